Context: an optimization exercise on an open-source flow, tuned for small area. The choices shown serve that exercise and are no tape-out recipe.
The RTL was checked by simulation tests, not by an equivalence proof against the original design.
The runs stand in the order in which they began. Some may have run side by side, so a run need not build on the results above it, and the first need not be the original design.
Not every run is shown, and edits may drop behaviour that the tests do not exercise.
Power and IR drop assume default switching activity.

**design/flow/config.mk**
```make
export PLATFORM = sky130hd
export DESIGN_NAME = top
export DESIGN_NICKNAME = top
export VERILOG_FILES = /design/flow/design.v
export SDC_FILE = /design/flow/constraint.sdc
export NUM_CORES = 4
export LEC_CHECK = 0
export CAP_MARGIN = 20
export CORE_MARGIN = 2
export CORE_UTILIZATION = 30
export SLEW_MARGIN = 20
export SYNTH_MEMORY_MAX_BITS = 1048576
```
**design/flow/constraint.sdc**
```tcl
create_clock -name core_clock -period 10.0 [get_ports {clk}]
set_input_delay 2.0000 -clock core_clock [delete_from_list [all_inputs] [get_ports {clk}]]
set_output_delay 2.0000 -clock core_clock [all_outputs]
set_load 0.01 [all_outputs]
```
**design/flow/design.v**
```verilog
`timescale 1ns / 1ps
module top(
clk, rst, Xdata, Ydata, btn1, btn2,
vgaRed, vgaGreen, vgaBlue, Hsync, Vsync
    );
input clk;
input rst;
output [2:0] vgaRed;
output [2:0] vgaGreen;
output [2:1] vgaBlue;
output Hsync;
output Vsync;
input [9:0] Xdata;
input [9:0] Ydata;
input btn1;
input btn2;
reg [9:0] h;
reg [9:0] v;
always @(posedge clk)
	if (rst) begin
		h <= 0;
		v <= 0;
	end else if (h == 10'd799) begin
		h <= 0;
		v <= (v == 10'd520) ? 10'd0 : v + 10'd1;
	end else
		h <= h + 10'd1;
assign Hsync = (h >= 10'd96);
assign Vsync = (v >= 10'd2);
reg [1:0] cx;
reg [1:0] cy;
reg pend, axis_y, dec;
wire xl = Xdata < 10'd200;
wire xh = Xdata > 10'd800;
wire yl = Ydata < 10'd200;
wire yh = Ydata > 10'd800;
wire neutral = (Xdata > 10'd200) && (Xdata < 10'd800) && (Ydata > 10'd200) && (Ydata < 10'd800);
always @(posedge clk)
	if (rst) begin
		cx <= 2'd1;
		cy <= 2'd1;
		pend <= 1'b0;
	end else if (!pend) begin
		pend <= xl | xh | yl | yh;
		axis_y <= yl | yh;
		dec <= (yl | yh) ? yh : xh;
	end else if (neutral) begin
		pend <= 1'b0;
		if (!axis_y) begin
			if (!dec && cx != 2'd2) cx <= cx + 2'd1;
			if (dec && cx != 2'd0) cx <= cx - 2'd1;
		end else begin
			if (!dec && cy != 2'd2) cy <= cy + 2'd1;
			if (dec && cy != 2'd0) cy <= cy - 2'd1;
		end
	end
wire [2:0] colh = {cx == 2'd2, cx == 2'd1, cx == 2'd0};
wire [2:0] rowh = {cy == 2'd2, cy == 2'd1, cy == 2'd0};
wire [8:0] cur = {rowh[2] & colh[2], rowh[2] & colh[1], rowh[2] & colh[0],
                  rowh[1] & colh[2], rowh[1] & colh[1], rowh[1] & colh[0],
                  rowh[0] & colh[2], rowh[0] & colh[1], rowh[0] & colh[0]};
reg [8:0] gx;
reg [8:0] go;
reg [7:0] p1wins;
reg [7:0] p2wins;
reg [7:0] ties;
reg mode;
reg turn;
reg [19:0] hold;    
function line3;
	input [8:0] g;
	line3 = (g[0] & g[1] & g[2]) | (g[3] & g[4] & g[5]) | (g[6] & g[7] & g[8]) |
	        (g[0] & g[3] & g[6]) | (g[1] & g[4] & g[7]) | (g[2] & g[5] & g[8]) |
	        (g[0] & g[4] & g[8]) | (g[6] & g[4] & g[2]);
endfunction
wire xwin = line3(gx);
wire owin = line3(go);
wire full = &(gx | go);
wire place = btn1 & ~|((gx | go) & cur);
wire [8:0] keepx = btn2 ? 9'd0 : gx;
wire [8:0] keepo = btn2 ? 9'd0 : go;
always @(posedge clk) begin
	if (rst) begin
		gx <= 0;
		go <= 0;
		p1wins <= 0;
		p2wins <= 0;
		ties <= 0;
		mode <= 1'b0;
		turn <= 1'b0;
	end else if (!mode) begin
		if (place) turn <= ~turn;
		if (xwin | owin | full) begin
			gx <= 0;
			go <= 0;
			mode <= 1'b1;
		end else begin
			gx <= keepx | ((place & ~turn) ? cur : 9'd0);
			go <= keepo | ((place & turn) ? cur : 9'd0);
		end
		if (xwin) p1wins <= p1wins + 8'd1;
		else if (owin) p2wins <= p2wins + 8'd1;
		else if (full) ties <= ties + 8'd1;
	end else begin
		if (btn2 || hold == 20'h7fe00) mode <= 1'b0;
	end
end
always @(posedge clk)
	if (!mode) hold <= 20'd0;
	else hold <= {hold[18:0], ~(hold[19] ^ hold[16])};
wire in_gx = (h >= 10'd344) && (h < 10'd584);
wire in_gy = (v >= 10'd151) && (v < 10'd391);
wire in_grid = in_gx & in_gy;
wire [9:0] hh = h - 10'd344;
wire [9:0] vv = v - 10'd151;
wire [1:0] ccol = (hh < 10'd80) ? 2'd0 : (hh < 10'd160) ? 2'd1 : 2'd2;
wire [1:0] crow = (vv < 10'd80) ? 2'd0 : (vv < 10'd160) ? 2'd1 : 2'd2;
wire [6:0] cu = hh[6:0] - (ccol == 2'd0 ? 7'd0 : ccol == 2'd1 ? 7'd80 : 7'd32);  
wire [6:0] cw = vv[6:0] - (crow == 2'd0 ? 7'd0 : crow == 2'd1 ? 7'd80 : 7'd32);
wire [5:0] a = (cu >= 7'd40) ? cu - 7'd40 : 7'd39 - cu;
wire [5:0] b = (cw >= 7'd40) ? cw - 7'd40 : 7'd39 - cw;
wire gridline = in_grid & ((hh[7:0] >= 8'd78 && hh[7:0] <= 8'd81) || (hh[7:0] >= 8'd158 && hh[7:0] <= 8'd161) ||
                           (vv[7:0] >= 8'd78 && vv[7:0] <= 8'd81) || (vv[7:0] >= 8'd158 && vv[7:0] <= 8'd161));
wire [6:0] apb = a + b;
wire [5:0] amb = (a >= b) ? a - b : b - a;
wire img_x = in_grid & (amb <= 6'd2) & (apb <= 7'd49);
wire img_o = in_grid & (a <= 6'd17) & (b <= 6'd25) & (apb <= 7'd33) & ~((a <= 6'd13) & (b <= 6'd21) & (apb <= 7'd28));
wire img_c = in_grid & ~((a == 6'd33) & (b == 6'd33)) &
	(((b >= 6'd30) & (b <= 6'd33) & (a >= 6'd6) & (a <= 6'd33) & ~(((b == 6'd30) | (b == 6'd33)) & (a == 6'd6))) |
	 ((a >= 6'd30) & (a <= 6'd33) & (b >= 6'd6) & (b <= 6'd33) & ~(((a == 6'd30) | (a == 6'd33)) & (b == 6'd6))));
wire in_sx = (h >= 10'd344) && (h <= 10'd376);
wire in_sy = (v >= 10'd151) && (v <= 10'd167);
reg [32:0] srow;
always @(*)
	case (vv[4:0])
	5'd0: srow = 33'h021ba2617;
	5'd1: srow = 33'h132894915;
	5'd2: srow = 33'h021b88f17;
	5'd3: srow = 33'h122888911;
	5'd4: srow = 33'h072b88971;
	5'd6: srow = 33'h021ba2617;
	5'd7: srow = 33'h152894915;
	5'd8: srow = 33'h041b88f17;
	5'd9: srow = 33'h122888911;
	5'd10: srow = 33'h072b88971;
	5'd12: srow = 33'h067770000;
	5'd13: srow = 33'h111220000;
	5'd14: srow = 33'h027220000;
	5'd15: srow = 33'h141220000;
	5'd16: srow = 33'h037720000;
	default: srow = 33'h0;
	endcase
wire stext = in_sx & in_sy & srow[hh[5:0]];
wire in_dx = (h >= 10'd378) && (h <= 10'd380);
wire [1:0] du = h[1:0] - 2'd2;    
wire d1 = (v >= 10'd151) && (v <= 10'd155);
wire d2 = (v >= 10'd157) && (v <= 10'd161);
wire d3 = (v >= 10'd163) && (v <= 10'd167);
wire [2:0] dw = d1 ? vv[2:0] : d2 ? vv[2:0] - 3'd6 : vv[2:0] - 3'd4;   
wire [7:0] num = d1 ? p1wins : d2 ? p2wins : ties;
wire [3:0] dcls = (num > 8'd9) ? 4'd10 : num[3:0];
reg [14:0] glyph;
always @(*)
	case (dcls)
	4'd0: glyph = 15'h2b6a;
	4'd1: glyph = 15'h749a;
	4'd2: glyph = 15'h752a;
	4'd3: glyph = 15'h38e3;
	4'd4: glyph = 15'h49ed;
	4'd5: glyph = 15'h38cf;
	4'd6: glyph = 15'h2ace;
	4'd7: glyph = 15'h12a7;
	4'd8: glyph = 15'h2aaa;
	4'd9: glyph = 15'h49aa;
	default: glyph = 15'h00aa;
	endcase
wire [3:0] gi = {dw, 1'b0} + dw + du;   
wire sdig = in_dx & (d1 | d2 | d3) & glyph[gi];
wire spic = stext | sdig;
reg gpix;           
reg spix;           
reg hx, ho, hc;     
reg [1:0] hcol, hrow;
reg cw_r, cb_r;     
reg [1:0] p1, p2, p3;
wire [1:0] chc = hcol;
wire [8:0] hsel = {hrow == 2'd2 & chc == 2'd2, hrow == 2'd2 & chc == 2'd1, hrow == 2'd2 & chc == 2'd0,
                   hrow == 2'd1 & chc == 2'd2, hrow == 2'd1 & chc == 2'd1, hrow == 2'd1 & chc == 2'd0,
                   hrow == 2'd0 & chc == 2'd2, hrow == 2'd0 & chc == 2'd1, hrow == 2'd0 & chc == 2'd0};
wire selx = |(gx & hsel);
wire selo = |(go & hsel);
wire selc = |(cur & hsel);
always @(posedge clk) begin
	if (rst) begin
		gpix <= 1'b0;
		spix <= 1'b1;
		hc <= 1'b0;
		cw_r <= 1'b0;
		cb_r <= 1'b0;
		p1 <= 2'b00;
		p2 <= 2'b00;
		p3 <= 2'b00;
	end else begin
		if (!mode) begin
			gpix <= gridline;
			hx <= img_x;
			ho <= img_o;
			hc <= img_c;
			hcol <= ccol;
			hrow <= crow;
		end else
			spix <= spic;
		cw_r <= (selx & hx) | (selo & ho);
		cb_r <= (selx & hx) | (selo & ho) | (selc & hc);
		p1 <= mode ? {spix, spix} : {gpix | cw_r, gpix | cb_r};
		p2 <= p1;
		p3 <= p2;
	end
end
assign vgaRed = {3{p3[1]}};
assign vgaGreen = {3{p3[1]}};
assign vgaBlue = {2{p3[0]}};
endmodule
```
**design/flow/run.sh**
```bash
#!/bin/bash
# synth_recipe.tcl (not shown) runs the flow's synth.tcl, then flattens the netlist and writes it again
# the make line also repeats each setting of config.mk as NAME=value (left out here)
make -C /OpenROAD-flow-scripts/flow DESIGN_CONFIG=/design/flow/config.mk WORK_HOME=/design/flow/orfs CLKGATE_MAP_FILE= SYNTH_SCRIPT=/design/flow/synth_recipe.tcl finish
```
==> results of run 1 <==
[layout make-up]
class,instances,share of cell area
Multi-Input combinational cell,887,0.6190
Clock inverter,7,0.009534
Clock buffer,9,0.02351
Timing Repair Buffer,41,0.04022
Inverter,60,0.02351
Tap cell,384,0.05015
Sequential cell,108,0.2340
[worst reg2reg max path, cell delays in order, from the launching register on]
cell and delay, ps:
dfxtp_1 710, clkinv_1 430, ha_1 490, inv_1 130, o211a_1 240, a211oi_1 220
o21ai_1 140, inv_1 110, ha_1 160, fa_1 470, a21oi_1 190, nor2_1 80
mux2i_2 830, xnor2_1 280, ha_1 440, inv_1 110, nor4_1 620, a221oi_4 170
a222oi_1 430, o311ai_2 130, xnor2_1 160, nor4_2 270
[placed cells by master, fill, tap and decap left out, types with 8 or more instances in the layout]
cell type	netlist	layout
nor2_1	116	115
dfxtp_1	100	100
nand2_1	87	87
a21oi_1	75	75
o21ai_0	75	75
ha_1	56	56
inv_1	55	55
xnor2_1	51	51
nand3_1	38	38
clkdlybuf4s50_1	0	32
nor3_1	30	30
and2_1	28	28
xor2_1	21	21
nor2b_1	18	18
a31oi_1	18	18
nand4_1	15	15
nor4_1	13	13
o22ai_1	13	13
and3_1	12	12
nand2b_1	12	12
mux2i_1	13	12
a211oi_1	10	10
o31ai_1	10	10
a32o_1	10	10
clkbuf_16	0	9
or3_1	8	8
edfxtp_1	8	8
buf_4	11	8
[flip-flops by register name, summed over array words and instances, names as in the netlist, 8 cells and up]
signal,flops
p1wins,8
h,10
gx,9
hold,20
v,10
ties,8
p2wins,8
go,9
[report_power, final]
part	total [mW]	switching (mW)	internal [mW]
Sequential	0.447	0.00638	0.440
Combinational	0.124	0.0734	0.0507
Clock	0.377	0.196	0.182
Total	0.948	0.276	0.673
[worst paths after layout]
check                                        end  slack, ps  depth (start not counted)
worst max-delay path                hx$_DFFE_PP_       3020                         21
worst min-delay path            p2[0]$_SDFF_PP0_        440                          1
worst max register to register      hx$_DFFE_PP_       3020                         21
worst min register to register  p2[0]$_SDFF_PP0_        440                          1
[metrics by stage]
stage | power (mW) | cell area (µm²) | hold WS (ps) | utilization
6_report | 0.9483 | 9580 | 444.7 | 0.3338
5_1_grt | 0.9903 | 9580 | 461.7 | 0.3338
4_1_cts | 0.9598 | 9580 | 448.4 | 0.3338
3_5_place_dp | 0.5794 | 9264 | 431.0 | 0.3228
3_3_place_gp | 0.5795 | 9261 | 420.4 | 0.3227
2_1_floorplan | 0.5429 | 8731 | 412.7 | -
[logic make-up after synthesis]
| logic type | count (synthesis) | share of synthesized area |
|---|---|---|
| compound gates | 311 | 0.2402 |
| xor+xnor | 76 | 0.08169 |
| fa+ha+maj | 62 | 0.09172 |
| buf+inv | 137 | 0.06463 |
| flops | 108 | 0.2568 |
| mux | 19 | 0.02393 |
| simple gates | 419 | 0.2410 |
[metal layers]
layer	wire, µm	global-route usage	vias to the layer above
met1	10850	0.2024	3847
li1	-	-	4040
met2	10620	0.2454	268
met4	368	0.04167	0
met5	0	0	-
met3	1384	0.02872	33
==> impl_metrics.json, run 1 <==
{
  "start_util": 0.3042,
  "timing.final.crit_period_ps": 6975,
  "ioPinCount": 34,
  "timing.final.crit_share": 0.6975,
  "drv.max_cap_violation_count": 0,
  "cp-startpoint": "h[3]$_SDFF_PP0_",
  "grt_pass1_vias": 7563,
  "r2r_start": "h[3]$_SDFF_PP0_",
  "slew_headroom": 0.2747,
  "cts_resized": 0,
  "gp_congestion": 0.8786,
  "ir_drop_uv": 76.98,
  "clk_latency_ps": 360,
  "hold_viol": 0,
  "tightest_slew_ps": 1067,
  "cts_tree": "built",
  "path_max_fanout": 20,
  "min_from": "p1[0]$_SDFF_PP0_",
  "finalWorstSetupSlack_ps": 3025,
  "routedWlPerCell_um": 15.52,
  "cts_setup_buffers": 0,
  "diodes": 0,
  "critical_path_class": "reg2reg",
  "p_leak_nw": 3.408,
  "cts_hold_buf": 0,
  "final.setup.tns_ps": 0,
  "die_h_um": 174.6,
  "synth-warning-count": 1,
  "hold_class": "reg2reg",
  "post-synth-top-area-cell": "dfxtp_1",
  "cp_slowest_cell": "mux2i_2",
  "fmax_ghz": 0.1434,
  "finalSetupViolCount": 0,
  "drv_slew": 0,
  "synth_edf_count": 8,
  "multi_input_area_um2": 5931,
  "io_buffer_count": 33,
  "cp.required_ps": 10190,
  "path_clk_slew_ps": 90,
  "htreeDepth": 3,
  "clk_path_buf_depth": 2,
  "antenna_found_initial": 0,
  "cts_buffers": 9,
  "seq_area_frac_synth": 0.2568,
  "clk_root_buffer_cell": "clkbuf_16",
  "ys_types": 89,
  "post-place-cells": 1480,
  "start_kind": "flip-flop",
  "synthMostInstantiatedCell": "nor2_1",
  "drive_above_1_share": 0.05126,
  "routed_wirelength_um": 23220,
  "skew_ps": 10.30,
  "fp.dieArea_um2": 30480,
  "synth_fp_nets": 1216,
  "syn2layout_area_growth_pct": 9.731,
  "instances_no_fill": 1496,
  "rsz0062_at_grt": "no",
  "vias": 8188,
  "cts.sinks": 108,
  "synth-async-reset-ratio": 0,
  "rows": 62,
  "critical_path_buf_inv_count": 4,
  "drcViolationCount": 0,
  "nets": 1191,
  "drtIter0Drc": 728,
  "die_x_um": 174.6,
  "critPathTopFamily": "adder cells",
  "dp_slack_ps": 3104,
  "post-dp-hpwl_um": 16770,
  "floorplan.core_area_um2": 28700,
  "syn_avg_cell_area_um2": 7.713,
  "synth_top_area_frac": 0.2293,
  "fillers": 3039,
  "ys_seq_elements": 108,
  "grt_pass1_wl_um": 38070,
  "overflow": 0,
  "synth_commonest_cells": "nor2_1 (116), dfxtp_1 (100), nand2_1 (87)",
  "slowest_delay_ps": 830,
  "crit_path_end_kind": "flip-flop",
  "grt_util_all_layers": 0.1502,
  "ant_nets": 0,
  "cp.arrival_ps": 7170,
  "dr.pass1.iters": 6,
  "synthCells": 1132,
  "seq_area_um2": 2242,
  "netlist_area_um2": 8731,
  "cp_cell_sequence": "clkinv_1 -> ha_1 -> inv_1 -> o211a_1 -> a211oi_1 -> o21ai_1 -> inv_1 -> ha_1 -> fa_1 -> a21oi_1 -> nor2_1 -> mux2i_2 -> xnor2_1 -> ha_1 -> inv_1 -> nor4_1 -> a221oi_4 -> a222oi_1 -> o311ai_2 -> xnor2_1 -> nor4_2",
  "outcome": "complete, no violations",
  "synth_top_cells_by_area": "dfxtp_1 (23%), ha_1 (8.0%), xnor2_1 (5.1%)",
  "viasPerCell": 5.473,
  "p_per_area_nw_per_um2": 98.98,
  "grt_max_degree": 53,
  "yosys_most_used_dff": "dfxtp_1"
}
==> run 2: changes to the inputs <==
==> design/flow/design.v (replaced) <==
`timescale 1ns / 1ps
module cell_sprite(hc, hp, vc, vp, gridline, img_x, img_o, img_c);
input [3:0] hc;
input [6:0] hp;
input [2:0] vc;
input [6:0] vp;
output gridline;
output img_x;
output img_o;
output img_c;
wire in_grid = (hc >= 4'd5) & (hc <= 4'd7) & (vc >= 3'd2) & (vc <= 3'd4);
wire [5:0] a = hp[5:0] ^ {6{hp[6]}};
wire [5:0] b = vp[5:0] ^ {6{vp[6]}};
wire glx = (a[5:1] == 5'b10011) & ~(hc == 4'd5 & hp[6]) & ~(hc == 4'd7 & ~hp[6]);
wire gly = (b[5:1] == 5'b10011) & ~(vc == 3'd2 & vp[6]) & ~(vc == 3'd4 & ~vp[6]);
assign gridline = in_grid & (glx | gly);
wire img_x_, img_o_, img_c_;
cell_images images_(.a(a), .b(b), .img_x(img_x_), .img_o(img_o_), .img_c(img_c_));
assign img_x = in_grid & img_x_;
assign img_o = in_grid & img_o_;
assign img_c = in_grid & img_c_;
endmodule
module cell_images(a, b, img_x, img_o, img_c);
input [5:0] a;
input [5:0] b;
output img_x;
output img_o;
output img_c;
wire [6:0] d = {1'b0, a} - {1'b0, b};
assign img_x = ((d <= 7'd2) | (d >= 7'd126)) & (a <= 6'd25) & (b <= 6'd25) & ~(a == 6'd25 & b == 6'd25);
wire [6:0] s = a + b;
assign img_o = (a <= 6'd17) & (b <= 6'd25) & (s <= 7'd33) & ~((a <= 6'd13) & (b <= 6'd21) & (s <= 7'd28));
assign img_c = ~((a == 6'd33) & (b == 6'd33)) &
	(((b >= 6'd30) & (b <= 6'd33) & (a >= 6'd6) & (a <= 6'd33) & ~(((b == 6'd30) | (b == 6'd33)) & (a == 6'd6))) |
	 ((a >= 6'd30) & (a <= 6'd33) & (b >= 6'd6) & (b <= 6'd33) & ~(((a == 6'd30) | (a == 6'd33)) & (b == 6'd6))));
endmodule
`timescale 1ns / 1ps
module score_sprite(hc, hp, vc, vp, p1wins, p2wins, ties, pix);
input [3:0] hc;
input [6:0] hp;
input [2:0] vc;
input [6:0] vp;
input [7:0] p1wins;
input [7:0] p2wins;
input [7:0] ties;
output pix;
reg sv;             
reg [1:0] band;
reg [2:0] r5;       
always @(*) begin
	sv = 1'b1; band = 2'd0; r5 = 3'd0;
	case (vp[4:0])
	5'd24: begin band = 2'd0; r5 = 3'd0; end
	5'd25: begin band = 2'd0; r5 = 3'd1; end
	5'd26: begin band = 2'd0; r5 = 3'd2; end
	5'd27: begin band = 2'd0; r5 = 3'd3; end
	5'd28: begin band = 2'd0; r5 = 3'd4; end
	5'd30: begin band = 2'd1; r5 = 3'd0; end
	5'd31: begin band = 2'd1; r5 = 3'd1; end
	5'd0:  begin band = 2'd1; r5 = 3'd2; end
	5'd1:  begin band = 2'd1; r5 = 3'd3; end
	5'd2:  begin band = 2'd1; r5 = 3'd4; end
	5'd4:  begin band = 2'd2; r5 = 3'd0; end
	5'd5:  begin band = 2'd2; r5 = 3'd1; end
	5'd6:  begin band = 2'd2; r5 = 3'd2; end
	5'd7:  begin band = 2'd2; r5 = 3'd3; end
	5'd8:  begin band = 2'd2; r5 = 3'd4; end
	default: sv = 1'b0;
	endcase
end
wire in_s = sv & (vc == 3'd2) & vp[6] & (vp[5:0] <= 6'd40) & (hc == 4'd5) & hp[6];
reg [63:0] player, one, two, tword;
always @(*) begin
	case (r5)
	3'd0: player = 64'h0001ba2617000000;
	3'd1: player = 64'h0002894915000000;
	3'd2: player = 64'h0001b88f17000000;
	3'd3: player = 64'h0002888911000000;
	default: player = 64'h0002b88971000000;
	endcase
	case (r5)
	3'd0: one = 64'h0020000000000000;
	3'd1: one = 64'h0030000000000000;
	3'd2: one = 64'h0020000000000000;
	3'd3: one = 64'h0020000000000000;
	default: one = 64'h0070000000000000;
	endcase
	case (r5)
	3'd0: two = 64'h0020000000000000;
	3'd1: two = 64'h0050000000000000;
	3'd2: two = 64'h0040000000000000;
	3'd3: two = 64'h0020000000000000;
	default: two = 64'h0070000000000000;
	endcase
	case (r5)
	3'd0: tword = 64'h0067770000000000;
	3'd1: tword = 64'h0011220000000000;
	3'd2: tword = 64'h0027220000000000;
	3'd3: tword = 64'h0041220000000000;
	default: tword = 64'h0037720000000000;
	endcase
end
wire [5:0] col = hp[5:0];
wire colon = (col == 6'd56) & (r5 == 3'd1 | r5 == 3'd3);
wire stext = colon | (band != 2'd2 & player[col]) | (band == 2'd0 & one[col]) |
             (band == 2'd1 & two[col]) | (band == 2'd2 & tword[col]);
wire [7:0] num = (band == 2'd0) ? p1wins : (band == 2'd1) ? p2wins : ties;
wire [3:0] dcls = (num > 8'd9) ? 4'd10 : num[3:0];
reg [19:0] glyph;   
always @(*)
	case (dcls)
	4'd0: glyph = 20'h85558;
	4'd1: glyph = 20'hd88c8;
	4'd2: glyph = 20'hd8158;
	4'd3: glyph = 20'hc1c1c;
	4'd4: glyph = 20'h11d55;
	4'd5: glyph = 20'hc1c4d;
	4'd6: glyph = 20'h85c49;
	4'd7: glyph = 20'h4481d;
	4'd8: glyph = 20'h85858;
	4'd9: glyph = 20'h11958;
	default: glyph = 20'h00858;
	endcase
wire in_dx = (col >= 6'd58) & (col <= 6'd60);
wire sdig = in_dx & glyph[{r5, col[1:0]}];
assign pix = in_s & (stext | sdig);
endmodule
`timescale 1ns / 1ps
module vga_sync(clk, sys_rst, hc, hp, vc, vp, Hsync, Vsync);
input clk;
input sys_rst;
output reg [3:0] hc;       
output reg [6:0] hp;       
output reg [2:0] vc;       
output reg [6:0] vp;       
output Hsync;
output Vsync;
wire hp_end = (hp == 7'd39);
wire line_end = (hc == 4'd10) & (hp == 7'd15);         
wire frame_end = (vc == 3'd6) & (vp == 7'd9);           
always @(posedge clk)
	if (sys_rst) begin
		hc <= 4'd0;
		hp <= 7'd16;           
		vc <= 3'd0;
		vp <= 7'd97;           
	end else begin
		hp <= hp_end ? 7'd88 : hp + 7'd1;    
		if (line_end) hc <= 4'd0;
		else if (hp_end) hc <= hc + 4'd1;
		if (line_end) begin
			if (frame_end) begin
				vc <= 3'd0;
				vp <= 7'd97;
			end else if (vp == 7'd39) begin
				vc <= vc + 3'd1;
				vp <= 7'd88;
			end else
				vp <= vp + 7'd1;
		end
	end
assign Hsync = (hc >= 4'd2) | ((hc == 4'd1) & ~hp[6] & hp[5]);
assign Vsync = (vc != 3'd0) | ~vp[6] | (vp[5:0] >= 6'd35);
endmodule
`timescale 1ns / 1ps
module display(clk, sys_rst, cur, gx, go, mode, p1wins, p2wins, ties,
	vgaRed, vgaGreen, vgaBlue, Hsync, Vsync);
input clk;
input sys_rst;
input [8:0] cur;
input [8:0] gx;
input [8:0] go;
input mode;
input [7:0] p1wins;
input [7:0] p2wins;
input [7:0] ties;
output [2:0] vgaRed;
output [2:0] vgaGreen;
output [1:0] vgaBlue;
output Hsync;
output Vsync;
wire [3:0] hc;
wire [6:0] hp;
wire [2:0] vc;
wire [6:0] vp;
vga_sync vga_(.clk(clk), .sys_rst(sys_rst), .hc(hc), .hp(hp), .vc(vc), .vp(vp), .Hsync(Hsync), .Vsync(Vsync));
wire gridline, img_x, img_o, img_c, spic;
cell_sprite cells_(.hc(hc), .hp(hp), .vc(vc), .vp(vp), .gridline(gridline), .img_x(img_x), .img_o(img_o), .img_c(img_c));
score_sprite score_(.hc(hc), .hp(hp), .vc(vc), .vp(vp), .p1wins(p1wins), .p2wins(p2wins), .ties(ties), .pix(spic));
reg gpix;           
reg spix;           
reg hx, ho;         
reg hc_img;         
reg [1:0] hcol;     
reg [1:0] hrow;
reg cw, cb;         
reg [1:0] p1, p2, p3;
wire [2:0] hcs = {hcol == 2'd3, hcol == 2'd2, hcol == 2'd1};
wire [2:0] hrs = {hrow == 2'd0, hrow == 2'd3, hrow == 2'd2};
wire [8:0] hsel = {hrs[2] & hcs[2], hrs[2] & hcs[1], hrs[2] & hcs[0],
                   hrs[1] & hcs[2], hrs[1] & hcs[1], hrs[1] & hcs[0],
                   hrs[0] & hcs[2], hrs[0] & hcs[1], hrs[0] & hcs[0]};
wire selx = |(gx & hsel);
wire selo = |(go & hsel);
wire selc = |(cur & hsel);
always @(posedge clk) begin
	hx <= img_x;
	ho <= img_o;
	if (sys_rst) begin
		gpix <= 1'b0;
		spix <= 1'b1;
		hc_img <= 1'b0;
		cw <= 1'b0;
		cb <= 1'b0;
		p1 <= 2'b00;
		p2 <= 2'b00;
		p3 <= 2'b00;
	end else begin
		if (!mode) begin
			gpix <= gridline;
			hc_img <= img_c;
			hcol <= hc[1:0];
			hrow <= vc[1:0];
		end else
			spix <= spic;
		cw <= (selx & hx) | (selo & ho);
		cb <= (selx & hx) | (selo & ho) | (selc & hc_img);
		p1 <= mode ? {spix, spix} : {gpix | cw, gpix | cb};
		p2 <= p1;
		p3 <= p2;
	end
end
assign vgaRed = {3{p3[1]}};
assign vgaGreen = {3{p3[1]}};
assign vgaBlue = {2{p3[0]}};
endmodule
`timescale 1ns / 1ps
module cursor_logic(clk, sys_rst, Xdata, Ydata, cur);
input clk;
input sys_rst;
input [9:0] Xdata;
input [9:0] Ydata;
output [8:0] cur;    
reg [1:0] cx;
reg [1:0] cy;
reg pend, axis_y, dec;
wire xl = Xdata < 10'd200;
wire xh = Xdata > 10'd800;
wire yl = Ydata < 10'd200;
wire yh = Ydata > 10'd800;
wire neutral = (Xdata > 10'd200) && (Xdata < 10'd800) && (Ydata > 10'd200) && (Ydata < 10'd800);
always @(posedge clk)
	if (sys_rst) begin
		cx <= 2'd1;
		cy <= 2'd1;
		pend <= 1'b0;
	end else if (!pend) begin
		pend <= xl | xh | yl | yh;
		axis_y <= yl | yh;
		dec <= (yl | yh) ? yh : xh;
	end else if (neutral) begin
		pend <= 1'b0;
		if (!axis_y) begin
			if (!dec && cx != 2'd2) cx <= cx + 2'd1;
			if (dec && cx != 2'd0) cx <= cx - 2'd1;
		end else begin
			if (!dec && cy != 2'd2) cy <= cy + 2'd1;
			if (dec && cy != 2'd0) cy <= cy - 2'd1;
		end
	end
wire [2:0] colh = {cx == 2'd2, cx == 2'd1, cx == 2'd0};
wire [2:0] rowh = {cy == 2'd2, cy == 2'd1, cy == 2'd0};
assign cur = {rowh[2] & colh[2], rowh[2] & colh[1], rowh[2] & colh[0],
              rowh[1] & colh[2], rowh[1] & colh[1], rowh[1] & colh[0],
              rowh[0] & colh[2], rowh[0] & colh[1], rowh[0] & colh[0]};
endmodule
`timescale 1ns / 1ps
module game(clk, sys_rst, cur, set, clr, gx, go, p1wins, p2wins, ties, mode);
input clk;
input sys_rst;
input [8:0] cur;
input set;
input clr;
output reg [8:0] gx;
output reg [8:0] go;
output reg [7:0] p1wins;
output reg [7:0] p2wins;
output reg [7:0] ties;
output reg mode;      
reg turn;
reg [19:0] hold;      
function line3;
	input [8:0] g;
	line3 = (g[0] & g[1] & g[2]) | (g[3] & g[4] & g[5]) | (g[6] & g[7] & g[8]) |
	        (g[0] & g[3] & g[6]) | (g[1] & g[4] & g[7]) | (g[2] & g[5] & g[8]) |
	        (g[0] & g[4] & g[8]) | (g[6] & g[4] & g[2]);
endfunction
wire xwin = line3(gx);
wire owin = line3(go);
wire full = &(gx | go);
wire place = set & ~|((gx | go) & cur);
wire [8:0] keepx = clr ? 9'd0 : gx;
wire [8:0] keepo = clr ? 9'd0 : go;
always @(posedge clk) begin
	if (sys_rst) begin
		gx <= 0;
		go <= 0;
		p1wins <= 0;
		p2wins <= 0;
		ties <= 0;
		mode <= 1'b0;
		turn <= 1'b0;
	end else if (!mode) begin
		if (place) turn <= ~turn;
		if (xwin | owin | full) begin
			gx <= 0;
			go <= 0;
			mode <= 1'b1;
		end else begin
			gx <= keepx | ((place & ~turn) ? cur : 9'd0);
			go <= keepo | ((place & turn) ? cur : 9'd0);
		end
		if (xwin) p1wins <= p1wins + 8'd1;
		else if (owin) p2wins <= p2wins + 8'd1;
		else if (full) ties <= ties + 8'd1;
	end else begin
		if (clr || hold == 20'h7fe00) mode <= 1'b0;
	end
end
always @(posedge clk)
	if (!mode) hold <= 20'd0;
	else hold <= {hold[18:0], ~(hold[19] ^ hold[16])};
endmodule
`timescale 1ns / 1ps
module top(
clk, rst, Xdata, Ydata, btn1, btn2,
vgaRed, vgaGreen, vgaBlue, Hsync, Vsync
    );
input clk;
input rst;
output [2:0] vgaRed;
output [2:0] vgaGreen;
output [2:1] vgaBlue;
output Hsync;
output Vsync;
input [9:0] Xdata;
input [9:0] Ydata;
input btn1;
input btn2;
wire [8:0] cur;
wire [8:0] gx;
wire [8:0] go;
wire [7:0] p1wins;
wire [7:0] p2wins;
wire [7:0] ties;
wire mode;
cursor_logic cursor_(.clk(clk), .sys_rst(rst), .Xdata(Xdata), .Ydata(Ydata), .cur(cur));
game game_(.clk(clk), .sys_rst(rst), .cur(cur), .set(btn1), .clr(btn2), .gx(gx), .go(go),
	.p1wins(p1wins), .p2wins(p2wins), .ties(ties), .mode(mode));
display display_(.clk(clk), .sys_rst(rst), .cur(cur), .gx(gx), .go(go), .mode(mode),
	.p1wins(p1wins), .p2wins(p2wins), .ties(ties),
	.vgaRed(vgaRed), .vgaGreen(vgaGreen), .vgaBlue(vgaBlue), .Hsync(Hsync), .Vsync(Vsync));
endmodule
==> run 2 against run 1 <==
Against the previous run:
- still clean
- combinational power is 37% lower
- clock skew is 2.1 ps lower
- sequential power is 6.9% higher
- wire length is 24% lower
- total power is 27% higher
- setup slack better by 2800 ps
- fmax is 66% higher
- critical path depth is 18 lower
- largest cell class unchanged
- largest power group is now clock
- highest routed layer unchanged
==> impl_metrics.json, run 2 <==
{
  "drive_above_1_share": 0.06954,
  "p_per_area_nw_per_um2": 139.4,
  "synth_commonest_cells": "dfxtp_1 (109), nor2_1 (88), nand2_1 (52)",
  "synth-async-reset-ratio": 0,
  "tightest_slew_ps": 1016,
  "ir_drop_uv": 101.9,
  "post-place-cells": 1198,
  "pwr-share-seq": 0.398,
  "cp.required_ps": 8000,
  "ys_seq_elements": 115,
  "cp.arrival_ps": 2190,
  "critical_path_class": "reg2out",
  "synth_edf_count": 6,
  "yosys_most_used_dff": "dfxtp_1",
  "syn2layout_area_growth_pct": 15.11,
  "final_cell_mix": "dfxtp_1 (109), nor2_1 (88), nand2_1 (52)",
  "netlist_area_um2": 7480,
  "ys_types": 88,
  "min_path_cells": 1,
  "cts.sinks": 115,
  "critical_path_buf_inv_count": 2,
  "antenna_found_initial": 0,
  "clk_root_buffer_cell": "clkbuf_16",
  "p_int_uw": 933.0,
  "cp_slowest_cell": "clkdlybuf4s50_1",
  "timing.final.crit_share": 0.4193,
  "clkPwrFrac": 0.537,
  "floorplan.core_area_um2": 24390,
  "largest_register_ffs": 20,
  "cts_hold_buf": 0,
  "hold_class": "reg2reg",
  "synth-warning-count": 5,
  "largest_register": "game_.hold",
  "top_regs": "game_.hold (20), game_.go (9), game_.gx (9)",
  "start_kind": "flip-flop",
  "grt_pass1_vias": 5960,
  "viasPerCell": 5.295,
  "synth_fp_nets": 962,
  "slowest_delay_ps": 610,
  "drv_slew": 0,
  "synthCells": 895,
  "dr.pass1.iters": 5,
  "p_sw_frac": 0.2229,
  "finalSetupViolCount": 0,
  "final_core_util": 0.3530,
  "skew_ps": 8.157,
  "cts_resized": 0,
  "combPwrFrac": 0.065,
  "gp_congestion": 0.8839,
  "post-dp-hpwl_um": 12570,
  "reg2reg_depth": 11,
  "routed_wirelength_um": 17650,
  "drcViolationCount": 0,
  "start_util": 0.3067,
  "nets": 960,
  "cts_buffers": 17,
  "path_max_fanout": 10,
  "fmax_ghz": 0.2385,
  "drtIter0Drc": 431,
  "drv.max_cap_violation_count": 0,
  "critPathTopFamily": "buffers and inverters",
  "rsz0062_at_grt": "no",
  "htreeDepth": 4,
  "crit_path_end_kind": "output pin",
  "clk_latency_ps": 410,
  "vias": 6513,
  "die_h_um": 161.9,
  "diodes": 0,
  "path_depth": 3,
  "p_leak_nw": 3.085,
  "ioPinCount": 34,
  "hold_viol": 0,
  "synth_top_area_frac": 0.2917,
  "synthMostInstantiatedCell": "dfxtp_1",
  "instances_no_fill": 1230,
  "die_x_um": 161.9,
  "cts_setup_buffers": 0,
  "grt_util_all_layers": 0.1376,
  "ant_nets": 0,
  "io_buffer_count": 33,
  "grt_pass1_wl_um": 29730,
  "clk_path_buf_depth": 2,
  "synth_top_cells_by_area": "dfxtp_1 (29%), ha_1 (6.9%), nor2_1 (4.4%)",
  "fp.dieArea_um2": 26210,
  "rows": 57,
  "post-synth-top-area-cell": "dfxtp_1",
  "path_clk_slew_ps": 50,
  "overflow": 0,
  "timing.final.crit_period_ps": 4193,
  "grt_max_degree": 64,
  "final_common_cell": "dfxtp_1",
  "routedWlPerCell_um": 14.35,
  "final.setup.tns_ps": 0,
  "seq_area_frac_synth": 0.3158,
  "slew_headroom": 0.3177,
  "p_switching_uw": 267.6,
  "cp_cell_sequence": "inv_1 -> o31ai_1 -> clkdlybuf4s50_1",
  "outcome": "complete, no violations",
  "fillers": 2519,
  "syn_avg_cell_area_um2": 8.357,
  "cts_tree": "built"
}
==> run 2: layer usage <==
| metal | track usage | vias up | wire length [µm] |
|---|---|---|---|
| met4 | 0.04465 | 0 | 215 |
| met1 | 0.1859 | 3069 | 8461 |
| met3 | 0.03039 | 17 | 737 |
| li1 | - | 3267 | - |
| met5 | 0 | - | 0 |
| met2 | 0.2182 | 160 | 8237 |
==> run 2: worst register-to-register path, delay by kind of cell, from the launching register on <==
family                     cells  cell delay, ps
DFF                            1             610
AOI/OAI and AO/OA              5            1560
adders and majority gates      1             230
buffers and inverters          1             120
and+or+nand+nor                3             770
muxes                          1             440
==> run 2: layout make-up <==
cell class | instances | area, µm² | share of cell area
clock buffers | 20 | 457.9 | 0.05319
clock inverters | 12 | 180.2 | 0.02093
inverters | 53 | 198.9 | 0.02311
multi-input cells | 670 | 4657 | 0.5409
flip-flops and latches | 115 | 2362 | 0.2744
well taps | 324 | 405.4 | 0.04709
repair buffers | 36 | 347.8 | 0.04040
==> run 2: final timing paths <==
check | from | to | slack (ps)
min | display_.p1[0]$_SDFF_PP0_ | display_.p2[0]$_SDFF_PP0_ | 440
max reg2reg | display_.score_.band[0]$_DFF_P_ | display_.spix$_SDFFE_PP1P_ | 6170
min reg2reg | display_.p1[0]$_SDFF_PP0_ | display_.p2[0]$_SDFF_PP0_ | 440
max | display_.vga_.hp[5]$_SDFF_PP0_ | Hsync | 5810
==> run 2: kinds of logic (layout without fill, tap and decap cells) <==
kind of cell             after synthesis  after routing  share of synthesized area
AO/OA/AOI/OAI                        229            229                     0.2203
XOR/XNOR                              51             51                    0.05972
adder cells (fa/ha/maj)               43             43                    0.07394
buffers and inverters                110            121                    0.06156
flip-flops                           115            115                     0.3158
multiplexers                          24             24                    0.03429
AND/OR/NAND/NOR                      323            323                     0.2344
==> run 2: power groups by stage <==
| stage | registers (mW) | clock network (mW) | logic [mW] |
|---|---|---|---|
| CTS | 0.478 | 0.657 | 0.0773 |
| finish | 0.478 | 0.645 | 0.0776 |
| global placement | 0.488 | 0 | 0.0766 |
| floorplan | 0.481 | 0 | 0.0584 |
| detailed placement | 0.488 | 0 | 0.0770 |
| global route | 0.479 | 0.681 | 0.0863 |
==> run 2: per-stage QoR <==
| stage | power [mW] | cell area (µm²) | setup slack, ps | hold WS [ps] |
|---|---|---|---|---|
| final | 1.201 | 8610 | 5807 | 437.0 |
| after global placement | 0.5643 | 7971 | 5950 | 415.7 |
| after floorplan | 0.5392 | 7480 | 6487 | 412.7 |
| after CTS | 1.213 | 8610 | 5732 | 437.9 |
| after global routing | 1.246 | 8610 | 5660 | 454.7 |
| after detailed placement | 0.5647 | 7971 | 5954 | 427.9 |
==> run 3: changes to the inputs <==
==> design/flow/flow/run.sh (new file) <==
#!/bin/bash
# Layout flow: the standard flow (standard.sh) with one change in synthesis:
# Yosys's abc pass maps the logic with an area-oriented ABC script (area.abc,
# beside this file) in place of ORFS's speed script.  Everything else --
# the synthesis steps and register names, floorplan, power grid, placement,
# clock tree, routing -- is standard.sh's.
set -euo pipefail
cd "$(dirname "$0")/.."
W=$(pwd)

# The synthesis script: synth_recipe.tcl, with the abc command given area.abc.
{
	cat <<EOT
proc abc {args} {
  set i [lsearch -exact \$args -script]
  if {\$i >= 0} { set args [lreplace \$args [expr {\$i + 1}] [expr {\$i + 1}] {$W/flow/area.abc}] }
  yosys abc {*}\$args
}
EOT
	cat "$W/synth_recipe.tcl"
} > "$W/area_synth.tcl"

sed "s#SYNTH_SCRIPT=[^ ']*#SYNTH_SCRIPT=$W/area_synth.tcl#" "$W/standard.sh" > "$W/area_standard.sh"
grep -q "SYNTH_SCRIPT=$W/area_synth.tcl" "$W/area_standard.sh"

bash "$W/area_standard.sh" finish > "$W/flow_make.log" 2>&1
test -s "$W/out/final.def"
==> design/flow/flow/area.abc (new file) <==
strash
&get -n
&deepsyn -T 20
&put
dch -f
amap
topo
==> design/flow/standard.sh (new file) <==
#!/bin/bash
# synth_recipe.tcl (not shown) runs the flow's synth.tcl, then flattens the netlist and writes it again
# the make line also repeats each setting of config.mk as NAME=value (left out here)
make -C /OpenROAD-flow-scripts/flow DESIGN_CONFIG=/design/flow/config.mk WORK_HOME=/design/flow/orfs CLKGATE_MAP_FILE= SYNTH_SCRIPT=/design/flow/synth_recipe.tcl "${@:-finish}"
removed: design/flow/run.sh
==> run 3 against run 2 <==
Against the previous run:
- still clean on timing, DRC and antenna
- sequential power about the same
- die area down 13%
- global-route usage up 1.0 points
- hold slack worse by 26 ps
- clock power down 8.2%
- clock skew about the same
- wire length down 7.8%
- fmax down 7.6%
- total power down 4.0%
- cell count down 3.4%
- utilization up 1.2 points
- combinational power up 9.1%
- critical path type is now in2reg
==> impl_metrics.json, run 3 <==
{
  "synth-xor-area-share": 0,
  "timing.reg2reg.setup_slack_ps": 6050,
  "synthMostInstantiatedCell": "nor2_1",
  "grt_max_degree": 41,
  "final.setup.tns_ps": 0,
  "drcViolationCount": 0,
  "grt_pass1_vias": 5623,
  "diodes": 0,
  "skew_ps": 8.072,
  "largest_register": "game_.hold",
  "synth_top_area_frac": 0.3369,
  "synth_top_cells_by_area": "dfxtp_1 (34%), nor2_1 (8.1%), ha_1 (7.9%)",
  "synth-async-reset-ratio": 0,
  "die_h_um": 150.9,
  "cts_tree": "built",
  "ir_drop_uv": 120.8,
  "min_from": "game_.hold[7]$_SDFF_PN0_",
  "critical_path_class": "in2reg",
  "die_x_um": 150.9,
  "floorplan.core_area_um2": 21090,
  "ys_types": 49,
  "reg2reg_depth": 21,
  "fp.dieArea_um2": 22780,
  "r2r_start": "display_.score_.band[0]$_DFF_P_",
  "clk_latency_ps": 410,
  "synth-warning-count": 5,
  "ioPinCount": 34,
  "synthAdderAreaFrac": 0.08539,
  "antenna_found_initial": 0,
  "synthSimpleGateAreaFrac": 0.2181,
  "hold_ws_ps": 410.6,
  "drtIter0Drc": 347,
  "cp.required_ps": 10320,
  "fin_area_um2": 7692,
  "post-synth-top-area-cell": "dfxtp_1",
  "p_per_area_nw_per_um2": 149.9,
  "viasPerCell": 5.187,
  "r2r-end": "display_.spix$_SDFFE_PP1P_",
  "timing.final.crit_share": 0.4536,
  "timing.final.crit_period_ps": 4536,
  "grt_util_all_layers": 0.1480,
  "vias": 6162,
  "fmax_ghz": 0.2204,
  "drv.max_cap_violation_count": 0,
  "netlist_area_um2": 6476,
  "grt_pass1_wl_um": 27180,
  "seq_area_frac_synth": 0.3648,
  "start_kind": "input pin",
  "dr.pass1.iters": 5,
  "cts.sinks": 115,
  "hold_class": "reg2reg",
  "cp.arrival_ps": 4850,
  "yosys_most_used_dff": "dfxtp_1",
  "gp_congestion": 0.8826,
  "nets": 967,
  "synth-compound-area-share": 0.2454,
  "synthMuxAreaShare": 0,
  "tightest_slew_ps": 725.3,
  "final_common_cell": "nor2_1",
  "final_cell_mix": "nor2_1 (139), clkinv_1 (135), dfxtp_1 (109)",
  "slew_headroom": 0.5120,
  "path_max_fanout": 40,
  "ys_seq_elements": 115,
  "routedWlPerCell_um": 13.70,
  "p_leak_nw": 2.602,
  "dpl_cell_area_um2": 7106,
  "clk_root_buffer_cell": "clkbuf_16",
  "start_util": 0.3071,
  "synth_commonest_cells": "nor2_1 (139), clkinv_1 (135), dfxtp_1 (109)",
  "rows": 53,
  "synth_edf_count": 6,
  "finalSetupViolCount": 0,
  "synthCells": 855,
  "cts_hold_buf": 0,
  "htreeDepth": 4,
  "top_regs": "game_.hold (20), game_.go (9), game_.gx (9)",
  "drv_slew": 0,
  "cts_setup_buffers": 0,
  "final_core_util": 0.3648,
  "synth_fp_nets": 922,
  "cts_buffers": 17,
  "cp-startpoint": "rst",
  "cts_resized": 0,
  "drive_above_1_share": 0.03505,
  "overflow": 0,
  "crit_path_end_kind": "flip-flop",
  "endpoint": "display_.score_.band[1]$_SDFF_PP0_",
  "path_clk_slew_ps": 50,
  "hold_viol": 0,
  "rsz0062_at_grt": "no",
  "ant_nets": 0,
  "post-dp-hpwl_um": 12290,
  "outcome": "complete, no violations",
  "io_buffer_count": 33,
  "routed_wirelength_um": 16280,
  "synth_top_family_by_area": "compound AO/OA/AOI/OAI gates",
  "largest_register_ffs": 20,
  "clk_path_buf_depth": 2,
  "syn_avg_cell_area_um2": 7.575,
  "syn2layout_area_growth_pct": 18.78
}
==> run 3: through the flow <==
| step | power [mW] | std cells | setup WS, ps |
|---|---|---|---|
| 2_1_floorplan | 0.5375 | 855 | 6165 |
| 5_1_grt | 1.199 | 1188 | 5084 |
| 4_1_cts | 1.164 | 1188 | 5435 |
| 6_report | 1.153 | 1188 | 5464 |
| 3_5_place_dp | 0.5700 | 1156 | 5019 |
| 3_3_place_gp | 0.5699 | 1156 | 5103 |
==> run 3: logic make-up (layout without fill, tap and decap cells) <==
logic type	after synthesis	count (layout)
adder cells (fa/ha/maj)	43	43
AO/OA/AOI/OAI	240	240
AND/OR/NAND/NOR	314	314
buffers and inverters	143	201
flip-flops	115	115
==> run 3: worst max-delay path, stage by stage <==
cell	delay [ps]
clkdlybuf4s50_1	400
buf_4	270
a41oi_1	410
clkinv_1	160
nor3_1	530
nor2_1	120
clkinv_1	100
nor2_1	50
o21ai_0	380
a31oi_1	220
a211oi_1	220
==> run 3: layout make-up <==
| type | count | area [µm²] |
|---|---|---|
| Timing Repair Buffer | 34 | 337.8 |
| Clock buffer | 20 | 467.9 |
| Inverter | 135 | 506.7 |
| Sequential cell | 115 | 2362 |
| Tap cell | 275 | 344.1 |
| Fill cell | 2174 | 13400 |
| Multi-Input combinational cell | 597 | 3555 |
| Clock inverter | 12 | 118.9 |
==> run 3: worst min-delay path by stage <==
| stage | endpoint | slack, ps | depth (start not counted) |
|---|---|---|---|
| after global placement | game_.hold[8]$_SDFF_PN0_ | 410 | 2 |
| final | game_.hold[8]$_SDFF_PN0_ | 410 | 2 |
| after global routing | game_.hold[5]$_SDFF_PN0_ | 430 | 2 |
| after floorplan | game_.hold[3]$_SDFF_PN0_ | 400 | 2 |
| after CTS | game_.hold[8]$_SDFF_PN0_ | 410 | 2 |
| after detailed placement | game_.hold[8]$_SDFF_PN0_ | 410 | 2 |
==> run 3: layer usage <==
metal	track usage	vias up	wire, µm
met5	0	-	0
met4	0.05234	0	232
met3	0.03645	14	833
met2	0.2307	165	7274
met1	0.1991	2795	7936
li1	-	3188	-
==> run 3: report_power, final <==
group          internal, mW  switching [mW]
Combinational        0.0340          0.0507
Sequential            0.469         0.00786
Clock                 0.367           0.225
==> run 4: changes to the inputs <==
==> design/flow/flow/run.sh (replaced) <==
#!/bin/bash
# Layout flow: the standard flow (standard.sh) with these changes:
#  - synthesis: Yosys's abc pass maps the logic with an area-oriented ABC
#    script (area.abc, beside this file) in place of ORFS's speed script, and
#    adders are left to ABC (ADDER_MAP_FILE empty) instead of being mapped to
#    half/full-adder cells first.  The synthesis steps and register names are
#    standard.sh's (synth_recipe.tcl, sourced unchanged).
#  - clock tree: smaller clock buffers, larger sink clusters, no dummy loads.
# Floorplan, power grid, placement, routing and the final DEF are standard.sh's.
set -euo pipefail
cd "$(dirname "$0")/.."
W=$(pwd)

# The synthesis script: synth_recipe.tcl, with the abc command given area.abc.
{
	cat <<EOT
proc abc {args} {
  set i [lsearch -exact \$args -script]
  if {\$i >= 0} { set args [lreplace \$args [expr {\$i + 1}] [expr {\$i + 1}] {$W/flow/area.abc}] }
  yosys abc {*}\$args
}
EOT
	cat "$W/synth_recipe.tcl"
} > "$W/area_synth.tcl"

CTS="-sink_clustering_enable -repair_clock_nets -dont_use_dummy_load -sink_clustering_size 24 -buf_list sky130_fd_sc_hd__clkbuf_4 sky130_fd_sc_hd__clkbuf_8"
sed -e "s#SYNTH_SCRIPT=[^ ']*#SYNTH_SCRIPT=$W/area_synth.tcl#" \
    -e "s#CLKGATE_MAP_FILE= #CLKGATE_MAP_FILE= ADDER_MAP_FILE= 'CTS_ARGS=$CTS' #" \
    "$W/standard.sh" > "$W/area_standard.sh"
grep -q "SYNTH_SCRIPT=$W/area_synth.tcl" "$W/area_standard.sh"
grep -q "ADDER_MAP_FILE= 'CTS_ARGS=" "$W/area_standard.sh"

bash "$W/area_standard.sh" finish > "$W/flow_make.log" 2>&1
test -s "$W/out/final.def"
--- a/design/flow/config.mk
+++ b/design/flow/config.mk
@@ -7,6 +7,8 @@
 export LEC_CHECK = 0
 export CAP_MARGIN = 20
 export CORE_MARGIN = 2
-export CORE_UTILIZATION = 30
+export CORE_UTILIZATION = 40
 export SLEW_MARGIN = 20
+export SYNTH_HIERARCHICAL = 1
 export SYNTH_MEMORY_MAX_BITS = 1048576
+export SYNTH_MINIMUM_KEEP_SIZE = 0
==> run 4 against run 3 <==
Against the previous run:
- the flow now stops in clock tree synthesis (4_1_cts)
- synthesized cell count fell by 9.6%
- synthesized area fell by 12%
==> impl_metrics.json, run 4 <==
{
  "outcome": "aborted with a tool error",
  "stop_stage": "clock tree synthesis (4_1_cts)",
  "stop_error": "[ERROR STA-0564] clock_tree_synthesis positional arguments not supported.",
  "dp_slack_ps": 5266,
  "synthSimpleGateAreaFrac": 0.3141,
  "synth_top_area_frac": 0.3636,
  "synth-async-reset-ratio": 0,
  "synth-warning-count": 11,
  "start_util": 0.4086,
  "syn_avg_cell_area_um2": 7.337,
  "ys_types": 51,
  "synth_commonest_cells": "nor2_1 (169), dfxtp_1 (103), clkinv_1 (98)",
  "synth-compound-area-share": 0.2177,
  "synthCells": 773,
  "post-dp-hpwl_um": 10850,
  "synth_edf_count": 6,
  "synthMostInstantiatedCell": "nor2_1",
  "rows": 43,
  "synth_top_cells_by_area": "dfxtp_1 (36%), nor2_1 (11%), clkinv_1 (6.5%)",
  "synthAdderAreaFrac": 0,
  "gp_congestion": 0.9550,
  "die_x_um": 123.1,
  "synth_fp_nets": 797,
  "netlist_area_um2": 5672,
  "seq_area_frac_synth": 0.3953,
  "synthMuxAreaShare": 0,
  "die_h_um": 123.1,
  "io_buffer_count": 33,
  "synth-xor-area-share": 0,
  "yosys_most_used_dff": "dfxtp_1",
  "ioPinCount": 34,
  "synth_top_family_by_area": "simple AND/OR/NAND/NOR gates",
  "ys_seq_elements": 109,
  "post-synth-top-area-cell": "dfxtp_1"
}
[run 4: changes by cell type after synthesis, moves of 12 or more]
cell      previous run  this run
a21oi_1             45        33
clkinv_1           135        98
ha_1                41         0
nor2_1             139       169
nor3_1              36        60
o21ai_0             43        23
o22ai_1             45        29
[run 4: Yosys stat by module, one instance, submodules excluded, a selection]
| module | cells | times used | flip-flops and latches |
|---|---|---|---|
| cell_images | 76 | 1 | 0 |
| display | 72 | 1 | 17 |
| score_sprite | 132 | 1 | 0 |
| cell_sprite | 41 | 1 | 0 |
| game | 273 | 1 | 64 |
| vga_sync | 105 | 1 | 21 |
| cursor_logic | 74 | 1 | 7 |
[run 4: cell families after synthesis]
| logic type | count (synthesis) |
|---|---|
| and+or+nand+nor | 382 |
| AOI/OAI and AO/OA | 178 |
| buffers and inverters | 104 |
| DFF | 109 |
[run 4: how the worst max path moves through the flow]
stage	from	endpoint	slack, ps	cells after the start
after floorplan	display_.vga_.vp[2]$_SDFFE_PP0P_	display_.spix$_SDFFE_PP1P_	6020	19
after global placement	display_.vga_.vp[2]$_SDFFE_PP0P_	display_.spix$_SDFFE_PP1P_	5470	19
after detailed placement	display_.vga_.vp[2]$_SDFFE_PP0P_	display_.spix$_SDFFE_PP1P_	5270	19
[run 4: metrics by stage]
| step | hold slack, ps | cells | instance area, µm² |
|---|---|---|---|
| after floorplan | 397.5 | 773 | 5672 |
| after global placement | 404.0 | 981 | 6185 |
| after detailed placement | 412.9 | 981 | 6188 |
[run 4: power by group through the flow]
| stage | logic, mW | registers (mW) | clock network (mW) |
|---|---|---|---|
| floorplan | 0.0356 | 0.458 | 0 |
| global placement | 0.0577 | 0.460 | 0 |
| detailed placement | 0.0581 | 0.460 | 0 |
==> run 5: changes to the inputs <==
--- a/design/flow/flow/run.sh
+++ b/design/flow/flow/run.sh
@@ -23,7 +23,7 @@
 	cat "$W/synth_recipe.tcl"
 } > "$W/area_synth.tcl"
 
-CTS="-sink_clustering_enable -repair_clock_nets -dont_use_dummy_load -sink_clustering_size 24 -buf_list sky130_fd_sc_hd__clkbuf_4 sky130_fd_sc_hd__clkbuf_8"
+CTS="-sink_clustering_enable -repair_clock_nets -dont_use_dummy_load -sink_clustering_size 24 -buf_list {sky130_fd_sc_hd__clkbuf_4 sky130_fd_sc_hd__clkbuf_8}"
 sed -e "s#SYNTH_SCRIPT=[^ ']*#SYNTH_SCRIPT=$W/area_synth.tcl#" \
     -e "s#CLKGATE_MAP_FILE= #CLKGATE_MAP_FILE= ADDER_MAP_FILE= 'CTS_ARGS=$CTS' #" \
     "$W/standard.sh" > "$W/area_standard.sh"
==> run 5 against run 4 <==
Against the previous run:
- the run now finishes clean
- synthesized area increased by 0.26%
- synthesized cell count increased by 0.13%
==> impl_metrics.json, run 5 <==
{
  "outcome": "complete, no violations",
  "timing.reg2reg.setup_slack_ps": 5200,
  "drive_above_1_share": 0.01480,
  "slowest_delay_ps": 500,
  "finalSetupViolCount": 0,
  "p_leak_nw": 2.091,
  "timing.final.crit_period_ps": 4799,
  "critical_path_class": "reg2reg",
  "cp_slowest_cell": "dfxtp_1",
  "crit_top_cell": "nor2_1",
  "ys_seq_elements": 109,
  "synth_top_area_frac": 0.3626,
  "p_per_area_nw_per_um2": 113.9,
  "synthMostInstantiatedCell": "nor2_1",
  "synth_top_family_by_area": "simple AND/OR/NAND/NOR gates",
  "clk_latency_ps": 390,
  "ys_types": 55,
  "synth-xor-area-share": 0,
  "critPathTopFamily": "simple AND/OR/NAND/NOR gates",
  "critical_path_buf_inv_count": 2,
  "start_kind": "flip-flop",
  "cp_cell_sequence": "nor2_1 -> a31oi_1 -> clkinv_1 -> nor2_1 -> a222oi_1 -> nand2_1 -> nor2_1 -> nor2_1 -> nor3_1 -> a311oi_1 -> clkinv_1 -> nor3_1 -> and2_0 -> o311a_1 -> o21a_1 -> a211oi_1 -> or4_1 -> o2111a_1 -> a221o_1",
  "final_cell_mix": "nor2_1 (168), dfxtp_1 (103), clkinv_1 (98)",
  "path_clk_slew_ps": 110,
  "floorplan.core_area_um2": 13880,
  "cts_buffers": 9,
  "netlist_area_um2": 5687,
  "skew_ps": 32.56,
  "grt_util_all_layers": 0.2012,
  "r2r-end": "display_.spix$_SDFFE_PP1P_",
  "top_layer": "met4",
  "min_from": "display_.p2[0]$_SDFF_PP0_",
  "diodes": 0,
  "synth_fp_nets": 798,
  "top_regs": "game_.hold (20), game_.go (9), game_.gx (9)",
  "grt_max_degree": 51,
  "cp.arrival_ps": 5050,
  "hold_viol": 0,
  "cts_tree": "built",
  "timing.final.crit_share": 0.4799,
  "cp.required_ps": 10250,
  "syn2layout_area_growth_pct": 11.27,
  "overflow": 0,
  "gp_congestion": 0.9253,
  "drv_slew": 0,
  "tightest_slew_ps": 832.0,
  "final_common_cell": "nor2_1",
  "drv.max_cap_violation_count": 0,
  "grt_pass1_vias": 5154,
  "ioPinCount": 34,
  "synth-warning-count": 11,
  "largest_register_ffs": 20,
  "routed_wirelength_um": 14420,
  "htreeDepth": 3,
  "power_uw": 720.9,
  "viasPerCell": 5.632,
  "rows": 43,
  "synthAdderAreaFrac": 0,
  "dr.pass1.iters": 5,
  "largest_register": "game_.hold",
  "synth-async-reset-ratio": 0,
  "antenna_found_initial": 0,
  "rsz0062_at_grt": "no",
  "wl_met1_um": 6730,
  "synthSimpleGateAreaFrac": 0.3113,
  "fillers": 1398,
  "die_x_um": 123.2,
  "synthCells": 774,
  "cts_resized": 0,
  "final.setup.tns_ps": 0,
  "routedWlPerCell_um": 14.55,
  "wl_met3_um": 654,
  "io_buffer_count": 33,
  "hold_class": "reg2reg",
  "fmax_ghz": 0.2084,
  "clk_root_buffer_cell": "clkbuf_8",
  "yosys_most_used_dff": "dfxtp_1",
  "path_max_fanout": 11,
  "synth_top_cells_by_area": "dfxtp_1 (36%), nor2_1 (11%), clkinv_1 (6.5%)",
  "nets": 837,
  "post-synth-top-area-cell": "dfxtp_1",
  "fp.dieArea_um2": 15190,
  "die_h_um": 123.2,
  "cts_hold_buf": 0,
  "cts.sinks": 109,
  "min_path_cells": 1,
  "vias": 5581,
  "wl_met2_um": 6760,
  "ir_drop_uv": 54.24,
  "slew_headroom": 0.4453,
  "start_util": 0.4097,
  "synthMuxAreaShare": 0,
  "drtIter0Drc": 433,
  "post-dp-hpwl_um": 11000,
  "grt_pass1_wl_um": 24340,
  "crit_path_end_kind": "flip-flop",
  "reg2reg_depth": 19,
  "r2r_start": "display_.vga_.vp[2]$_SDFFE_PP0P_",
  "synth_edf_count": 6,
  "synth-compound-area-share": 0.2218,
  "seq_area_frac_synth": 0.3943,
  "ant_nets": 0,
  "hold_end": "display_.p3[0]$_SDFF_PP0_",
  "clk_path_buf_depth": 2,
  "synth_commonest_cells": "nor2_1 (168), dfxtp_1 (103), clkinv_1 (98)",
  "syn_avg_cell_area_um2": 7.347,
  "cts_setup_buffers": 0,
  "drcViolationCount": 0
}
==> run 5: layout make-up <==
cell class              count  area (µm²)  share of cell area
repair buffers             34       332.8             0.05260
clock buffers               9       123.9             0.01958
flip-flops and latches    109        2242              0.3544
inverters                  98       367.9             0.05814
well taps                 180       225.2             0.03559
multi-input cells         561        3035              0.4797
==> run 5: power by group <==
part           switching (mW)  internal (mW)  total, mW
combinational          0.0347         0.0236     0.0583
sequential            0.00711          0.443      0.450
clock                   0.132         0.0812      0.213
==> run 5: through the flow <==
stage / hold WS [ps] / instance area, µm² / util / worst slack, ps / instances
final: 412.9 / 6327 / 0.4558 / 5201 / 991
after global routing: 427.5 / 6327 / 0.4558 / 4769 / 991
after CTS: 410.7 / 6327 / 0.4558 / 5322 / 991
after detailed placement: 412.1 / 6203 / 0.4469 / 5324 / 982
after global placement: 405.2 / 6200 / 0.4466 / 5616 / 982
after floorplan: 397.5 / 5687 / - / 6016 / 774
==> run 5: per-layer routing <==
| metal | up-vias | track usage |
|---|---|---|
| met5 | - | 0 |
| met4 | 0 | 0.05966 |
| met3 | 29 | 0.04290 |
| met2 | 165 | 0.3369 |
| met1 | 2525 | 0.2602 |
| li1 | 2862 | - |
==> run 5: per-module statistics from Yosys, one instance, submodules excluded, excerpt <==
module | copies in the design | area [µm²]
game | 1 | 2312
vga_sync | 1 | 842.1
score_sprite | 1 | 723.2
display | 1 | 719.4
cursor_logic | 1 | 489.2
cell_images | 1 | 390.4
cell_sprite | 1 | 210.2
==> run 5: cells by family (layout without fill, tap and decap cells) <==
logic type / after synthesis / in the layout
buf+inv: 104 / 141
simple gates: 380 / 380
flops: 109 / 109
compound gates: 181 / 181
==> run 5: worst max path at each step <==
stage                                     startpoint                          to  slack [ps]  depth (start not counted)
CTS                 display_.vga_.vp[2]$_SDFFE_PP0P_  display_.spix$_SDFFE_PP1P_        5320                         19
global route        display_.vga_.vp[2]$_SDFFE_PP0P_  display_.spix$_SDFFE_PP1P_        4770                         19
finish              display_.vga_.vp[2]$_SDFFE_PP0P_  display_.spix$_SDFFE_PP1P_        5200                         19
floorplan           display_.vga_.vp[2]$_SDFFE_PP0P_  display_.spix$_SDFFE_PP1P_        6020                         19
detailed placement  display_.vga_.vp[2]$_SDFFE_PP0P_  display_.spix$_SDFFE_PP1P_        5320                         19
global placement    display_.vga_.vp[2]$_SDFFE_PP0P_  display_.spix$_SDFFE_PP1P_        5620                         19
==> run 6: changes to the inputs <==
--- a/design/flow/flow/run.sh
+++ b/design/flow/flow/run.sh
@@ -6,6 +6,8 @@
 #    half/full-adder cells first.  The synthesis steps and register names are
 #    standard.sh's (synth_recipe.tcl, sourced unchanged).
 #  - clock tree: smaller clock buffers, larger sink clusters, no dummy loads.
+#  - port buffers: every input and output port still gets its own buffer,
+#    the library's smallest (buf_1).
 # Floorplan, power grid, placement, routing and the final DEF are standard.sh's.
 set -euo pipefail
 cd "$(dirname "$0")/.."
@@ -25,7 +27,7 @@
 
 CTS="-sink_clustering_enable -repair_clock_nets -dont_use_dummy_load -sink_clustering_size 24 -buf_list {sky130_fd_sc_hd__clkbuf_4 sky130_fd_sc_hd__clkbuf_8}"
 sed -e "s#SYNTH_SCRIPT=[^ ']*#SYNTH_SCRIPT=$W/area_synth.tcl#" \
-    -e "s#CLKGATE_MAP_FILE= #CLKGATE_MAP_FILE= ADDER_MAP_FILE= 'CTS_ARGS=$CTS' #" \
+    -e "s#CLKGATE_MAP_FILE= #CLKGATE_MAP_FILE= ADDER_MAP_FILE= 'CTS_ARGS=$CTS' 'BUFFER_PORTS_ARGS=-buffer_cell sky130_fd_sc_hd__buf_1' #" \
     "$W/standard.sh" > "$W/area_standard.sh"
 grep -q "SYNTH_SCRIPT=$W/area_synth.tcl" "$W/area_standard.sh"
 grep -q "ADDER_MAP_FILE= 'CTS_ARGS=" "$W/area_standard.sh"
==> run 6 against run 5 <==
Against the previous run:
- synthesized area is the same
- total power shrank 0.29%
- critical endpoint unchanged
- critical path type unchanged
- utilization shrank 1.4 points
==> impl_metrics.json, run 6 <==
{
  "drv.max_cap_violation_count": 0,
  "routedWlPerCell_um": 14.86,
  "cts_hold_buf": 0,
  "seq_area_frac_synth": 0.3943,
  "synth_top_area_frac": 0.3626,
  "fmax_ghz": 0.2039,
  "ant_nets": 0,
  "die_x_um": 123.2,
  "nets": 838,
  "diodes": 0,
  "combPwrFrac": 0.074,
  "p_switching_uw": 176.7,
  "vias": 5684,
  "drtIter0Drc": 471,
  "tightest_slew_ps": 807.3,
  "syn2layout_area_growth_pct": 7.811,
  "yosys_most_used_dff": "dfxtp_1",
  "final_cell_mix": "nor2_1 (168), dfxtp_1 (103), clkinv_1 (98)",
  "finalSetupViolCount": 0,
  "outcome": "complete, no violations",
  "largest_register_ffs": 20,
  "reg2reg_depth": 20,
  "cts_setup_buffers": 0,
  "p_per_area_nw_per_um2": 117.3,
  "netlist_area_um2": 5687,
  "slew_headroom": 0.4618,
  "antenna_found_initial": 0,
  "fillers": 1364,
  "cts_resized": 0,
  "critical_path_class": "reg2reg",
  "grt_max_degree": 51,
  "clkPwrFrac": 0.300,
  "drcViolationCount": 0,
  "start_util": 0.4097,
  "top_regs": "game_.hold (20), game_.go (9), game_.gx (9)",
  "drv_slew": 0,
  "synth-async-reset-ratio": 0,
  "timing.final.crit_share": 0.4905,
  "overflow": 0,
  "synth_commonest_cells": "nor2_1 (168), dfxtp_1 (103), clkinv_1 (98)",
  "grt_pass1_vias": 5125,
  "path_clk_slew_ps": 120,
  "synthCells": 774,
  "hold_viol": 0,
  "power_uw": 718.9,
  "post-synth-top-area-cell": "dfxtp_1",
  "min_path_cells": 2,
  "synth-warning-count": 11,
  "ioPinCount": 34,
  "cp.arrival_ps": 5150,
  "ys_types": 55,
  "synth_top_cells_by_area": "dfxtp_1 (36%), nor2_1 (11%), clkinv_1 (6.5%)",
  "cp.required_ps": 10240,
  "final.setup.tns_ps": 0,
  "synthMostInstantiatedCell": "nor2_1",
  "grt_util_all_layers": 0.2040,
  "hold_class": "reg2reg",
  "start_kind": "flip-flop",
  "fp.dieArea_um2": 15190,
  "p_int_uw": 542.2,
  "routed_wirelength_um": 14740,
  "p_sw_frac": 0.2457,
  "io_buffer_count": 33,
  "cts.sinks": 109,
  "timing.final.crit_period_ps": 4905,
  "crit_path_end_kind": "flip-flop",
  "gp_congestion": 0.9581,
  "ir_drop_uv": 56.20,
  "dr.pass1.iters": 5,
  "htreeDepth": 3,
  "cts_buffers": 9,
  "cts_tree": "built",
  "clk_latency_ps": 400,
  "ys_seq_elements": 109,
  "largest_register": "game_.hold",
  "p_leak_nw": 2.014,
  "final_common_cell": "nor2_1",
  "clk_path_buf_depth": 2,
  "path_max_fanout": 11,
  "grt_busiest_layer": "met2",
  "rsz0062_at_grt": "no",
  "viasPerCell": 5.730,
  "pwr-share-seq": 0.626,
  "grt_pass1_wl_um": 24630,
  "floorplan.core_area_um2": 13880,
  "skew_ps": 46.60,
  "syn_avg_cell_area_um2": 7.347,
  "rows": 43,
  "drive_above_1_share": 0.01478,
  "use_met3": 0.04613,
  "post-dp-hpwl_um": 11080,
  "met1_usage": 0.2735,
  "grtUsageMet2": 0.3255,
  "synth_fp_nets": 798,
  "synth_edf_count": 6,
  "clk_root_buffer_cell": "clkbuf_8",
  "die_h_um": 123.2
}
==> run 6: cell counts after synthesis <==
Identical to the previous run, type by type.
==> run 6: cells by family (layout without fill, tap and decap cells) <==
group / Yosys count / after routing / share of synthesized area
flops: 109 / 109 / 0.3943
compound gates: 181 / 181 / 0.2218
buf+inv: 104 / 142 / 0.07261
simple gates: 380 / 380 / 0.3113
==> run 6: metal layers <==
metal	up-vias	routed length, µm
met1	2611	6771
met4	0	216
met5	-	0
met2	189	6866
met3	21	882
li1	2863	-
==> run 6: critical path, cell delays in order (launching register included) <==
cell      delay [ps]
dfxtp_1          510
nor2_1           110
a31oi_1          390
clkinv_1         240
nor2_1           440
a222oi_1         300
nand2_1          150
nor2_1            50
nor2_1           240
nor3_1            90
a311oi_1         410
clkinv_1         180
nor3_1           290
a2111o_1         140
o311ai_0         140
nand2_1          100
o21a_1           130
a211oi_1          40
or4_1            390
o2111a_1         140
a221o_1          310
==> run 6: final timing paths <==
path         slack, ps                    endpoint                        startpoint
max               5090  display_.spix$_SDFFE_PP1P_  display_.vga_.vp[2]$_SDFFE_PP0P_
max reg2reg       5090  display_.spix$_SDFFE_PP1P_  display_.vga_.vp[2]$_SDFFE_PP0P_
min reg2reg        400    game_.hold[6]$_SDFF_PN0_          game_.hold[5]$_SDFF_PN0_
min                400    game_.hold[6]$_SDFF_PN0_          game_.hold[5]$_SDFF_PN0_
==> run 6: area by class of cell <==
type,count,area [µm²],area share
Clock buffer,9,123.9,0.02020
Tap cell,180,225.2,0.03673
Multi-Input combinational cell,561,3032,0.4945
Timing Repair Buffer,35,140.1,0.02286
Inverter,98,367.9,0.06000
Sequential cell,109,2242,0.3657
==> run 6: Yosys stat by module, one instance, submodules excluded, excerpt <==
module,flip-flops and latches,area [µm²]
vga_sync,21,842.1
cell_sprite,0,210.2
score_sprite,0,723.2
display,17,719.4
game,64,2312
cell_images,0,390.4
cursor_logic,7,489.2
==> run 6: power groups by stage <==
stage,clock (mW),combinational (mW),sequential (mW)
final,0.215,0.0534,0.450
after global routing,0.243,0.0602,0.451
after CTS,0.224,0.0529,0.450
after detailed placement,0,0.0528,0.460
after global placement,0,0.0521,0.460
after floorplan,0,0.0357,0.458
==> run 6: metrics by stage <==
| stage | hold WS (ps) | area [µm²] | std cells | util | setup WS (ps) |
|---|---|---|---|---|---|
| CTS | 404.5 | 6131 | 992 | 0.4417 | 5218 |
| detailed placement | 409.4 | 6007 | 983 | 0.4328 | 5264 |
| floorplan | 397.5 | 5687 | 774 | - | 6016 |
| finish | 399.4 | 6131 | 992 | 0.4417 | 5095 |
| global route | 447.3 | 6131 | 992 | 0.4417 | 4605 |
| global placement | 403.3 | 6007 | 983 | 0.4328 | 5515 |
==> run 7: changes to the inputs <==
--- a/design/flow/design.v
+++ b/design/flow/design.v
@@ -248,7 +248,7 @@
 wire xh = Xdata > 10'd800;
 wire yl = Ydata < 10'd200;
 wire yh = Ydata > 10'd800;
-wire neutral = (Xdata > 10'd200) && (Xdata < 10'd800) && (Ydata > 10'd200) && (Ydata < 10'd800);
+wire neutral = ~(xl | xh | yl | yh | (Xdata == 10'd200) | (Xdata == 10'd800) | (Ydata == 10'd200) | (Ydata == 10'd800));
 always @(posedge clk)
 	if (sys_rst) begin
 		cx <= 2'd1;
@@ -283,12 +283,11 @@
 input clr;
 output reg [8:0] gx;
 output reg [8:0] go;
-output reg [7:0] p1wins;
-output reg [7:0] p2wins;
-output reg [7:0] ties;
+output [7:0] p1wins;
+output [7:0] p2wins;
+output [7:0] ties;
 output reg mode;      
 reg turn;
-reg [19:0] hold;      
 function line3;
 	input [8:0] g;
 	line3 = (g[0] & g[1] & g[2]) | (g[3] & g[4] & g[5]) | (g[6] & g[7] & g[8]) |
@@ -298,16 +297,12 @@
 wire xwin = line3(gx);
 wire owin = line3(go);
 wire full = &(gx | go);
-wire place = set & ~|((gx | go) & cur);
-wire [8:0] keepx = clr ? 9'd0 : gx;
-wire [8:0] keepo = clr ? 9'd0 : go;
+wire place = set & ~mode & ~|((gx | go) & cur);
+wire done;
 always @(posedge clk) begin
 	if (sys_rst) begin
 		gx <= 0;
 		go <= 0;
-		p1wins <= 0;
-		p2wins <= 0;
-		ties <= 0;
 		mode <= 1'b0;
 		turn <= 1'b0;
 	end else if (!mode) begin
@@ -317,19 +312,36 @@
 			go <= 0;
 			mode <= 1'b1;
 		end else begin
-			gx <= keepx | ((place & ~turn) ? cur : 9'd0);
-			go <= keepo | ((place & turn) ? cur : 9'd0);
+			gx <= (clr ? 9'd0 : gx) | ((place & ~turn) ? cur : 9'd0);
+			go <= (clr ? 9'd0 : go) | ((place & turn) ? cur : 9'd0);
 		end
-		if (xwin) p1wins <= p1wins + 8'd1;
-		else if (owin) p2wins <= p2wins + 8'd1;
-		else if (full) ties <= ties + 8'd1;
 	end else begin
-		if (clr || hold == 20'h7fe00) mode <= 1'b0;
+		if (clr || done) mode <= 1'b0;
 	end
 end
+score_count c1_(.clk(clk), .sys_rst(sys_rst), .inc(~mode & xwin), .n(p1wins));
+score_count c2_(.clk(clk), .sys_rst(sys_rst), .inc(~mode & owin), .n(p2wins));
+score_count c3_(.clk(clk), .sys_rst(sys_rst), .inc(~mode & ~xwin & ~owin & full), .n(ties));
+hold_timer t_(.clk(clk), .run(mode), .done(done));
+endmodule
+module score_count(clk, sys_rst, inc, n);
+input clk;
+input sys_rst;
+input inc;
+output reg [7:0] n;
+always @(posedge clk)
+	if (sys_rst) n <= 8'd0;
+	else if (inc) n <= n + 8'd1;
+endmodule
+module hold_timer(clk, run, done);
+input clk;
+input run;
+output done;
+reg [19:0] hold;
 always @(posedge clk)
-	if (!mode) hold <= 20'd0;
+	if (!run) hold <= 20'd0;
 	else hold <= {hold[18:0], ~(hold[19] ^ hold[16])};
+assign done = (hold == 20'h7fe00);
 endmodule
 `timescale 1ns / 1ps
 module top(
--- a/design/flow/flow/run.sh
+++ b/design/flow/flow/run.sh
@@ -25,7 +25,7 @@
 	cat "$W/synth_recipe.tcl"
 } > "$W/area_synth.tcl"
 
-CTS="-sink_clustering_enable -repair_clock_nets -dont_use_dummy_load -sink_clustering_size 24 -buf_list {sky130_fd_sc_hd__clkbuf_4 sky130_fd_sc_hd__clkbuf_8}"
+CTS="-sink_clustering_enable -repair_clock_nets -dont_use_dummy_load -sink_clustering_size 16 -sink_clustering_max_diameter 60 -buf_list {sky130_fd_sc_hd__clkbuf_4 sky130_fd_sc_hd__clkbuf_8}"
 sed -e "s#SYNTH_SCRIPT=[^ ']*#SYNTH_SCRIPT=$W/area_synth.tcl#" \
     -e "s#CLKGATE_MAP_FILE= #CLKGATE_MAP_FILE= ADDER_MAP_FILE= 'CTS_ARGS=$CTS' 'BUFFER_PORTS_ARGS=-buffer_cell sky130_fd_sc_hd__buf_1' #" \
     "$W/standard.sh" > "$W/area_standard.sh"
==> run 7 against run 6 <==
Against the previous run:
- total power increased by 0.13%
- clock power about the same
- still clean on timing, DRC and antenna
- combinational power shrank 1%
- count of clock-buffer cells in the layout unchanged
- setup slack better by 100 ps
- critical endpoint unchanged
==> impl_metrics.json, run 7 <==
{
  "outcome": "complete, no violations",
  "grt_pass1_vias": 5085,
  "finalSetupViolCount": 0,
  "grt_pass1_wl_um": 24160,
  "die_h_um": 123.0,
  "ys_seq_elements": 109,
  "ioPinCount": 34,
  "synth_fp_nets": 789,
  "die_x_um": 123.0,
  "start_kind": "flip-flop",
  "final_common_cell": "nor2_1",
  "cp.arrival_ps": 5060,
  "rows": 43,
  "largest_register_ffs": 20,
  "antenna_found_initial": 0,
  "timing.final.crit_period_ps": 4801,
  "hold_viol": 0,
  "overflow": 0,
  "tightest_slew_ps": 847.6,
  "rsz0062_at_grt": "no",
  "synth_top_cells_by_area": "dfxtp_1 (36%), nor2_1 (11%), clkinv_1 (6.7%)",
  "post-synth-top-area-cell": "dfxtp_1",
  "synth-warning-count": 13,
  "seq_area_frac_synth": 0.3958,
  "routed_wirelength_um": 14510,
  "drtIter0Drc": 594,
  "syn_avg_cell_area_um2": 7.406,
  "start_util": 0.4081,
  "top_regs": "game_.t_.hold (20), game_.go (9), game_.gx (9)",
  "path_clk_slew_ps": 100,
  "grt_max_degree": 54,
  "clk_root_buffer_cell": "clkbuf_8",
  "netlist_area_um2": 5665,
  "vias": 5619,
  "hold_class": "reg2reg",
  "cts_tree": "built",
  "grt_util_all_layers": 0.1986,
  "htreeDepth": 3,
  "cts_setup_buffers": 0,
  "drv.max_cap_violation_count": 0,
  "synth_edf_count": 6,
  "synthMostInstantiatedCell": "nor2_1",
  "diodes": 0,
  "viasPerCell": 5.722,
  "p_leak_nw": 1.997,
  "syn2layout_area_growth_pct": 7.708,
  "cts_buffers": 9,
  "drv_slew": 0,
  "cp.required_ps": 10260,
  "fillers": 1431,
  "ant_nets": 0,
  "cts_resized": 0,
  "critical_path_class": "reg2reg",
  "timing.final.crit_share": 0.4801,
  "ir_drop_uv": 59.80,
  "crit_path_end_kind": "flip-flop",
  "clk_latency_ps": 390,
  "slew_headroom": 0.4349,
  "clk_path_buf_depth": 2,
  "fmax_ghz": 0.2083,
  "final_cell_mix": "nor2_1 (170), dfxtp_1 (103), clkinv_1 (101)",
  "ys_types": 50,
  "routedWlPerCell_um": 14.78,
  "fp.dieArea_um2": 15130,
  "drcViolationCount": 0,
  "cts.sinks": 109,
  "dr.pass1.iters": 6,
  "nets": 828,
  "final.setup.tns_ps": 0,
  "largest_register": "game_.t_.hold",
  "synth_top_area_frac": 0.3640,
  "drive_above_1_share": 0.01372,
  "p_per_area_nw_per_um2": 118.0,
  "yosys_most_used_dff": "dfxtp_1",
  "gp_congestion": 0.9427,
  "synthCells": 765,
  "io_buffer_count": 33,
  "floorplan.core_area_um2": 13880,
  "synth_commonest_cells": "nor2_1 (170), dfxtp_1 (103), clkinv_1 (101)",
  "post-dp-hpwl_um": 10870,
  "dp_slack_ps": 5327,
  "cts_hold_buf": 0,
  "finalWorstSetupSlack_ps": 5199,
  "skew_ps": 22.41,
  "path_max_fanout": 11,
  "synth-async-reset-ratio": 0,
  "power_uw": 719.8
}
[run 7: changes by cell type after synthesis, sizes merged, moves of 3 or more]
cell	change
nand2	-13
nor3	-8
o22ai	+4
a21oi	-3
a221oi	+3
a31oi	-3
clkinv	+3
o221ai	-3
[run 7: final timing paths]
check,depth (start not counted),from,slack [ps],to
min,2,game_.t_.hold[8]$_SDFF_PN0_,410,game_.t_.hold[9]$_SDFF_PN0_
min reg2reg,2,game_.t_.hold[8]$_SDFF_PN0_,410,game_.t_.hold[9]$_SDFF_PN0_
max,19,display_.vga_.vp[2]$_SDFFE_PP0P_,5200,display_.spix$_SDFFE_PP1P_
max reg2reg,19,display_.vga_.vp[2]$_SDFFE_PP0P_,5200,display_.spix$_SDFFE_PP1P_
[run 7: where the power goes]
| part | switching, mW | internal (mW) |
|---|---|---|
| Combinational | 0.0351 | 0.0177 |
| Clock | 0.136 | 0.0813 |
| Sequential | 0.00722 | 0.443 |
[run 7: cell type report]
type                            instances  area, µm²  area share
Clock buffer                            9      123.9     0.02030
Tap cell                              180      225.2     0.03691
Timing Repair Buffer                   34      132.6     0.02173
Inverter                              101      379.1     0.06213
Multi-Input combinational cell        549       2999      0.4915
Sequential cell                       109       2242      0.3674
[run 7: Yosys stat by module, one instance, submodules excluded, excerpt]
module / cells inside / cell area (µm²) / flip-flops and latches
cell_sprite: 41 / 210.2 / 0
game: 113 / 883.3 / 20
cursor_logic: 74 / 491.7 / 7
score_count: 31 / 276.5 / 8
vga_sync: 105 / 842.1 / 21
score_sprite: 132 / 723.2 / 0
hold_timer: 59 / 590.6 / 20
display: 72 / 719.4 / 17
cell_images: 76 / 375.4 / 0
[run 7: cells by family after synthesis]
group,count (synthesis),synth area share
AND/OR/NAND/NOR,362,0.2995
AO/OA/AOI/OAI,187,0.2299
flip-flops,109,0.3958
buffers and inverters,107,0.07487
[run 7: layer usage]
metal  share of wire  vias up  routed length (µm)  GRT usage
li1                -     2833                   -          -
met1            0.47     2587                6832     0.2679
met2            0.45      166                6588     0.3108
met3           0.056       33                 812    0.04797
met4           0.019        0                 278    0.06889
met5               0        -                   0          0
[run 7: stage by stage]
step	instance area [µm²]	instances	util	hold slack, ps
floorplan	5665	765	-	397.8
global placement	5978	973	0.4307	408.2
detailed placement	5978	973	0.4307	413.6
CTS	6102	982	0.4396	409.5
global route	6102	982	0.4396	435.8
finish	6102	982	0.4396	413.2
[run 7: critical path, cell delays in order (launching register included)]
cell and delay [ps]:
dfxtp_1 520, nor2_1 110, a31oi_1 370, clkinv_1 240, nor2_1 450, a222oi_1 310, nand2_1 160, nor2_1 50
nor2_1 230, nor3_1 90, a311oi_1 360, clkinv_1 150, nor3_1 290, and2_0 190, o311a_1 170, o21a_1 120
a211oi_1 40, or4_1 410, o2111a_1 140, a221o_1 320
==> run 8: changes to the inputs <==
--- a/design/flow/design.v
+++ b/design/flow/design.v
@@ -14,8 +14,13 @@
 wire glx = (a[5:1] == 5'b10011) & ~(hc == 4'd5 & hp[6]) & ~(hc == 4'd7 & ~hp[6]);
 wire gly = (b[5:1] == 5'b10011) & ~(vc == 3'd2 & vp[6]) & ~(vc == 3'd4 & ~vp[6]);
 assign gridline = in_grid & (glx | gly);
-wire img_x_, img_o_, img_c_;
-cell_images images_(.a(a), .b(b), .img_x(img_x_), .img_o(img_o_), .img_c(img_c_));
+wire [6:0] d = {1'b0, a} + 7'd2 - {1'b0, b};
+wire img_x_ = (d <= 7'd4) & (a <= 6'd25) & (b <= 6'd25) & ~(a == 6'd25 & b == 6'd25);
+wire [6:0] s = a + b;
+wire img_o_ = (a <= 6'd17) & (b <= 6'd25) & (s <= 7'd33) & ~((a <= 6'd13) & (b <= 6'd21) & (s <= 7'd28));
+wire img_c_ = ~((a == 6'd33) & (b == 6'd33)) &
+	(((b >= 6'd30) & (b <= 6'd33) & (a >= 6'd6) & (a <= 6'd33) & ~(((b == 6'd30) | (b == 6'd33)) & (a == 6'd6))) |
+	 ((a >= 6'd30) & (a <= 6'd33) & (b >= 6'd6) & (b <= 6'd33) & ~(((a == 6'd30) | (a == 6'd33)) & (b == 6'd6))));
 assign img_x = in_grid & img_x_;
 assign img_o = in_grid & img_o_;
 assign img_c = in_grid & img_c_;
==> run 8 against run 7 <==
Against the previous run:
- still clean on timing, DRC and antenna
- first-iteration DRC count shrank 11%
- count of clock-buffer cells in the layout is the same
- critical path depth is the same
- utilization shrank 0.15 points
- largest cell class unchanged
- highest routed layer unchanged
==> impl_metrics.json, run 8 <==
{
  "outcome": "complete, no violations",
  "synthMostInstantiatedCell": "nor2_1",
  "floorplan.core_area_um2": 13830,
  "dr.pass1.iters": 6,
  "cts_tree": "built",
  "synth_edf_count": 6,
  "clkPwrFrac": 0.299,
  "post-dp-hpwl_um": 10680,
  "cts_resized": 0,
  "crit_top_cell": "nor2_1",
  "p_switching_uw": 175.6,
  "clk_path_buf_depth": 2,
  "start_kind": "flip-flop",
  "die_h_um": 122.6,
  "netlist_area_um2": 5622,
  "path_clk_slew_ps": 110,
  "final.setup.tns_ps": 0,
  "synth_commonest_cells": "nor2_1 (160), dfxtp_1 (103), clkinv_1 (100)",
  "slew_headroom": 0.4410,
  "slowest_delay_ps": 590,
  "seq_area_frac_synth": 0.3988,
  "io_buffer_count": 33,
  "crit_path_end_kind": "flip-flop",
  "final_common_cell": "nor2_1",
  "hold_class": "reg2reg",
  "drive_above_1_share": 0.01394,
  "timing.final.crit_period_ps": 5047,
  "ys_seq_elements": 109,
  "p_sw_frac": 0.2446,
  "ioPinCount": 34,
  "cp.arrival_ps": 5290,
  "drtIter0Drc": 530,
  "synth-warning-count": 13,
  "tightest_slew_ps": 838.4,
  "syn2layout_area_growth_pct": 7.768,
  "syn_avg_cell_area_um2": 7.476,
  "fin_area_um2": 6058,
  "skew_ps": 29.75,
  "nets": 815,
  "synthCells": 752,
  "timing.final.crit_share": 0.5047,
  "die_x_um": 122.6,
  "cp.required_ps": 10240,
  "cts.sinks": 109,
  "clk_latency_ps": 380,
  "power_uw": 717.8,
  "start_util": 0.4066,
  "ys_types": 50,
  "grt_max_degree": 54,
  "synth_top_cells_by_area": "dfxtp_1 (37%), nor2_1 (11%), clkinv_1 (6.7%)",
  "ir_drop_uv": 60.30,
  "vias": 5619,
  "rows": 43,
  "fp.dieArea_um2": 15020,
  "largest_register": "game_.t_.hold",
  "yosys_most_used_dff": "dfxtp_1",
  "drv_slew": 0,
  "overflow": 0,
  "grt_pass1_vias": 5107,
  "antenna_found_initial": 0,
  "path_max_fanout": 14,
  "combPwrFrac": 0.073,
  "htreeDepth": 3,
  "clk_root_buffer_cell": "clkbuf_8",
  "instances_no_fill": 969,
  "p_per_area_nw_per_um2": 118.5,
  "cp_slowest_cell": "dfxtp_1",
  "grt_util_all_layers": 0.1997,
  "hold_viol": 0,
  "grt_pass1_wl_um": 23960,
  "cp_cell_sequence": "nor2_1 -> a31oi_1 -> clkinv_1 -> nor2_1 -> a222oi_1 -> nand2_1 -> nor2_1 -> nor2_1 -> nor3_1 -> a311oi_1 -> clkinv_1 -> nor3_1 -> and2_0 -> o311a_1 -> o21a_1 -> a211oi_1 -> or4_1 -> o2111a_1 -> a221o_1",
  "diodes": 0,
  "final_cell_mix": "nor2_1 (160), dfxtp_1 (103), clkinv_1 (100)",
  "critical_path_class": "reg2reg",
  "post-place-cells": 960,
  "dpl_cell_area_um2": 5934,
  "p_int_uw": 542.2,
  "p_leak_nw": 1.995,
  "routedWlPerCell_um": 14.68,
  "synth_fp_nets": 776,
  "post-synth-top-area-cell": "dfxtp_1",
  "largest_register_ffs": 20,
  "pwr-share-seq": 0.627,
  "viasPerCell": 5.799,
  "cts_setup_buffers": 0,
  "drcViolationCount": 0,
  "ant_nets": 0,
  "routed_wirelength_um": 14230,
  "rsz0062_at_grt": "no",
  "top_regs": "game_.t_.hold (20), game_.go (9), game_.gx (9)",
  "cts_hold_buf": 0,
  "cts_buffers": 9,
  "gp_congestion": 0.9416,
  "drv.max_cap_violation_count": 0,
  "fmax_ghz": 0.1981,
  "synth-async-reset-ratio": 0,
  "finalSetupViolCount": 0,
  "synth_top_area_frac": 0.3668
}
-- run 8: cell types whose count changed in the layout (fill, tap and decap cells not counted), sizes merged, moves of 3 or more --
cell    before  now
nor2       170  160
nor3        54   51
o21a         6    9
nand2       35   40
o22ai       31   38
o32a         0    3
a21oi       31   23
a211oi      16   13
-- run 8: power by group through the flow --
stage          clock, mW  sequential, mW  combinational, mW
2_1_floorplan          0           0.458             0.0353
3_5_place_dp           0           0.460             0.0519
4_1_cts            0.226           0.450             0.0520
5_1_grt            0.240           0.451             0.0596
3_3_place_gp           0           0.460             0.0505
6_report           0.215           0.450             0.0526
-- run 8: final timing paths --
kind	from	to	slack [ps]	depth (start not counted)
worst max-delay path	display_.vga_.vp[2]$_SDFFE_PP0P_	display_.spix$_SDFFE_PP1P_	4950	19
worst min-delay path	display_.p1[0]$_SDFF_PP0_	display_.p2[0]$_SDFF_PP0_	430	1
worst max register to register	display_.vga_.vp[2]$_SDFFE_PP0P_	display_.spix$_SDFFE_PP1P_	4950	19
worst min register to register	display_.p1[0]$_SDFF_PP0_	display_.p2[0]$_SDFF_PP0_	430	1
-- run 8: cell families (layout without fill, tap and decap cells) --
family / Yosys count / after routing / share of synthesized area
and+or+nand+nor: 349 / 349 / 0.2896
buffers and inverters: 106 / 143 / 0.07478
DFF: 109 / 109 / 0.3988
AOI/OAI and AO/OA: 188 / 188 / 0.2368
-- run 8: final cells by class --
cell class	count	area, µm²
Fill cell	1381	7769
Inverter	100	375.4
Timing Repair Buffer	34	132.6
Sequential cell	109	2242
Multi-Input combinational cell	537	2959
Tap cell	180	225.2
Clock buffer	9	123.9
-- run 8: per-layer routing --
layer	vias up	GRT usage	routed length, µm
li1	2804	-	-
met1	2631	0.2677	6669
met2	164	0.3253	6587
met3	20	0.04507	776
met4	0	0.05029	193
met5	-	0	0
-- run 8: through the flow --
stage	worst slack, ps	hold WS, ps	utilization
after floorplan	5951	397.8	-
final	4953	426.1	0.4382
after global routing	4580	443.2	0.4382
after detailed placement	5129	412.8	0.4292
after CTS	5096	429.3	0.4382
after global placement	5490	411.1	0.4292
-- run 8: modules after synthesis (local to each module, per instance), excerpt --
module        cells  times used
cell_sprite     104           1
cursor_logic     74           1
display          72           1
game            113           1
hold_timer       59           1
score_count      31           3
score_sprite    132           1
vga_sync        105           1
-- run 8: critical path, delay by kind of cell (launching register included) --
kind | cells | cell delay, ps
flops | 1 | 590
buf+inv | 2 | 440
simple gates | 9 | 1940
compound gates | 8 | 1950
==> run 9: changes to the inputs <==
--- a/design/flow/design.v
+++ b/design/flow/design.v
@@ -228,8 +228,8 @@
 			hrow <= vc[1:0];
 		end else
 			spix <= spic;
-		cw <= (selx & hx) | (selo & ho);
-		cb <= (selx & hx) | (selo & ho) | (selc & hc_img);
+		cw <= ~mode & ((selx & hx) | (selo & ho));
+		cb <= (~mode & ((selx & hx) | (selo & ho))) | (selc & hc_img);
 		p1 <= mode ? {spix, spix} : {gpix | cw, gpix | cb};
 		p2 <= p1;
 		p3 <= p2;
@@ -293,6 +293,7 @@
 output [7:0] ties;
 output reg mode;      
 reg turn;
+reg [1:0] th;         
 function line3;
 	input [8:0] g;
 	line3 = (g[0] & g[1] & g[2]) | (g[3] & g[4] & g[5]) | (g[6] & g[7] & g[8]) |
@@ -303,14 +304,17 @@
 wire owin = line3(go);
 wire full = &(gx | go);
 wire place = set & ~mode & ~|((gx | go) & cur);
-wire done;
+wire [19:0] timer = {th, go, gx};
+wire done = (timer == 20'h7fe00);
 always @(posedge clk) begin
 	if (sys_rst) begin
 		gx <= 0;
 		go <= 0;
+		th <= 0;
 		mode <= 1'b0;
 		turn <= 1'b0;
 	end else if (!mode) begin
+		th <= 2'd0;
 		if (place) turn <= ~turn;
 		if (xwin | owin | full) begin
 			gx <= 0;
@@ -321,13 +325,17 @@
 			go <= (clr ? 9'd0 : go) | ((place & turn) ? cur : 9'd0);
 		end
 	end else begin
-		if (clr || done) mode <= 1'b0;
+		if (clr || done) begin
+			mode <= 1'b0;
+			gx <= 0;
+			go <= 0;
+		end else
+			{th, go, gx} <= {timer[18:0], ~(timer[19] ^ timer[16])};
 	end
 end
 score_count c1_(.clk(clk), .sys_rst(sys_rst), .inc(~mode & xwin), .n(p1wins));
 score_count c2_(.clk(clk), .sys_rst(sys_rst), .inc(~mode & owin), .n(p2wins));
 score_count c3_(.clk(clk), .sys_rst(sys_rst), .inc(~mode & ~xwin & ~owin & full), .n(ties));
-hold_timer t_(.clk(clk), .run(mode), .done(done));
 endmodule
 module score_count(clk, sys_rst, inc, n);
 input clk;
@@ -338,16 +346,6 @@
 	if (sys_rst) n <= 8'd0;
 	else if (inc) n <= n + 8'd1;
 endmodule
-module hold_timer(clk, run, done);
-input clk;
-input run;
-output done;
-reg [19:0] hold;
-always @(posedge clk)
-	if (!run) hold <= 20'd0;
-	else hold <= {hold[18:0], ~(hold[19] ^ hold[16])};
-assign done = (hold == 20'h7fe00);
-endmodule
 `timescale 1ns / 1ps
 module top(
 clk, rst, Xdata, Ydata, btn1, btn2,
==> run 9 against run 8 <==
Against the previous run:
- still clean
- largest cell class unchanged
- largest power group unchanged
- first-iteration DRC count up 22%
- hold slack better by 19 ps
- non-clock buffer count up 1
- final area is 5.9% lower
==> impl_metrics.json, run 9 <==
{
  "timing.final.crit_period_ps": 4848,
  "instances_no_fill": 935,
  "hold_class": "reg2reg",
  "crit_top_cell": "nor2_1",
  "cp_slowest_cell": "dfxtp_1",
  "gp_congestion": 0.9076,
  "post-dp-hpwl_um": 11330,
  "final_common_cell": "nor2_1",
  "netlist_area_um2": 5259,
  "rows": 41,
  "syn2layout_area_growth_pct": 8.399,
  "tightest_slew_ps": 921.5,
  "yosys_most_used_dff": "dfxtp_1",
  "diodes": 0,
  "post-place-cells": 926,
  "cp.arrival_ps": 5100,
  "synth_commonest_cells": "nor2_1 (143), clkinv_1 (94), dfxtp_1 (85)",
  "synth-compound-area-share": 0.2750,
  "post-synth-top-area-cell": "dfxtp_1",
  "top_regs": "game_.go (9), game_.gx (9)",
  "cp_cell_sequence": "nor2_1 -> a31oi_1 -> clkinv_1 -> nor2_1 -> a222oi_1 -> nand2_1 -> nor2_1 -> nor2_1 -> nor3_1 -> a311oi_1 -> clkinv_1 -> nor3_1 -> a2111o_1 -> o311ai_0 -> nand2_1 -> o21a_1 -> a211oi_1 -> or4_1 -> o2111a_1 -> o22a_1",
  "synth-async-reset-ratio": 0,
  "ys_types": 52,
  "cts_setup_buffers": 0,
  "fp.dieArea_um2": 14080,
  "cp.required_ps": 10260,
  "outcome": "complete, no violations",
  "dr.pass1.iters": 8,
  "synthAdderAreaFrac": 0,
  "synth_edf_count": 6,
  "die_x_um": 118.7,
  "rsz0062_at_grt": "no",
  "drtIter0Drc": 645,
  "clk_root_buffer_cell": "clkbuf_8",
  "critical_path_buf_inv_count": 2,
  "cts_buffers": 9,
  "routedWlPerCell_um": 15.96,
  "slew_headroom": 0.3857,
  "grt_max_degree": 51,
  "vias": 5576,
  "antenna_found_initial": 0,
  "syn_avg_cell_area_um2": 7.254,
  "critical_path_class": "reg2reg",
  "synth_fp_nets": 749,
  "htreeDepth": 3,
  "ys_seq_elements": 91,
  "critPathTopFamily": "compound AO/OA/AOI/OAI gates",
  "path_max_fanout": 14,
  "finalSetupViolCount": 0,
  "nets": 789,
  "cts.sinks": 91,
  "slowest_delay_ps": 590,
  "timing.final.crit_share": 0.4848,
  "final_cell_mix": "nor2_1 (143), clkinv_1 (94), dfxtp_1 (85)",
  "path_clk_slew_ps": 80,
  "ioPinCount": 34,
  "drive_above_1_share": 0.01704,
  "clk_latency_ps": 380,
  "drcViolationCount": 0,
  "synthMuxAreaShare": 0,
  "clk_path_buf_depth": 2,
  "synth_top_family_by_area": "simple AND/OR/NAND/NOR gates",
  "seq_area_um2": 1882,
  "start_util": 0.4134,
  "drv.max_cap_violation_count": 0,
  "cts_resized": 0,
  "grt_pass1_wl_um": 24270,
  "synthSimpleGateAreaFrac": 0.2915,
  "io_buffer_count": 33,
  "cts_tree": "built",
  "skew_ps": 25.99,
  "routed_wirelength_um": 14920,
  "p_leak_nw": 1.851,
  "final.setup.tns_ps": 0,
  "crit_path_end_kind": "flip-flop",
  "cts_hold_buf": 0,
  "fmax_ghz": 0.2063,
  "die_h_um": 118.7,
  "synth_top_cells_by_area": "dfxtp_1 (32%), nor2_1 (10%), clkinv_1 (6.7%)",
  "multi_input_area_um2": 2987,
  "drv_slew": 0,
  "fillers": 1325,
  "seq_area_frac_synth": 0.3578,
  "ant_nets": 0,
  "synth-xor-area-share": 0,
  "viasPerCell": 5.964,
  "start_kind": "flip-flop",
  "synth-warning-count": 12,
  "hold_viol": 0,
  "ir_drop_uv": 79.90,
  "floorplan.core_area_um2": 12720,
  "grt_pass1_vias": 5165,
  "overflow": 0,
  "p_per_area_nw_per_um2": 113.3,
  "grt_util_all_layers": 0.2102,
  "synth_top_area_frac": 0.3236,
  "synthMostInstantiatedCell": "nor2_1",
  "synthCells": 725
}
## run 9: cell count changes in the layout (fill, tap and decap cells not counted), sizes merged, moves of 4 or more
cell and change:
dfxtp -18, nor2b -11, nor2 -17, o21ai +13
or3 -4, nor3 +6, nand2 +5, clkinv -6
o22a +12, o221ai +5, o22ai -17
## run 9: area by class of cell
type                            count  share of cell area
Inverter                           94             0.06190
Sequential cell                    91              0.3301
Multi-Input combinational cell    534              0.5239
Clock buffer                        9             0.02173
Timing Repair Buffer               35             0.02458
Tap cell                          172             0.03775
## run 9: per-module statistics from Yosys (local to each module, per instance), a selection
module | flops+latches | times used | cell area, µm² | cells
cell_sprite | 0 | 1 | 541.8 | 104
display | 17 | 1 | 718.2 | 70
score_count | 8 | 3 | 276.5 | 31
vga_sync | 21 | 1 | 842.1 | 105
game | 22 | 1 | 1112 | 147
score_sprite | 0 | 1 | 723.2 | 132
cursor_logic | 7 | 1 | 491.7 | 74
## run 9: cell families after synthesis
family / count (synthesis)
compound gates: 203
buf+inv: 100
flops: 91
simple gates: 331
## run 9: worst register-to-register path, delay by kind of cell, from the launching register on
kind                   cells  cell delay, ps
AO/OA/AOI/OAI              9            1880
buffers and inverters      2             430
flip-flops                 1             590
AND/OR/NAND/NOR            9            1850
## run 9: worst paths after layout
| path | from | end | slack, ps | cells past startpoint |
|---|---|---|---|---|
| worst max-delay path | display_.vga_.vp[2]$_SDFFE_PP0P_ | display_.spix$_SDFFE_PP1P_ | 5150 | 20 |
| worst min-delay path | display_.p1[1]$_SDFF_PP0_ | display_.p2[1]$_SDFF_PP0_ | 440 | 1 |
| worst max register to register | display_.vga_.vp[2]$_SDFFE_PP0P_ | display_.spix$_SDFFE_PP1P_ | 5150 | 20 |
| worst min register to register | display_.p1[1]$_SDFF_PP0_ | display_.p2[1]$_SDFF_PP0_ | 440 | 1 |
## run 9: power breakdown
| group | switching [mW] | leakage [nW] | internal [mW] |
|---|---|---|---|
| logic | 0.0395 | 1.04 | 0.0203 |
| clock network | 0.122 | 0.0647 | 0.0809 |
| registers | 0.0101 | 0.747 | 0.373 |
| total | 0.172 | 1.85 | 0.474 |
## run 9: through the flow
step	utilization	hold WS, ps	power, mW	cell area [µm²]	setup slack (ps)
2_1_floorplan	-	413.8	0.4286	5259	6061
3_3_place_gp	0.4383	421.9	0.4494	5577	5598
3_5_place_dp	0.4383	431.9	0.4506	5577	5291
4_1_cts	0.4481	455.9	0.6550	5700	5243
5_1_grt	0.4481	458.9	0.6747	5700	4624
6_report	0.4481	444.6	0.6461	5700	5152
## run 9: layer usage
layer	vias up	routed length, µm	track usage
met2	192	7054	0.3459
met3	40	936	0.05598
met5	-	0	0
li1	2751	-	-
met1	2593	6483	0.2589
met4	0	447	0.08780
==> run 10: changes to the inputs <==
--- a/design/flow/design.v
+++ b/design/flow/design.v
@@ -310,7 +310,6 @@
 	if (sys_rst) begin
 		gx <= 0;
 		go <= 0;
-		th <= 0;
 		mode <= 1'b0;
 		turn <= 1'b0;
 	end else if (!mode) begin
==> design/flow/flow/area.abc (replaced) <==
strash
&get -n
&deepsyn -T 20
&put
dch -f
amap
mfs3 -ae
topo
==> run 10 against run 9 <==
Against the previous run:
- fmax shrank 0.89%
- wire length fell by 4.6%
- highest routed layer unchanged
- largest power group unchanged
- total power down 2.2%
- utilization is 0.12 points lower
- die area down 0.57%
==> impl_metrics.json, run 10 <==
{
  "outcome": "complete, no violations",
  "nets": 782,
  "grt_util_all_layers": 0.2097,
  "drive_above_1_share": 0.01587,
  "syn2layout_area_growth_pct": 8.305,
  "diodes": 0,
  "final_common_cell": "nor2_1",
  "drcViolationCount": 0,
  "skew_ps": 30.27,
  "timing.final.crit_share": 0.4892,
  "post-synth-top-area-cell": "dfxtp_1",
  "ys_seq_elements": 91,
  "synth_commonest_cells": "nor2_1 (148), dfxtp_1 (83), clkinv_1 (78)",
  "die_h_um": 118.3,
  "cts_tree": "built",
  "ant_nets": 0,
  "clk_path_buf_depth": 2,
  "timing.final.crit_period_ps": 4892,
  "p_leak_nw": 1.880,
  "drv_slew": 0,
  "start_kind": "flip-flop",
  "synth-async-reset-ratio": 0,
  "netlist_area_um2": 5228,
  "routed_wirelength_um": 14240,
  "slew_headroom": 0.4105,
  "die_x_um": 118.3,
  "io_buffer_count": 33,
  "yosys_most_used_dff": "dfxtp_1",
  "clk_latency_ps": 370,
  "hold_class": "reg2reg",
  "cts.sinks": 91,
  "cp.required_ps": 10260,
  "clk_root_buffer_cell": "clkbuf_8",
  "drv.max_cap_violation_count": 0,
  "rows": 41,
  "syn_avg_cell_area_um2": 7.281,
  "synthMostInstantiatedCell": "nor2_1",
  "gp_congestion": 0.9945,
  "synth_fp_nets": 742,
  "dr.pass1.iters": 5,
  "top_regs": "game_.go (9), game_.gx (9)",
  "synth_top_area_frac": 0.3179,
  "rsz0062_at_grt": "no",
  "ys_types": 49,
  "cts_setup_buffers": 0,
  "grt_pass1_wl_um": 24270,
  "antenna_found_initial": 0,
  "finalSetupViolCount": 0,
  "cts_hold_buf": 0,
  "ioPinCount": 34,
  "drtIter0Drc": 522,
  "p_per_area_nw_per_um2": 111.7,
  "grt_max_degree": 53,
  "synth-warning-count": 12,
  "critical_path_class": "reg2reg",
  "dp_slack_ps": 5149,
  "final_cell_mix": "nor2_1 (148), dfxtp_1 (83), clkinv_1 (78)",
  "synth_edf_count": 8,
  "ir_drop_uv": 50.20,
  "seq_area_frac_synth": 0.3638,
  "cts_resized": 0,
  "tightest_slew_ps": 880.9,
  "overflow": 0,
  "grt_pass1_vias": 4956,
  "synthCells": 718,
  "post-dp-hpwl_um": 10820,
  "floorplan.core_area_um2": 12670,
  "cp.arrival_ps": 5150,
  "fmax_ghz": 0.2044,
  "routedWlPerCell_um": 15.35,
  "final.setup.tns_ps": 0,
  "start_util": 0.4126,
  "hold_viol": 0,
  "viasPerCell": 5.827,
  "vias": 5407,
  "synth_top_cells_by_area": "dfxtp_1 (32%), nor2_1 (11%), clkinv_1 (5.6%)",
  "path_clk_slew_ps": 100,
  "cts_buffers": 9,
  "htreeDepth": 3,
  "fp.dieArea_um2": 14000,
  "finalWorstSetupSlack_ps": 5108,
  "crit_path_end_kind": "flip-flop",
  "path_max_fanout": 15
}
-- run 10: cell count changes in the layout (fill, tap and decap cells not counted), moves of 5 or more --
cell,previous run,this run
o22a_1,20,6
clkinv_1,94,78
nor2b_1,10,15
nor2_1,143,148
nand2_1,45,53
o21ai_0,40,35
a22oi_1,13,18
nor3_1,57,50
a21oi_1,24,34
-- run 10: where the power goes --
group | internal, mW | switching, mW
Sequential | 0.373 | 0.00853
Combinational | 0.0187 | 0.0351
Clock | 0.0808 | 0.116
-- run 10: cell families (layout without fill, tap and decap cells) --
group                  Yosys count  count (layout)  synth area share
AND/OR/NAND/NOR                342             342            0.3021
buffers and inverters           84             122           0.06462
AO/OA/AOI/OAI                  201             201            0.2695
flip-flops                      91              91            0.3638
-- run 10: routing by layer --
layer / part of all wire / vias to the layer above / global-route usage / wire, µm
li1: - / 2716 / - / -
met1: 0.47 / 2497 / 0.2834 / 6640
met2: 0.46 / 174 / 0.3432 / 6571
met3: 0.055 / 20 / 0.02896 / 787
met4: 0.017 / 0 / 0.07078 / 242
met5: 0 / - / 0 / 0
-- run 10: critical path, stage by stage, from the launching register on --
cell and delay (ps):
dfxtp_1 620, nor2_1 130, a31oi_1 410, clkinv_1 250, nor2_1 390, clkinv_1 230
o22a_1 190, o21ai_0 60, nor2b_1 240, clkinv_1 170, nor2_1 260, nor3_1 80
a21oi_1 230, nand2_1 90, nor2_1 190, a2111o_1 110, o311ai_0 120, nand2_1 100
o21a_1 120, a211oi_1 40, or4_1 410, o2111a_1 140, o22a_1 200
-- run 10: worst paths after layout --
path	from	end	slack (ps)	cells after the start
max reg2reg	display_.vga_.vp[2]$_SDFFE_PP0P_	display_.spix$_SDFFE_PP1P_	5110	22
max	display_.vga_.vp[2]$_SDFFE_PP0P_	display_.spix$_SDFFE_PP1P_	5110	22
min reg2reg	display_.p2[0]$_SDFF_PP0_	display_.p3[0]$_SDFF_PP0_	450	1
min	display_.p2[0]$_SDFF_PP0_	display_.p3[0]$_SDFF_PP0_	450	1
-- run 10: per-stage QoR --
stage | instances | hold slack [ps] | instance area (µm²) | power (mW) | util
after global routing | 928 | 472.3 | 5662 | 0.6603 | 0.4468
final | 928 | 450.7 | 5662 | 0.6323 | 0.4468
after detailed placement | 919 | 433.2 | 5538 | 0.4425 | 0.4370
after global placement | 919 | 421.6 | 5538 | 0.4409 | 0.4370
after CTS | 928 | 456.0 | 5662 | 0.6392 | 0.4468
after floorplan | 718 | 413.8 | 5228 | 0.4221 | -
-- run 10: Yosys stat by module (local to each module, per instance), excerpt --
module        flops+latches  copies in the design  area [µm²]
cell_sprite               0                     1       536.8
game                     22                     1        1094
cursor_logic              7                     1       498.0
score_count               8                     3       276.5
display                  17                     1       721.9
vga_sync                 21                     1       837.1
-- run 10: final cells by class --
class / count / area (µm²)
clock buffer: 9 / 123.9
fill: 1294 / 7009
timing repair buffer: 35 / 140.1
sequential: 91 / 1902
tap: 172 / 215.2
inverter: 78 / 292.8
multi-input combinational: 543 / 2988
==> run 11: changes to the inputs <==
--- a/design/flow/design.v
+++ b/design/flow/design.v
@@ -25,20 +25,6 @@
 assign img_o = in_grid & img_o_;
 assign img_c = in_grid & img_c_;
 endmodule
-module cell_images(a, b, img_x, img_o, img_c);
-input [5:0] a;
-input [5:0] b;
-output img_x;
-output img_o;
-output img_c;
-wire [6:0] d = {1'b0, a} - {1'b0, b};
-assign img_x = ((d <= 7'd2) | (d >= 7'd126)) & (a <= 6'd25) & (b <= 6'd25) & ~(a == 6'd25 & b == 6'd25);
-wire [6:0] s = a + b;
-assign img_o = (a <= 6'd17) & (b <= 6'd25) & (s <= 7'd33) & ~((a <= 6'd13) & (b <= 6'd21) & (s <= 7'd28));
-assign img_c = ~((a == 6'd33) & (b == 6'd33)) &
-	(((b >= 6'd30) & (b <= 6'd33) & (a >= 6'd6) & (a <= 6'd33) & ~(((b == 6'd30) | (b == 6'd33)) & (a == 6'd6))) |
-	 ((a >= 6'd30) & (a <= 6'd33) & (b >= 6'd6) & (b <= 6'd33) & ~(((a == 6'd30) | (a == 6'd33)) & (b == 6'd6))));
-endmodule
 `timescale 1ns / 1ps
 module score_sprite(hc, hp, vc, vp, p1wins, p2wins, ties, pix);
 input [3:0] hc;
==> design/flow/run.sh (new file) <==
#!/bin/bash
# synth_recipe.tcl (not shown) runs the flow's synth.tcl, then flattens the netlist and writes it again
# the make line also repeats each setting of config.mk as NAME=value (left out here)
make -C /OpenROAD-flow-scripts/flow DESIGN_CONFIG=/design/flow/config.mk WORK_HOME=/design/flow/orfs CLKGATE_MAP_FILE= SYNTH_SCRIPT=/design/flow/synth_recipe.tcl finish
--- a/design/flow/config.mk
+++ b/design/flow/config.mk
@@ -7,8 +7,6 @@
 export LEC_CHECK = 0
 export CAP_MARGIN = 20
 export CORE_MARGIN = 2
-export CORE_UTILIZATION = 40
+export CORE_UTILIZATION = 30
 export SLEW_MARGIN = 20
-export SYNTH_HIERARCHICAL = 1
 export SYNTH_MEMORY_MAX_BITS = 1048576
-export SYNTH_MINIMUM_KEEP_SIZE = 0
removed: design/flow/flow/run.sh
removed: design/flow/flow/area.abc
removed: design/flow/standard.sh
==> run 11 against run 10 <==
Against the previous run:
- register-to-register slack better by 1500 ps
- synthesized area is 37% higher
- cell count rose by 30%
- synthesized cell count grew 25%
- flip-flop and latch count rose by 6
- first-iteration DRC count decreased by 19%
- wire length increased by 24%
- largest power group unchanged
- critical path type is now reg2out
- highest routed layer unchanged
- clock skew decreased by 21 ps
- via count up 19%
==> impl_metrics.json, run 11 <==
{
  "cp_cell_sequence": "inv_1 -> ha_1 -> nor4_1 -> o21ai_0 -> clkdlybuf4s50_1",
  "diodes": 0,
  "syn_avg_cell_area_um2": 7.944,
  "fp.dieArea_um2": 25060,
  "slew_headroom": 0.4313,
  "ys_seq_elements": 97,
  "synth-warning-count": 6,
  "cp.required_ps": 8000,
  "tightest_slew_ps": 831.6,
  "synth_edf_count": 8,
  "instances_no_fill": 1208,
  "seq_area_frac_synth": 0.2831,
  "viasPerCell": 5.344,
  "cts_tree": "built",
  "cts_resized": 0,
  "antenna_found_initial": 0,
  "drv.max_cap_violation_count": 0,
  "path_max_fanout": 6,
  "routed_wirelength_um": 17650,
  "final_common_cell": "nor2_1",
  "p_per_area_nw_per_um2": 108.0,
  "final_cell_mix": "nor2_1 (90), dfxtp_1 (89), nand2_1 (59)",
  "synthMostInstantiatedCell": "nor2_1",
  "die_x_um": 158.3,
  "start_kind": "flip-flop",
  "synth_top_area_frac": 0.2495,
  "cts_hold_buf": 0,
  "grt_util_all_layers": 0.1445,
  "drcViolationCount": 0,
  "path_clk_slew_ps": 80,
  "htreeDepth": 3,
  "post-dp-hpwl_um": 12600,
  "ys_types": 80,
  "syn2layout_area_growth_pct": 11.28,
  "floorplan.core_area_um2": 23400,
  "cts.sinks": 97,
  "drive_above_1_share": 0.04837,
  "timing.final.crit_share": 0.4088,
  "rsz0062_at_grt": "no",
  "synth_top_cells_by_area": "dfxtp_1 (25%), ha_1 (8.1%), nor2_1 (4.8%)",
  "cp_slowest_cell": "clkdlybuf4s50_1",
  "die_h_um": 158.3,
  "synth_commonest_cells": "nor2_1 (91), dfxtp_1 (89), nand2_1 (59)",
  "gp_congestion": 0.8574,
  "io_buffer_count": 33,
  "yosys_most_used_dff": "dfxtp_1",
  "timing.final.crit_period_ps": 4088,
  "final.setup.tns_ps": 0,
  "grt_pass1_vias": 5884,
  "slowest_delay_ps": 550,
  "critical_path_class": "reg2out",
  "rows": 56,
  "finalSetupViolCount": 0,
  "finalWorstSetupSlack_ps": 5912,
  "dp_slack_ps": 5746,
  "ioPinCount": 34,
  "fillers": 2467,
  "synthCells": 899,
  "cts_buffers": 9,
  "crit_path_end_kind": "output pin",
  "cp.arrival_ps": 2090,
  "skew_ps": 9.097,
  "hold_viol": 0,
  "vias": 6456,
  "cts_setup_buffers": 0,
  "synth-async-reset-ratio": 0,
  "fmax_ghz": 0.2446,
  "hold_class": "reg2reg",
  "clk_latency_ps": 360,
  "netlist_area_um2": 7142,
  "top_regs": "game_.go (9), game_.gx (9)",
  "overflow": 0,
  "synth_fp_nets": 971,
  "ir_drop_uv": 64.25,
  "ant_nets": 0,
  "p_leak_nw": 2.952,
  "drv_slew": 0,
  "post-place-cells": 1192,
  "clk_path_buf_depth": 2,
  "drtIter0Drc": 425,
  "routedWlPerCell_um": 14.61,
  "grt_max_degree": 50,
  "dr.pass1.iters": 6,
  "nets": 956,
  "start_util": 0.3052,
  "outcome": "complete, no violations",
  "post-synth-top-area-cell": "dfxtp_1",
  "grt_pass1_wl_um": 29590,
  "clk_root_buffer_cell": "clkbuf_16"
}
[run 11: cells by family after synthesis]
family / synth area share
adder cells (fa/ha/maj): 0.08619
AND/OR/NAND/NOR: 0.2255
AO/OA/AOI/OAI: 0.2421
flip-flops: 0.2831
multiplexers: 0.03451
XOR/XNOR: 0.06500
buffers and inverters: 0.06359
[run 11: through the flow]
stage / instance area (µm²) / power [mW] / utilization / hold WS, ps
2_1_floorplan: 7142 / 0.4839 / - / 412.7
3_3_place_gp: 7634 / 0.5133 / 0.3262 / 421.9
3_5_place_dp: 7634 / 0.5134 / 0.3262 / 424.6
4_1_cts: 7945 / 0.8679 / 0.3395 / 441.6
5_1_grt: 7948 / 0.8990 / 0.3396 / 457.1
6_report: 7948 / 0.8581 / 0.3396 / 441.5
[run 11: final timing paths]
check	start	endpoint	slack (ps)	cells after the start
setup / recovery	display_.vga_.hc[0]$_SDFFE_PP0P_	Hsync	5910	5
hold / removal	display_.cb$_SDFF_PP0_	display_.p1[0]$_SDFF_PP0_	440	1
setup reg to reg	display_.score_.band[0]$_DFF_P_	display_.spix$_SDFFE_PP1P_	6590	11
hold reg to reg	display_.cb$_SDFF_PP0_	display_.p1[0]$_SDFF_PP0_	440	1
[run 11: per-layer routing]
metal | track usage | up-vias | share of wire
li1 | - | 3251 | -
met1 | 0.2061 | 3023 | 0.49
met2 | 0.2232 | 166 | 0.45
met3 | 0.02776 | 16 | 0.048
met4 | 0.03689 | 0 | 0.0096
met5 | 0 | - | 0
[run 11: cell type report]
cell class	count	area, µm²	share of cell area
well taps	319	399.1	0.05022
clock buffers	9	225.2	0.02834
multi-input cells	690	4668	0.5874
flip-flops and latches	97	2022	0.2544
clock inverters	7	86.33	0.01086
inverters	47	176.4	0.02220
repair buffers	39	370.4	0.04660
[run 11: critical path, delay by kind of cell, from the launching register on]
| kind | cells | cell delay [ps] |
|---|---|---|
| flip-flops | 1 | 500 |
| AO/OA/AOI/OAI | 1 | 190 |
| buffers and inverters | 2 | 660 |
| AND/OR/NAND/NOR | 1 | 180 |
| adder cells (fa/ha/maj) | 1 | 220 |
[run 11: report_power, final]
group | total, mW | internal [mW] | switching, mW
combinational | 0.0995 | 0.0426 | 0.0568
sequential | 0.406 | 0.398 | 0.00767
clock | 0.353 | 0.178 | 0.174
==> run 12: changes to the inputs <==
--- a/design/flow/design.v
+++ b/design/flow/design.v
@@ -154,7 +154,7 @@
 assign Vsync = (vc != 3'd0) | ~vp[6] | (vp[5:0] >= 6'd35);
 endmodule
 `timescale 1ns / 1ps
-module display(clk, sys_rst, cur, gx, go, mode, p1wins, p2wins, ties,
+module display(clk, sys_rst, cur, gx, go, mode, ending, p1wins, p2wins, ties, th,
 	vgaRed, vgaGreen, vgaBlue, Hsync, Vsync);
 input clk;
 input sys_rst;
@@ -162,6 +162,8 @@
 input [8:0] gx;
 input [8:0] go;
 input mode;
+input ending;
+output [1:0] th;
 input [7:0] p1wins;
 input [7:0] p2wins;
 input [7:0] ties;
@@ -185,6 +187,7 @@
 reg [1:0] hcol;     
 reg [1:0] hrow;
 reg cw, cb;         
+assign th = {ho, hx};
 reg [1:0] p1, p2, p3;
 wire [2:0] hcs = {hcol == 2'd3, hcol == 2'd2, hcol == 2'd1};
 wire [2:0] hrs = {hrow == 2'd0, hrow == 2'd3, hrow == 2'd2};
@@ -195,8 +198,8 @@
 wire selo = |(go & hsel);
 wire selc = |(cur & hsel);
 always @(posedge clk) begin
-	hx <= img_x;
-	ho <= img_o;
+	hx <= mode ? go[8] : img_x & ~ending;
+	ho <= mode ? hx : img_o & ~ending;
 	if (sys_rst) begin
 		gpix <= 1'b0;
 		spix <= 1'b1;
@@ -266,7 +269,7 @@
               rowh[0] & colh[2], rowh[0] & colh[1], rowh[0] & colh[0]};
 endmodule
 `timescale 1ns / 1ps
-module game(clk, sys_rst, cur, set, clr, gx, go, p1wins, p2wins, ties, mode);
+module game(clk, sys_rst, cur, set, clr, gx, go, p1wins, p2wins, ties, mode, ending, th);
 input clk;
 input sys_rst;
 input [8:0] cur;
@@ -279,7 +282,8 @@
 output [7:0] ties;
 output reg mode;      
 reg turn;
-reg [1:0] th;         
+input [1:0] th;       
+output ending;        
 function line3;
 	input [8:0] g;
 	line3 = (g[0] & g[1] & g[2]) | (g[3] & g[4] & g[5]) | (g[6] & g[7] & g[8]) |
@@ -291,6 +295,7 @@
 wire full = &(gx | go);
 wire place = set & ~mode & ~|((gx | go) & cur);
 wire [19:0] timer = {th, go, gx};
+assign ending = ~mode & (xwin | owin | full);
 wire done = (timer == 20'h7fe00);
 always @(posedge clk) begin
 	if (sys_rst) begin
@@ -299,7 +304,6 @@
 		mode <= 1'b0;
 		turn <= 1'b0;
 	end else if (!mode) begin
-		th <= 2'd0;
 		if (place) turn <= ~turn;
 		if (xwin | owin | full) begin
 			gx <= 0;
@@ -315,7 +319,7 @@
 			gx <= 0;
 			go <= 0;
 		end else
-			{th, go, gx} <= {timer[18:0], ~(timer[19] ^ timer[16])};
+			{go, gx} <= {timer[16:0], ~(timer[19] ^ timer[16])};
 	end
 end
 score_count c1_(.clk(clk), .sys_rst(sys_rst), .inc(~mode & xwin), .n(p1wins));
@@ -354,10 +358,12 @@
 wire [7:0] p2wins;
 wire [7:0] ties;
 wire mode;
+wire ending;
+wire [1:0] th;
 cursor_logic cursor_(.clk(clk), .sys_rst(rst), .Xdata(Xdata), .Ydata(Ydata), .cur(cur));
 game game_(.clk(clk), .sys_rst(rst), .cur(cur), .set(btn1), .clr(btn2), .gx(gx), .go(go),
-	.p1wins(p1wins), .p2wins(p2wins), .ties(ties), .mode(mode));
-display display_(.clk(clk), .sys_rst(rst), .cur(cur), .gx(gx), .go(go), .mode(mode),
+	.p1wins(p1wins), .p2wins(p2wins), .ties(ties), .mode(mode), .ending(ending), .th(th));
+display display_(.clk(clk), .sys_rst(rst), .cur(cur), .gx(gx), .go(go), .mode(mode), .ending(ending), .th(th),
 	.p1wins(p1wins), .p2wins(p2wins), .ties(ties),
 	.vgaRed(vgaRed), .vgaGreen(vgaGreen), .vgaBlue(vgaBlue), .Hsync(Hsync), .Vsync(Vsync));
 endmodule
==> design/flow/flow/run.sh (new file) <==
#!/bin/bash
# Layout flow: the standard flow (standard.sh) with these changes:
#  - synthesis: Yosys's abc pass maps the logic with an area-oriented ABC
#    script (area.abc, beside this file) in place of ORFS's speed script, and
#    adders are left to ABC (ADDER_MAP_FILE empty) instead of being mapped to
#    half/full-adder cells first.  The synthesis steps and register names are
#    standard.sh's (synth_recipe.tcl, sourced unchanged).
#  - clock tree: smaller clock buffers, larger sink clusters, no dummy loads.
#  - port buffers: every input and output port still gets its own buffer,
#    the library's smallest (buf_1).
# Floorplan, power grid, placement, routing and the final DEF are standard.sh's.
set -euo pipefail
cd "$(dirname "$0")/.."
W=$(pwd)

# The synthesis script: synth_recipe.tcl, with the abc command given area.abc.
{
	cat <<EOT
proc abc {args} {
  set i [lsearch -exact \$args -script]
  if {\$i >= 0} { set args [lreplace \$args [expr {\$i + 1}] [expr {\$i + 1}] {$W/flow/area.abc}] }
  yosys abc {*}\$args
}
EOT
	cat "$W/synth_recipe.tcl"
} > "$W/area_synth.tcl"

CTS="-sink_clustering_enable -repair_clock_nets -dont_use_dummy_load -sink_clustering_size 16 -sink_clustering_max_diameter 60 -buf_list {sky130_fd_sc_hd__clkbuf_4 sky130_fd_sc_hd__clkbuf_8}"
sed -e "s#SYNTH_SCRIPT=[^ ']*#SYNTH_SCRIPT=$W/area_synth.tcl#" \
    -e "s#CLKGATE_MAP_FILE= #CLKGATE_MAP_FILE= ADDER_MAP_FILE= 'CTS_ARGS=$CTS' 'BUFFER_PORTS_ARGS=-buffer_cell sky130_fd_sc_hd__buf_1' #" \
    "$W/standard.sh" > "$W/area_standard.sh"
grep -q "SYNTH_SCRIPT=$W/area_synth.tcl" "$W/area_standard.sh"
grep -q "ADDER_MAP_FILE= 'CTS_ARGS=" "$W/area_standard.sh"

bash "$W/area_standard.sh" finish > "$W/flow_make.log" 2>&1
test -s "$W/out/final.def"
==> design/flow/flow/area.abc (new file) <==
strash
&get -n
&deepsyn -T 20
&put
dch -f
amap
mfs3 -ae
topo
==> design/flow/standard.sh (new file) <==
#!/bin/bash
# synth_recipe.tcl (not shown) runs the flow's synth.tcl, then flattens the netlist and writes it again
# the make line also repeats each setting of config.mk as NAME=value (left out here)
make -C /OpenROAD-flow-scripts/flow DESIGN_CONFIG=/design/flow/config.mk WORK_HOME=/design/flow/orfs CLKGATE_MAP_FILE= SYNTH_SCRIPT=/design/flow/synth_recipe.tcl "${@:-finish}"
--- a/design/flow/config.mk
+++ b/design/flow/config.mk
@@ -7,6 +7,8 @@
 export LEC_CHECK = 0
 export CAP_MARGIN = 20
 export CORE_MARGIN = 2
-export CORE_UTILIZATION = 30
+export CORE_UTILIZATION = 40
 export SLEW_MARGIN = 20
+export SYNTH_HIERARCHICAL = 1
 export SYNTH_MEMORY_MAX_BITS = 1048576
+export SYNTH_MINIMUM_KEEP_SIZE = 0
removed: design/flow/run.sh
==> run 12 against run 11 <==
Against the previous run:
- fmax down 17%
- flip-flop and latch count fell by 8
- wire length decreased by 21%
- critical path type is now reg2reg
- synthesized area decreased by 28%
- cell count fell by 25%
- setup slack lost 820 ps
- sequential share of layout area grew 7.4 points
- die area down 45%
- utilization increased by 10 points
- non-clock buffer count decreased by 4
- critical path depth rose by 16
- global-route usage up 5.8 points
- largest power group unchanged
==> impl_metrics.json, run 12 <==
{
  "synthCells": 698,
  "p_leak_nw": 1.901,
  "clk_latency_ps": 370,
  "drive_above_1_share": 0.01907,
  "cp_cell_sequence": "nor2_1 -> a31oi_1 -> clkinv_1 -> nor2_1 -> clkinv_1 -> o22a_1 -> o21ai_0 -> nor2b_1 -> clkinv_1 -> nor2_1 -> nor3_1 -> a21oi_1 -> nand2_1 -> nor2_1 -> and2_0 -> o311a_1 -> o21a_1 -> a211oi_1 -> or4_1 -> o2111a_1 -> o32a_1",
  "wl_met2_um": 6308,
  "grt_pass1_wl_um": 23210,
  "gp_congestion": 0.9861,
  "top_layer": "met4",
  "syn2layout_area_growth_pct": 8.388,
  "clkPwrFrac": 0.314,
  "p_int_uw": 462.2,
  "grt_max_degree": 53,
  "timing.final.crit_period_ps": 4908,
  "ir_drop_uv": 83.63,
  "dr.pass1.iters": 8,
  "clk_root_buffer_cell": "clkbuf_8",
  "combPwrFrac": 0.086,
  "cp.arrival_ps": 5160,
  "final_core_util": 0.4446,
  "critical_path_class": "reg2reg",
  "cts_hold_buf": 0,
  "overflow": 0,
  "yosys_most_used_dff": "dfxtp_1",
  "synth-warning-count": 12,
  "ys_types": 50,
  "cts_setup_buffers": 0,
  "path_clk_slew_ps": 80,
  "htreeDepth": 3,
  "post-synth-top-area-cell": "dfxtp_1",
  "grt_pass1_vias": 4783,
  "slew_headroom": 0.3347,
  "final_cell_mix": "nor2_1 (139), clkinv_1 (87), dfxtp_1 (83)",
  "fmax_ghz": 0.2038,
  "synthMostInstantiatedCell": "nor2_1",
  "drv.max_cap_violation_count": 0,
  "crit_top_cell": "nor2_1",
  "seq_area_frac_synth": 0.3558,
  "skew_ps": 17.11,
  "synth_top_cells_by_area": "dfxtp_1 (32%), nor2_1 (10%), a222oi_1 (6.4%)",
  "fp.dieArea_um2": 13870,
  "cts_buffers": 9,
  "start_kind": "flip-flop",
  "synth_fp_nets": 722,
  "die_h_um": 117.8,
  "cts_resized": 0,
  "synth_edf_count": 6,
  "cts_tree": "built",
  "critPathTopFamily": "simple AND/OR/NAND/NOR gates",
  "crit_path_end_kind": "flip-flop",
  "floorplan.core_area_um2": 12620,
  "p_per_area_nw_per_um2": 110.3,
  "ys_seq_elements": 89,
  "min_path_cells": 2,
  "p_switching_uw": 156.9,
  "diodes": 0,
  "die_x_um": 117.8,
  "path_max_fanout": 15,
  "hold_ws_ps": 432.0,
  "synth_top_area_frac": 0.3210,
  "timing.reg2reg.setup_slack_ps": 5090,
  "fillers": 1319,
  "cp_slowest_cell": "dfxtp_1",
  "hold_viol": 0,
  "rows": 41,
  "nets": 760,
  "routedWlPerCell_um": 15.34,
  "rsz0062_at_grt": "no",
  "final_common_cell": "nor2_1",
  "p_sw_frac": 0.2535,
  "wl_met3_um": 976,
  "cp.required_ps": 10250,
  "finalSetupViolCount": 0,
  "io_buffer_count": 33,
  "drv_slew": 0,
  "final.setup.tns_ps": 0,
  "grt_util_all_layers": 0.2029,
  "drtIter0Drc": 722,
  "netlist_area_um2": 5176,
  "start_util": 0.4102,
  "top_regs": "game_.go (9), game_.gx (9)",
  "outcome": "complete, no violations",
  "routed_wirelength_um": 13900,
  "timing.final.crit_share": 0.4908,
  "drcViolationCount": 0,
  "viasPerCell": 5.900,
  "reg2reg_depth": 21,
  "slowest_delay_ps": 600,
  "hold_class": "reg2reg",
  "critical_path_buf_inv_count": 3,
  "clk_path_buf_depth": 2,
  "ant_nets": 0,
  "ioPinCount": 34,
  "syn_avg_cell_area_um2": 7.416,
  "synth_commonest_cells": "nor2_1 (140), clkinv_1 (87), dfxtp_1 (83)",
  "post-dp-hpwl_um": 10350,
  "path_depth": 21,
  "vias": 5345,
  "wl_met1_um": 6432,
  "synth-async-reset-ratio": 0,
  "antenna_found_initial": 0,
  "tightest_slew_ps": 995.7,
  "pwr-share-seq": 0.600,
  "cts.sinks": 89
}
[run 12: changes by cell type after synthesis, sizes merged, moves of 22 or more]
cell	change
nor2	+49
clkbuf	-51
inv	-47
clkinv	+87
a21oi	-27
nand3	-27
nor3	+22
xor2	-28
ha	-46
xnor2	-25
a222oi	+26
[run 12: cell families (layout without fill, tap and decap cells)]
kind of cell           count (synthesis)  in the layout  synth area share
AND/OR/NAND/NOR                      322            322            0.2913
buffers and inverters                 95            131           0.07469
flip-flops                            89             89            0.3558
AO/OA/AOI/OAI                        192            192            0.2782
[run 12: worst min-delay path, cell delays in order, from the launching register on]
cell     delay, ps
dfxtp_1        310
nor3_1          40
nor2_1          70
[run 12: routing by layer]
metal | up-vias | track usage
li1 | 2667 | -
met1 | 2462 | 0.2788
met2 | 195 | 0.3183
met3 | 21 | 0.04409
met4 | 0 | 0.06175
met5 | - | 0
[run 12: worst paths after layout]
check / startpoint / end
hold reg to reg: display_.cb$_SDFF_PP0_ / display_.p1[0]$_SDFF_PP0_
hold / removal: display_.cb$_SDFF_PP0_ / display_.p1[0]$_SDFF_PP0_
setup reg to reg: display_.vga_.vp[2]$_SDFFE_PP0P_ / display_.spix$_SDFFE_PP1P_
setup / recovery: display_.vga_.vp[2]$_SDFFE_PP0P_ / display_.spix$_SDFFE_PP1P_
[run 12: stage by stage]
| stage | instances | power [mW] | setup WS, ps | cell area (µm²) |
|---|---|---|---|---|
| 6_report | 906 | 0.6191 | 5092 | 5610 |
| 5_1_grt | 906 | 0.6462 | 4546 | 5610 |
| 4_1_cts | 906 | 0.6258 | 5165 | 5600 |
| 3_5_place_dp | 897 | 0.4320 | 5181 | 5477 |
| 3_3_place_gp | 897 | 0.4309 | 5405 | 5477 |
| 2_1_floorplan | 698 | 0.4121 | 5918 | 5176 |
[run 12: power groups by stage]
| stage | Clock [mW] | Combinational [mW] | Sequential (mW) |
|---|---|---|---|
| 6_report | 0.194 | 0.0531 | 0.372 |
| 4_1_cts | 0.202 | 0.0526 | 0.371 |
| 2_1_floorplan | 0 | 0.0352 | 0.377 |
| 3_3_place_gp | 0 | 0.0514 | 0.379 |
| 3_5_place_dp | 0 | 0.0522 | 0.380 |
| 5_1_grt | 0.214 | 0.0598 | 0.373 |
[run 12: layout make-up]
| class | count | area [µm²] | area share |
|---|---|---|---|
| clock buffer | 9 | 123.9 | 0.02208 |
| tap | 172 | 215.2 | 0.03836 |
| timing repair buffer | 35 | 140.1 | 0.02498 |
| sequential | 89 | 1842 | 0.3283 |
| multi-input combinational | 514 | 2963 | 0.5281 |
| inverter | 87 | 326.6 | 0.05821 |
[run 12: Yosys stat by module, one instance, submodules excluded, excerpt]
module / flops+latches / times used / cells inside / cell area (µm²)
score_count: 8 / 3 / 31 / 276.5
score_sprite: 0 / 1 / 131 / 710.7
cursor_logic: 7 / 1 / 71 / 498.0
vga_sync: 21 / 1 / 103 / 837.1
cell_sprite: 0 / 1 / 103 / 536.8
game: 20 / 1 / 119 / 993.5
display: 17 / 1 / 78 / 770.7

static timing again, ports no longer ideal:
The flow's constraints put no driver on any port. The routed layouts listed below were extracted and timed again, unchanged, in two steps. Step 1 assumes that a clkbuf_16 drives the clock port and a buf_2 every other input. Step 2 also shifts input and output timing later by t, the mid clock arrival at the registers, as if the neighbouring blocks saw the same clock. Three values: ideal ports, drivers, drivers and shift; two values: the first two.
run | t (ns) | slack for setup (ns) | hold slack, ns | worst setup path at the end | clock arrival spread, ns
run 1 | 0.409 | 3.025 / 3.025 / 3.025 | 0.445 / 0.445 / 0.445 | register to register | 0.012 / 0.012
run 2 | 0.455 | 5.807 / 5.764 / 5.969 | 0.437 / 0.437 / 0.437 | input to register | 0.010 / 0.011
run 3 | 0.458 | 5.464 / 5.491 / 5.033 | 0.411 / 0.411 / 0.411 | input to register | 0.008 / 0.008
run 5 | 0.405 | 5.201 / 5.201 / 5.201 | 0.413 / 0.413 / 0.413 | register to register | 0.040 / 0.039
run 6 | 0.412 | 5.095 / 5.095 / 5.095 | 0.399 / 0.399 / 0.399 | register to register | 0.049 / 0.049
run 7 | 0.406 | 5.199 / 5.199 / 5.199 | 0.413 / 0.413 / 0.413 | register to register | 0.038 / 0.039
run 8 | 0.406 | 4.953 / 4.953 / 4.953 | 0.426 / 0.426 / 0.426 | register to register | 0.032 / 0.033
run 9 | 0.400 | 5.152 / 5.152 / 5.152 | 0.445 / 0.445 / 0.445 | register to register | 0.027 / 0.026
run 10 | 0.395 | 5.108 / 5.108 / 5.108 | 0.451 / 0.451 / 0.451 | register to register | 0.031 / 0.031
run 11 | 0.398 | 5.912 / 5.869 / 5.758 | 0.442 / 0.442 / 0.442 | input to register | 0.013 / 0.013
run 12 | 0.398 | 5.092 / 5.092 / 5.092 | 0.432 / 0.432 / 0.432 | register to register | 0.017 / 0.017
After both steps every run listed still meets setup and hold. The setup slack of run 3, which loses most, moves by +0.027 ns with the drivers and by -0.431 ns with both steps.
